Source: an optimization exercise on an open RTL-to-GDS flow (aim: small area). Production flows keep margins and buffers that such runs may drop. RTL that was checked went through simulation tests only; none was proved equivalent to the original. The runs stand in the order in which they began. Some may have run side by side, so a run need not build on the results above it, and the first need not be the original design. The series may have gaps, and a smaller design here may also do less where the tests do not look. No functional check of the RTL was part of runs 1 and 2. No activity file was given, so power comes from the tool's default toggle rates.

[flow/design.v]
module coretest(
                input wire           clk,
                input wire           reset_n,
                input wire           rx_syn,
                input wire [7 : 0]   rx_data,
                output wire          rx_ack,
                output wire          tx_syn,
                output wire [7 : 0]  tx_data,
                input wire           tx_ack,
                output wire          core_reset_n,
                output wire          core_cs,
                output wire          core_we,
                output wire [15 : 0] core_address,
                output wire [31 : 0] core_write_data,
                input wire  [31 : 0] core_read_data,
                input wire           core_error
               );
  parameter BUFFER_MAX = 4'hf;
  parameter SOC       = 8'h55;
  parameter EOC       = 8'haa;
  parameter RESET_CMD = 8'h01;
  parameter READ_CMD  = 8'h10;
  parameter WRITE_CMD = 8'h11;
  parameter SOR      = 8'haa;
  parameter EOR      = 8'h55;
  parameter UNKNOWN  = 8'hfe;
  parameter ERROR    = 8'hfd;
  parameter READ_OK  = 8'h7f;
  parameter WRITE_OK = 8'h7e;
  parameter RESET_OK = 8'h7d;
  parameter RX_IDLE  = 3'h0;
  parameter RX_ACK   = 3'h1;
  parameter RX_NSYN  = 3'h2;
  parameter TX_IDLE  = 3'h0;
  parameter TX_SYN   = 3'h1;
  parameter TX_NOACK = 3'h2;
  parameter TX_NEXT  = 3'h3;
  parameter TX_SENT  = 3'h4;
  parameter TX_DONE  = 3'h5;
  parameter TEST_IDLE          = 8'h00;
  parameter TEST_GET_CMD       = 8'h10;
  parameter TEST_PARSE_CMD     = 8'h11;
  parameter TEST_GET_ADDR0     = 8'h20;
  parameter TEST_GET_ADDR1     = 8'h21;
  parameter TEST_GET_DATA0     = 8'h24;
  parameter TEST_GET_DATA1     = 8'h25;
  parameter TEST_GET_DATA2     = 8'h26;
  parameter TEST_GET_DATA3     = 8'h27;
  parameter TEST_GET_EOC       = 8'h28;
  parameter TEST_RST_START     = 8'h30;
  parameter TEST_RST_WAIT      = 8'h31;
  parameter TEST_RST_END       = 8'h32;
  parameter TEST_RD_START      = 8'h50;
  parameter TEST_RD_WAIT       = 8'h51;
  parameter TEST_RD_END        = 8'h52;
  parameter TEST_WR_START      = 8'h60;
  parameter TEST_WR_WAIT       = 8'h61;
  parameter TEST_WR_END        = 8'h62;
  parameter TEST_CMD_UNKNOWN   = 8'h80;
  parameter TEST_CMD_ERROR     = 8'h81;
  parameter TEST_SEND_RESPONSE = 8'hc0;
  reg          rx_syn_reg;
  reg          rx_ack_reg;
  reg          rx_ack_new;
  reg          rx_ack_we;
  reg          tx_syn_reg;
  reg          tx_syn_new;
  reg          tx_syn_we;
  reg          tx_ack_reg;
  reg          core_reset_n_reg;
  reg          core_reset_n_new;
  reg          core_reset_n_we;
  reg          core_cs_reg;
  reg          core_cs_new;
  reg          core_cs_we;
  reg          core_we_reg;
  reg          core_we_new;
  reg          core_we_we;
  reg          send_response_reg;
  reg          send_response_new;
  reg          send_response_we;
  reg          response_sent_reg;
  reg          response_sent_new;
  reg          response_sent_we;
  reg [7 : 0]  cmd_reg;
  reg          cmd_we;
  reg [7 : 0]  core_addr_byte0_reg;
  reg          core_addr_byte0_we;
  reg [7 : 0]  core_addr_byte1_reg;
  reg          core_addr_byte1_we;
  reg [7 : 0]  core_wr_data_byte0_reg;
  reg          core_wr_data_byte0_we;
  reg [7 : 0]  core_wr_data_byte1_reg;
  reg          core_wr_data_byte1_we;
  reg [7 : 0]  core_wr_data_byte2_reg;
  reg          core_wr_data_byte2_we;
  reg [7 : 0]  core_wr_data_byte3_reg;
  reg          core_wr_data_byte3_we;
  reg [31 : 0] core_read_data_reg;
  reg          core_error_reg;
  reg          sample_core_output;
  reg [3 : 0]  rx_buffer_rd_ptr_reg;
  reg [3 : 0]  rx_buffer_rd_ptr_new;
  reg          rx_buffer_rd_ptr_we;
  reg          rx_buffer_rd_ptr_inc;
  reg [3 : 0]  rx_buffer_wr_ptr_reg;
  reg [3 : 0]  rx_buffer_wr_ptr_new;
  reg          rx_buffer_wr_ptr_we;
  reg          rx_buffer_wr_ptr_inc;
  reg [3 : 0]  rx_buffer_ctr_reg;
  reg [3 : 0]  rx_buffer_ctr_new;
  reg          rx_buffer_ctr_we;
  reg          rx_buffer_ctr_inc;
  reg          rx_buffer_ctr_dec;
  reg          rx_buffer_full;
  reg          rx_buffer_empty;
  reg [7 : 0]  rx_buffer [0 : 15];
  reg          rx_buffer_we;
  reg [3 : 0]  tx_buffer_ptr_reg;
  reg [3 : 0]  tx_buffer_ptr_new;
  reg          tx_buffer_ptr_we;
  reg          tx_buffer_ptr_inc;
  reg          tx_buffer_ptr_rst;
  reg [7 : 0]  tx_buffer [0 : 8];
  reg          tx_buffer_we;
  reg [3 : 0]  tx_msg_len_reg;
  reg [3 : 0]  tx_msg_len_new;
  reg          tx_msg_len_we;
  reg [2 : 0]  rx_engine_reg;
  reg [2 : 0]  rx_engine_new;
  reg          rx_engine_we;
  reg [2 : 0]  tx_engine_reg;
  reg [2 : 0]  tx_engine_new;
  reg          tx_engine_we;
  reg [7 : 0]  test_engine_reg;
  reg [7 : 0]  test_engine_new;
  reg          test_engine_we;
  reg [7 : 0] tx_buffer_muxed0;
  reg [7 : 0] tx_buffer_muxed1;
  reg [7 : 0] tx_buffer_muxed2;
  reg [7 : 0] tx_buffer_muxed3;
  reg [7 : 0] tx_buffer_muxed4;
  reg [7 : 0] tx_buffer_muxed5;
  reg [7 : 0] tx_buffer_muxed6;
  reg [7 : 0] tx_buffer_muxed7;
  reg [7 : 0] tx_buffer_muxed8;
  reg         update_tx_buffer;
  reg [7 : 0] response_type;
  reg [7 : 0] rx_byte;
  assign rx_ack          = rx_ack_reg;
  assign tx_syn          = tx_syn_reg;
  assign tx_data         = tx_buffer[tx_buffer_ptr_reg];
  assign core_reset_n    = core_reset_n_reg & reset_n;
  assign core_cs         = core_cs_reg;
  assign core_we         = core_we_reg;
  assign core_address    = {core_addr_byte0_reg, core_addr_byte1_reg};
  assign core_write_data = {core_wr_data_byte0_reg, core_wr_data_byte1_reg,
                            core_wr_data_byte2_reg, core_wr_data_byte3_reg};
  always @ (posedge clk or negedge reset_n)
    begin: reg_update
      if (!reset_n)
        begin
          rx_buffer[0]           <= 8'h00;
          rx_buffer[1]           <= 8'h00;
          rx_buffer[2]           <= 8'h00;
          rx_buffer[3]           <= 8'h00;
          rx_buffer[4]           <= 8'h00;
          rx_buffer[5]           <= 8'h00;
          rx_buffer[6]           <= 8'h00;
          rx_buffer[7]           <= 8'h00;
          rx_buffer[8]           <= 8'h00;
          rx_buffer[9]           <= 8'h00;
          rx_buffer[10]          <= 8'h00;
          rx_buffer[11]          <= 8'h00;
          rx_buffer[12]          <= 8'h00;
          rx_buffer[13]          <= 8'h00;
          rx_buffer[14]          <= 8'h00;
          rx_buffer[15]          <= 8'h00;
          tx_buffer[0]           <= 8'h00;
          tx_buffer[1]           <= 8'h00;
          tx_buffer[2]           <= 8'h00;
          tx_buffer[3]           <= 8'h00;
          tx_buffer[4]           <= 8'h00;
          tx_buffer[5]           <= 8'h00;
          tx_buffer[6]           <= 8'h00;
          tx_buffer[7]           <= 8'h00;
          tx_buffer[8]           <= 8'h00;
          rx_syn_reg             <= 0;
          rx_ack_reg             <= 0;
          tx_ack_reg             <= 0;
          tx_syn_reg             <= 0;
          rx_buffer_rd_ptr_reg   <= 4'h0;
          rx_buffer_wr_ptr_reg   <= 4'h0;
          rx_buffer_ctr_reg      <= 4'h0;
          tx_buffer_ptr_reg      <= 4'h0;
          tx_msg_len_reg         <= 4'h0;
          send_response_reg      <= 0;
          response_sent_reg      <= 0;
          cmd_reg                <= 8'h00;
          core_addr_byte0_reg    <= 8'h00;
          core_addr_byte1_reg    <= 8'h00;
          core_wr_data_byte0_reg <= 8'h00;
          core_wr_data_byte1_reg <= 8'h00;
          core_wr_data_byte2_reg <= 8'h00;
          core_wr_data_byte3_reg <= 8'h00;
          core_reset_n_reg       <= 1;
          core_cs_reg            <= 0;
          core_we_reg            <= 0;
          core_error_reg         <= 0;
          core_read_data_reg     <= 32'h00000000;
          rx_engine_reg          <= RX_IDLE;
          tx_engine_reg          <= TX_IDLE;
          test_engine_reg        <= TEST_IDLE;
        end
      else
        begin
          rx_syn_reg <= rx_syn;
          tx_ack_reg <= tx_ack;
          if (rx_ack_we)
            begin
              rx_ack_reg <= rx_ack_new;
            end
          if (tx_syn_we)
            begin
              tx_syn_reg <= tx_syn_new;
            end
          if (rx_buffer_we)
            begin
              rx_buffer[rx_buffer_wr_ptr_reg] <= rx_data;
            end
          if (tx_buffer_we)
            begin
              tx_buffer[0] <= tx_buffer_muxed0;
              tx_buffer[1] <= tx_buffer_muxed1;
              tx_buffer[2] <= tx_buffer_muxed2;
              tx_buffer[3] <= tx_buffer_muxed3;
              tx_buffer[4] <= tx_buffer_muxed4;
              tx_buffer[5] <= tx_buffer_muxed5;
              tx_buffer[6] <= tx_buffer_muxed6;
              tx_buffer[7] <= tx_buffer_muxed7;
              tx_buffer[8] <= tx_buffer_muxed8;
            end
          if (cmd_we)
            begin
              cmd_reg <= rx_byte;
            end
          if (core_addr_byte0_we)
            begin
              core_addr_byte0_reg <= rx_byte;
            end
          if (core_addr_byte1_we)
            begin
              core_addr_byte1_reg <= rx_byte;
            end
          if (core_wr_data_byte0_we)
            begin
              core_wr_data_byte0_reg <= rx_byte;
            end
          if (core_wr_data_byte1_we)
            begin
              core_wr_data_byte1_reg <= rx_byte;
            end
          if (core_wr_data_byte2_we)
            begin
              core_wr_data_byte2_reg <= rx_byte;
            end
          if (core_wr_data_byte3_we)
            begin
              core_wr_data_byte3_reg <= rx_byte;
            end
          if (rx_buffer_rd_ptr_we)
            begin
              rx_buffer_rd_ptr_reg <= rx_buffer_rd_ptr_new;
            end
          if (rx_buffer_wr_ptr_we)
            begin
              rx_buffer_wr_ptr_reg <= rx_buffer_wr_ptr_new;
            end
          if (rx_buffer_ctr_we)
            begin
              rx_buffer_ctr_reg <= rx_buffer_ctr_new;
            end
          if (tx_buffer_ptr_we)
            begin
              tx_buffer_ptr_reg <= tx_buffer_ptr_new;
            end
          if (tx_msg_len_we)
            begin
              tx_msg_len_reg <= tx_msg_len_new;
            end
          if (core_reset_n_we)
            begin
              core_reset_n_reg <= core_reset_n_new;
            end
          if (core_cs_we)
            begin
              core_cs_reg <= core_cs_new;
            end
          if (core_we_we)
            begin
              core_we_reg <= core_we_new;
            end
          if (send_response_we)
            begin
              send_response_reg <= send_response_new;
            end
          if (response_sent_we)
            begin
              response_sent_reg <= response_sent_new;
            end
          if (sample_core_output)
            begin
              core_error_reg     <= core_error;
              core_read_data_reg <= core_read_data;
            end
          if (rx_engine_we)
            begin
              rx_engine_reg <= rx_engine_new;
            end
          if (tx_engine_we)
            begin
              tx_engine_reg <= tx_engine_new;
            end
          if (test_engine_we)
            begin
              test_engine_reg <= test_engine_new;
            end
        end
    end  
  always @*
    begin : read_rx_buffer
      rx_byte = rx_buffer[rx_buffer_rd_ptr_reg];
    end  
  always @*
    begin: tx_buffer_logic
      tx_buffer_muxed0 = 8'h00;
      tx_buffer_muxed1 = 8'h00;
      tx_buffer_muxed2 = 8'h00;
      tx_buffer_muxed3 = 8'h00;
      tx_buffer_muxed4 = 8'h00;
      tx_buffer_muxed5 = 8'h00;
      tx_buffer_muxed6 = 8'h00;
      tx_buffer_muxed7 = 8'h00;
      tx_buffer_muxed8 = 8'h00;
      tx_msg_len_new   = 4'h0;
      tx_msg_len_we    = 0;
      tx_buffer_we     = 0;
      if (update_tx_buffer)
        begin
          tx_buffer_we = 1;
          tx_buffer_muxed0 = SOR;
          case (response_type)
            READ_OK:
              begin
                tx_buffer_muxed1 = READ_OK;
                tx_buffer_muxed2 = core_addr_byte0_reg;
                tx_buffer_muxed3 = core_addr_byte1_reg;
                tx_buffer_muxed4 = core_read_data_reg[31 : 24];
                tx_buffer_muxed5 = core_read_data_reg[23 : 16];
                tx_buffer_muxed6 = core_read_data_reg[15 :  8];
                tx_buffer_muxed7 = core_read_data_reg[7  :  0];
                tx_buffer_muxed8 = EOR;
                tx_msg_len_new   = 4'h8;
                tx_msg_len_we    = 1;
              end
            WRITE_OK:
              begin
                tx_buffer_muxed1 = WRITE_OK;
                tx_buffer_muxed2 = core_addr_byte0_reg;
                tx_buffer_muxed3 = core_addr_byte1_reg;
                tx_buffer_muxed4 = EOR;
                tx_msg_len_new   = 4'h4;
                tx_msg_len_we    = 1;
              end
            RESET_OK:
              begin
                tx_buffer_muxed1 = RESET_OK;
                tx_buffer_muxed2 = EOR;
                tx_msg_len_new   = 4'h2;
                tx_msg_len_we    = 1;
              end
            ERROR:
              begin
                tx_buffer_muxed1 = ERROR;
                tx_buffer_muxed2 = cmd_reg;
                tx_buffer_muxed3 = EOR;
                tx_msg_len_new   = 4'h3;
                tx_msg_len_we    = 1;
              end
            default:
              begin
                tx_buffer_muxed1 = UNKNOWN;
                tx_buffer_muxed2 = cmd_reg;
                tx_buffer_muxed3 = EOR;
                tx_msg_len_new   = 4'h3;
                tx_msg_len_we    = 1;
              end
          endcase  
        end
    end  
  always @*
    begin: rx_buffer_rd_ptr
      rx_buffer_rd_ptr_new = 4'h0;
      rx_buffer_rd_ptr_we  = 1'b0;
      rx_buffer_ctr_dec    = 0;
      if (rx_buffer_rd_ptr_inc)
        begin
          rx_buffer_ctr_dec    = 1;
          rx_buffer_rd_ptr_new = rx_buffer_rd_ptr_reg + 1'b1;
          rx_buffer_rd_ptr_we  = 1'b1;
        end
    end  
  always @*
    begin: rx_buffer_wr_ptr
      rx_buffer_wr_ptr_new = 4'h0;
      rx_buffer_wr_ptr_we  = 1'b0;
      rx_buffer_ctr_inc    = 0;
      if (rx_buffer_wr_ptr_inc)
        begin
          rx_buffer_ctr_inc    = 1;
          rx_buffer_wr_ptr_new = rx_buffer_wr_ptr_reg + 1'b1;
          rx_buffer_wr_ptr_we  = 1'b1;
        end
    end  
  always @*
    begin: rx_buffer_ctr
      rx_buffer_ctr_new = 4'h0;
      rx_buffer_ctr_we  = 1'b0;
      rx_buffer_empty   = 1'b0;
      rx_buffer_full    = 1'b0;
      if (rx_buffer_ctr_inc && !rx_buffer_ctr_dec)
        begin
          rx_buffer_ctr_new = rx_buffer_ctr_reg + 1'b1;
          rx_buffer_ctr_we  = 1'b1;
        end
      else if (rx_buffer_ctr_dec && !rx_buffer_ctr_inc)
        begin
          rx_buffer_ctr_new = rx_buffer_ctr_reg - 1'b1;
          rx_buffer_ctr_we  = 1'b1;
        end
      if (rx_buffer_ctr_reg == 4'h0)
        begin
          rx_buffer_empty = 1'b1;
        end
      if (rx_buffer_ctr_reg == BUFFER_MAX)
        begin
          rx_buffer_full = 1'b1;
        end
    end  
  always @*
    begin: tx_buffer_ptr
      tx_buffer_ptr_new = 4'h0;
      tx_buffer_ptr_we  = 1'b0;
      if (tx_buffer_ptr_inc)
        begin
          tx_buffer_ptr_new = tx_buffer_ptr_reg + 1'b1;
          tx_buffer_ptr_we  = 1'b1;
        end
      else if (tx_buffer_ptr_rst)
        begin
          tx_buffer_ptr_new = 4'h0;
          tx_buffer_ptr_we  = 1'b1;
        end
    end  
  always @*
    begin: rx_engine
      rx_ack_new           = 1'b0;
      rx_ack_we            = 1'b0;
      rx_buffer_we         = 1'b0;
      rx_buffer_wr_ptr_inc = 1'b0;
      rx_engine_new        = RX_IDLE;
      rx_engine_we         = 1'b0;
      case (rx_engine_reg)
        RX_IDLE:
          begin
            if (rx_syn_reg)
              begin
                if (!rx_buffer_full)
                  begin
                    rx_buffer_we  = 1'b1;
                    rx_engine_new = RX_ACK;
                    rx_engine_we  = 1'b1;
                  end
              end
          end
        RX_ACK:
          begin
            rx_ack_new           = 1'b1;
            rx_ack_we            = 1'b1;
            rx_buffer_wr_ptr_inc = 1'b1;
            rx_engine_new        = RX_NSYN;
            rx_engine_we         = 1'b1;
          end
        RX_NSYN:
          begin
            if (!rx_syn_reg)
              begin
                rx_ack_new    = 1'b0;
                rx_ack_we     = 1'b1;
                rx_engine_new = RX_IDLE;
                rx_engine_we  = 1;
              end
          end
        default:
          begin
          end
      endcase  
    end  
  always @*
    begin: tx_engine
      tx_buffer_ptr_inc = 0;
      tx_buffer_ptr_rst = 0;
      response_sent_new = 0;
      response_sent_we  = 0;
      tx_syn_new        = 0;
      tx_syn_we         = 0;
      tx_engine_new     = TX_IDLE;
      tx_engine_we      = 0;
      case (tx_engine_reg)
        TX_IDLE:
          begin
            if (send_response_reg)
              begin
                tx_syn_new    = 1;
                tx_syn_we     = 1;
                tx_engine_new = TX_SYN;
                tx_engine_we  = 1;
              end
          end
        TX_SYN:
          begin
            if (tx_ack_reg)
              begin
                tx_syn_new    = 0;
                tx_syn_we     = 1;
                tx_engine_new = TX_NOACK;
                tx_engine_we  = 1;
              end
          end
        TX_NOACK:
          begin
            if (!tx_ack_reg)
              begin
                tx_engine_new = TX_NEXT;
                tx_engine_we  = 1;
              end
          end
        TX_NEXT:
          begin
            if (tx_buffer_ptr_reg == tx_msg_len_reg)
              begin
                tx_engine_new = TX_SENT;
                tx_engine_we  = 1;
              end
            else
              begin
                tx_buffer_ptr_inc = 1;
                tx_syn_new        = 1;
                tx_syn_we         = 1;
                tx_engine_new     = TX_SYN;
                tx_engine_we      = 1;
              end
          end
        TX_SENT:
          begin
            response_sent_new = 1;
            response_sent_we  = 1;
            tx_engine_new     = TX_DONE;
            tx_engine_we      = 1;
          end
        TX_DONE:
          begin
            response_sent_new = 0;
            response_sent_we  = 1;
            tx_buffer_ptr_rst = 1;
            tx_engine_new     = TX_IDLE;
            tx_engine_we      = 1;
          end
        default:
          begin
            tx_engine_new = TX_IDLE;
            tx_engine_we  = 1;
          end
      endcase  
    end  
  always @*
    begin: test_engine
      core_reset_n_new      = 1;
      core_reset_n_we       = 0;
      core_cs_new           = 0;
      core_cs_we            = 0;
      core_we_new           = 0;
      core_we_we            = 0;
      sample_core_output    = 0;
      update_tx_buffer      = 0;
      response_type         = 8'h00;
      rx_buffer_rd_ptr_inc  = 0;
      cmd_we                = 0;
      core_addr_byte0_we    = 0;
      core_addr_byte1_we    = 0;
      core_wr_data_byte0_we = 0;
      core_wr_data_byte1_we = 0;
      core_wr_data_byte2_we = 0;
      core_wr_data_byte3_we = 0;
      send_response_new     = 0;
      send_response_we      = 0;
      test_engine_new       = TEST_IDLE;
      test_engine_we        = 0;
      case (test_engine_reg)
        TEST_IDLE:
          begin
            if (!rx_buffer_empty)
              begin
                rx_buffer_rd_ptr_inc = 1;
                if (rx_byte == SOC)
                  begin
                    test_engine_new = TEST_GET_CMD;
                    test_engine_we  = 1;
                  end
              end
          end
        TEST_GET_CMD:
          begin
            if (!rx_buffer_empty)
              begin
                rx_buffer_rd_ptr_inc = 1;
                cmd_we               = 1;
                test_engine_new      = TEST_PARSE_CMD;
                test_engine_we       = 1;
              end
          end
        TEST_PARSE_CMD:
          begin
            case (cmd_reg)
              RESET_CMD:
                begin
                  test_engine_new = TEST_GET_EOC;
                  test_engine_we  = 1;
                end
              READ_CMD:
                begin
                  test_engine_new = TEST_GET_ADDR0;
                  test_engine_we  = 1;
                end
              WRITE_CMD:
                begin
                  test_engine_new = TEST_GET_ADDR0;
                  test_engine_we  = 1;
                end
              default:
                begin
                  test_engine_new = TEST_CMD_UNKNOWN;
                  test_engine_we  = 1;
                end
            endcase  
          end
        TEST_GET_ADDR0:
          begin
            if (!rx_buffer_empty)
              begin
                rx_buffer_rd_ptr_inc = 1;
                core_addr_byte0_we   = 1;
                test_engine_new      = TEST_GET_ADDR1;
                test_engine_we       = 1;
              end
          end
        TEST_GET_ADDR1:
          begin
            if (!rx_buffer_empty)
              begin
                rx_buffer_rd_ptr_inc = 1;
                core_addr_byte1_we   = 1;
                case (cmd_reg)
                  READ_CMD:
                    begin
                      test_engine_new = TEST_GET_EOC;
                      test_engine_we  = 1;
                    end
                  WRITE_CMD:
                    begin
                      test_engine_new = TEST_GET_DATA0;
                      test_engine_we  = 1;
                    end
                  default:
                    begin
                      test_engine_new = TEST_CMD_UNKNOWN;
                      test_engine_we  = 1;
                    end
                endcase  
              end
          end
        TEST_GET_DATA0:
          begin
            if (!rx_buffer_empty)
              begin
                rx_buffer_rd_ptr_inc  = 1;
                core_wr_data_byte0_we = 1;
                test_engine_new       = TEST_GET_DATA1;
                test_engine_we        = 1;
              end
          end
        TEST_GET_DATA1:
          begin
            if (!rx_buffer_empty)
              begin
                rx_buffer_rd_ptr_inc  = 1;
                core_wr_data_byte1_we = 1;
                test_engine_new       = TEST_GET_DATA2;
                test_engine_we        = 1;
              end
          end
        TEST_GET_DATA2:
          begin
            if (!rx_buffer_empty)
              begin
                rx_buffer_rd_ptr_inc  = 1;
                core_wr_data_byte2_we = 1;
                test_engine_new       = TEST_GET_DATA3;
                test_engine_we        = 1;
              end
          end
        TEST_GET_DATA3:
          begin
            if (!rx_buffer_empty)
              begin
                rx_buffer_rd_ptr_inc  = 1;
                core_wr_data_byte3_we = 1;
                test_engine_new       = TEST_GET_EOC;
                test_engine_we        = 1;
              end
          end
        TEST_GET_EOC:
          begin
            if (!rx_buffer_empty)
              begin
                rx_buffer_rd_ptr_inc = 1;
                if (rx_byte == EOC)
                  begin
                    case (cmd_reg)
                      RESET_CMD:
                        begin
                          test_engine_new = TEST_RST_START;
                          test_engine_we  = 1;
                        end
                      READ_CMD:
                        begin
                          test_engine_new = TEST_RD_START;
                          test_engine_we  = 1;
                        end
                      WRITE_CMD:
                        begin
                          test_engine_new = TEST_WR_START;
                          test_engine_we  = 1;
                        end
                      default:
                        begin
                          test_engine_new = TEST_CMD_UNKNOWN;
                          test_engine_we  = 1;
                        end
                    endcase  
                  end
                else
                  begin
                    test_engine_new  = TEST_CMD_ERROR;
                    test_engine_we   = 1;
                  end
              end
          end
        TEST_RST_START:
          begin
            core_reset_n_new = 0;
            core_reset_n_we  = 1;
            test_engine_new  = TEST_RST_WAIT;
            test_engine_we   = 1;
          end
        TEST_RST_WAIT:
          begin
            test_engine_new = TEST_RST_END;
            test_engine_we  = 1;
          end
        TEST_RST_END:
          begin
            core_reset_n_new = 1;
            core_reset_n_we  = 1;
            update_tx_buffer = 1;
            response_type    = RESET_OK;
            test_engine_new  = TEST_SEND_RESPONSE;
            test_engine_we   = 1;
          end
        TEST_RD_START:
          begin
            core_cs_new     = 1;
            core_cs_we      = 1;
            test_engine_new = TEST_RD_WAIT;
            test_engine_we  = 1;
          end
        TEST_RD_WAIT:
          begin
            sample_core_output = 1;
            test_engine_new    = TEST_RD_END;
            test_engine_we     = 1;
          end
        TEST_RD_END:
          begin
            core_cs_new        = 0;
            core_cs_we         = 1;
            sample_core_output = 0;
            if (core_error_reg)
              begin
                update_tx_buffer = 1;
                response_type    = ERROR;
              end
            else
              begin
                update_tx_buffer = 1;
                response_type    = READ_OK;
              end
            test_engine_new = TEST_SEND_RESPONSE;
            test_engine_we  = 1;
          end
        TEST_WR_START:
          begin
            core_cs_new = 1;
            core_cs_we  = 1;
            core_we_new = 1;
            core_we_we  = 1;
            test_engine_new = TEST_WR_WAIT;
            test_engine_we  = 1;
          end
        TEST_WR_WAIT:
          begin
            sample_core_output = 1;
            test_engine_new  = TEST_WR_END;
            test_engine_we   = 1;
          end
        TEST_WR_END:
          begin
            core_cs_new        = 0;
            core_cs_we         = 1;
            core_we_new        = 0;
            core_we_we         = 1;
            sample_core_output = 0;
            if (core_error_reg)
              begin
                update_tx_buffer = 1;
                response_type    = ERROR;
              end
            else
              begin
                update_tx_buffer = 1;
                response_type    = WRITE_OK;
              end
            test_engine_new  = TEST_SEND_RESPONSE;
            test_engine_we   = 1;
          end
        TEST_CMD_UNKNOWN:
          begin
            update_tx_buffer = 1;
            response_type    = UNKNOWN;
            test_engine_new  = TEST_SEND_RESPONSE;
            test_engine_we   = 1;
          end
        TEST_CMD_ERROR:
          begin
            update_tx_buffer = 1;
            response_type    = ERROR;
            test_engine_new  = TEST_SEND_RESPONSE;
            test_engine_we   = 1;
          end
        TEST_SEND_RESPONSE:
          begin
            send_response_new = 1;
            send_response_we  = 1;
            if (response_sent_reg)
              begin
                send_response_new = 0;
                send_response_we  = 1;
                test_engine_new   = TEST_IDLE;
                test_engine_we    = 1;
              end
          end
        default:
          begin
            test_engine_new = TEST_IDLE;
            test_engine_we  = 1;
          end
      endcase  
    end  
endmodule  
[flow/run.sh]
#!/bin/bash
# synth_recipe.tcl (not shown) runs the flow's synth.tcl, then flattens the netlist and writes it again
# the make line also repeats each setting of config.mk as NAME=value (left out here)
make -C /OpenROAD-flow-scripts/flow DESIGN_CONFIG=/design/flow/config.mk WORK_HOME=/design/flow/orfs CLKGATE_MAP_FILE= SYNTH_SCRIPT=/design/flow/synth_recipe.tcl finish
[flow/config.mk]
export PLATFORM = sky130hd
export DESIGN_NAME = coretest
export DESIGN_NICKNAME = coretest
export VERILOG_FILES = /design/flow/design.v
export SDC_FILE = /design/flow/constraint.sdc
export NUM_CORES = 4
export LEC_CHECK = 0
export CAP_MARGIN = 20
export CORE_MARGIN = 2
export CORE_UTILIZATION = 40
export SLEW_MARGIN = 20
[flow/constraint.sdc]
create_clock -name core_clock -period 5.0 [get_ports {clk}]
set_input_delay 1.0000 -clock core_clock [delete_from_list [all_inputs] [get_ports {clk}]]
set_output_delay 1.0000 -clock core_clock [all_outputs]
set_load 0.01 [all_outputs]
==> impl_metrics.ini, run 1 <==
[status]
status = finished clean

[cts]
cts_repair_resize_count = 0
clock_tree_from_tritoncts = done
clkSinkCount = 312
cts_setup_buffers = 0
holdBufCountCts = 0
clk-insertion-delay-late_ns = 0.53
clock-root-buffer = clkbuf_16
cts_max_path_buffers = 3
cts.htree.levels = 2
cts_buffer_count = 35
clk_pin_slew_ns = 0.06

[cells_and_area]
final_layout_size_suffix_gt1_share_pct = 23.4
area_delta_synth_final_pct = 17.6
layout.nets = 1347
largest_register_ff_count = 128
fillerInstances = 3224
post-route-cell-area_um2 = 16900
diodes = 0

[setup_path]
timing.critical_path.arrival_ns = 3.10
sort_of_element_at_the_start_of_the_critical_path = flop
cp_slowest_cell = clkdlybuf4s50_1
sort_of_element_at_the_end_of_the_critical_path = output port
critical_path_class = flop to output port
critPathRequiredTime_ns = 4.00
crit_chain = ha_1 -> nor3b_1 -> a21oi_1 -> o311ai_0 -> clkdlybuf4s50_1
critPathMaxStageDelay_ns = 0.63
worst-path-max-fanout = 14

[synth]
syn_avg_cell_area_um2 = 12.1
postSynthNetCount = 1257
synthMostInstantiatedCell = dfrtp_1
ys_async_sr_fraction_pct = 100
yosys.area.top_type = dfrtp_1
netlist-cell-type-count = 77
synth.cells.most_frequent = 311 x dfrtp_1, 217 x mux2_2, 112 x nand2_1, 48 x nor2_1, 48 x o21ai_0
synthFlopType = dfrtp_1
synth_edf_count = 0
postSynthCellCount = 1192
netlist.area_leader.share_pct = 54.1
synth.area.top_cells = dfrtp_1 54%, mux2_2 17%, nand2_1 2.9%, a22o_1 2.4%, ha_1 1.7%
register_area_share_after_synthesis_pct = 54.3
ys_ff_latch = 312
yosys_warnings = 3
synthesis.area_um2 = 14400

[floorplanning]
starting_density_of_the_core_pct = 40.5
die-area_um2 = 37500
die-height_um = 194
die-width_um = 194
num_io_pins = 106
rows = 69
coreArea_um2 = 35500

[timing]
grt_setup_unrepaired = false
max_clock_freq_mhz = 244
final_hold_viol_count = 0
tightest_slew_ns = 1.05
number_of_endpoints_failing_setup_at_the_final_stage = 0
fin_crit_sh_pct = 82.1
final_max_slew_viol_count = 0
worst_clock_skew_ns = 0.0184
final.setup.tns_ns = 0
worst_slew_margin_rel_pct = 30.0
period_minus_slack_ns = 4.10

[power_and_ir_drop]
p_leak_nw = 7.38
internal_power_mw = 6.39
switching_share_pct = 36.8
irDropWorstVdd_uv = 364
seq_power_share_pct = 39.6
comb_power_share_pct = 35.7
p_per_area_nw_per_um2 = 599
netSwitchingPower_mw = 3.72
clock_power_share_pct = 24.6

[global_routing]
vias_in_the_first_global_route = 9903
track_usage_pct = 19.7
remaining_global_route_overflow = 0
grt_pass1_wl_um = 58800
grt_start_max_net_pins = 77
grt_antenna_before_repair = 0

[routing]
routed_wl_um = 37000
drtPass1Iterations = 5
dr_total_vias = 9843
drt.antenna.violating_nets = 0
detail_route.wl_per_cell_um = 20.9
initialDrtViolationCount = 729
route.detailed.drc = 0
vias_per_cell = 5.58

[flow_run]
drv_cap = 0

[placement]
port-buffer-count = 105
place_congestion = 0.895
detailedPlacementHpwl_um = 25100
detailed_place.area_um2 = 15800

[hold_path]
min-delay-path-class = input pin to async pin
metal layers:
layer | share of wire (%) | GRT usage (%)
met3 | 4.1 | 3.19
met4 | 1.8 | 4.66
met5 | 0 | 0
met2 | 48 | 31.5
met1 | 46 | 28.3
critical path, delay by kind of cell (launching register included):
| family | cells | cell delay, ns |
|---|---|---|
| fa+ha+maj | 1 | 0.55 |
| flops | 1 | 0.46 |
| buf+inv | 1 | 0.63 |
| simple gates | 1 | 0.60 |
| compound gates | 2 | 0.33 |
cell families (layout without fill, tap and decap cells):
kind of cell	Yosys count	after routing	share of synthesized area, %
DFF	312	312	54.3
and+or+nand+nor	262	262	8.78
AOI/OAI and AO/OA	248	248	12.6
muxes	235	235	18.4
buffers and inverters	102	214	3.31
adders and majority gates	20	20	1.74
xor gates and xnor gates	13	13	0.792
power groups by stage:
stage	Sequential [mW]	Clock (mW)	Combinational [mW]
floorplan	3.67	0	2.65
global placement	4.03	0	3.54
detailed placement	4.03	0	3.61
CTS	3.99	2.56	3.62
global route	4.10	2.66	3.98
finish	4.01	2.49	3.61
layout make-up:
cell class | instances | area (µm²) | share of cell area (%)
Multi-Input combinational cell | 778 | 6110 | 36.1
Clock inverter | 8 | 104 | 0.615
Timing Repair Buffer | 121 | 1180 | 6.96
Inverter | 34 | 128 | 0.755
Tap cell | 461 | 577 | 3.41
Sequential cell | 312 | 7810 | 46.2
Clock buffer | 51 | 996 | 5.89
per-stage QoR:
step	setup WS (ns)	cells	hold slack [ns]	utilization (%)	total power [mW]
floorplan	2.09	1192	0.439	-	6.33
global placement	1.35	1706	0.454	44.5	7.56
detailed placement	1.21	1706	0.460	44.5	7.63
CTS	0.886	1765	0.385	47.6	10.2
global route	0.648	1765	0.404	47.6	10.7
finish	0.895	1765	0.378	47.6	10.1
final timing paths:
check | from | endpoint | slack, ns | cells after the start
max | tx_buffer_ptr_reg[1] | tx_data[1] | 0.90 | 5
min | reset_n | core_wr_data_byte1_reg[1] | 0.38 | 1
max reg2reg | rx_buffer_rd_ptr_reg[0] | test_engine_reg[4] | 1.20 | 9
min reg2reg | core_read_data_reg[19] | tx_buffer[5][3] | 0.47 | 1
max in group asynchronous | reset_n | tx_buffer[7][6] | 2.81 | 3
min in group core_clock | core_read_data_reg[19] | tx_buffer[5][3] | 0.47 | 1
layout by cell type (no fill, tap or decap), drive strengths merged, types with 17 or more instances in the layout:
| cell | Yosys | routed |
|---|---|---|
| a21oi | 34 | 34 |
| a22o | 39 | 39 |
| a22oi | 19 | 19 |
| buf | 24 | 17 |
| clkbuf | 44 | 51 |
| clkdlybuf4s50 | 0 | 104 |
| dfrtp | 311 | 311 |
| ha | 20 | 20 |
| inv | 33 | 36 |
| mux2 | 217 | 217 |
| nand2 | 112 | 112 |
| nor2 | 50 | 50 |
| nor3 | 19 | 19 |
| o21ai | 49 | 49 |
==> inputs of run 2 (changes only) <==
==> flow/design.v (replaced) <==
module coretest(
                input wire           clk,
                input wire           reset_n,
                input wire           rx_syn,
                input wire [7 : 0]   rx_data,
                output wire          rx_ack,
                output wire          tx_syn,
                output wire [7 : 0]  tx_data,
                input wire           tx_ack,
                output wire          core_reset_n,
                output wire          core_cs,
                output wire          core_we,
                output wire [15 : 0] core_address,
                output wire [31 : 0] core_write_data,
                input wire  [31 : 0] core_read_data,
                input wire           core_error
               );
  localparam [1 : 0] C_UNK = 2'b00;
  localparam [1 : 0] C_RST = 2'b01;
  localparam [1 : 0] C_RD  = 2'b10;
  localparam [1 : 0] C_WR  = 2'b11;
  localparam [4 : 0] S_IDLE  = 5'd0;
  localparam [4 : 0] S_CMD   = 5'd1;
  localparam [4 : 0] S_PARSE = 5'd2;
  localparam [4 : 0] S_A0    = 5'd3;
  localparam [4 : 0] S_A1    = 5'd4;
  localparam [4 : 0] S_D0    = 5'd5;
  localparam [4 : 0] S_D1    = 5'd6;
  localparam [4 : 0] S_D2    = 5'd7;
  localparam [4 : 0] S_D3    = 5'd8;
  localparam [4 : 0] S_EOC   = 5'd9;
  localparam [4 : 0] S_X0    = 5'd10;
  localparam [4 : 0] S_X1    = 5'd11;
  localparam [4 : 0] S_X2    = 5'd12;
  localparam [4 : 0] S_PRE   = 5'd13;
  localparam [4 : 0] S_SEND0 = 5'd14;
  localparam [4 : 0] S_SEND1 = 5'd15;
  localparam [4 : 0] S_SYN   = 5'd16;
  localparam [4 : 0] S_NOACK = 5'd17;
  localparam [4 : 0] S_NEXT  = 5'd18;
  localparam [4 : 0] S_SENT  = 5'd19;
  localparam [4 : 0] S_DONE  = 5'd20;
  reg           rx_syn_reg;
  reg           tx_ack_reg;
  reg           rx_wr_reg;       
  reg           rx_ack_reg;      
  reg [3 : 0]   rx_ctr_reg;      
  reg [119 : 0] rx_fifo_reg;     
  reg [4 : 0]   st_reg;
  reg [1 : 0]   cls_reg;
  reg           err_reg;
  reg [3 : 0]   ptr_reg;
  reg [15 : 0]  addr_reg;
  reg [31 : 0]  data_reg;
  wire          empty   = (rx_ctr_reg == 4'h0);
  wire          full    = (rx_ctr_reg == 4'hf);
  wire [127 : 0] fifo_ext = {rx_fifo_reg, 8'h00};
  wire [7 : 0]  rx_byte = fifo_ext[{rx_ctr_reg, 3'b000} +: 8];
  wire          get_st  = (st_reg == S_IDLE) || (st_reg == S_CMD) ||
                          (st_reg == S_A0)   || (st_reg == S_A1)  ||
                          (st_reg == S_D0)   || (st_reg == S_D1)  ||
                          (st_reg == S_D2)   || (st_reg == S_D3)  ||
                          (st_reg == S_EOC);
  wire          consume = get_st && !empty;
  wire          access  = (st_reg == S_X1) || (st_reg == S_X2);
  reg  [3 : 0]  len;
  reg  [7 : 0]  type_byte;
  always @*
    begin
      if (cls_reg == C_UNK)
        begin
          len = 4'h3; type_byte = 8'hfe;
        end
      else if (err_reg)
        begin
          len = 4'h3; type_byte = 8'hfd;
        end
      else if (cls_reg == C_RST)
        begin
          len = 4'h2; type_byte = 8'h7d;
        end
      else if (cls_reg == C_RD)
        begin
          len = 4'h8; type_byte = 8'h7f;
        end
      else
        begin
          len = 4'h4; type_byte = 8'h7e;
        end
    end
  wire          last     = (ptr_reg == len);
  wire          tx_shift = (st_reg == S_NEXT) && !last && (ptr_reg[3 : 1] != 3'h0);
  reg  [7 : 0]  tx_byte;
  always @*
    begin
      if (ptr_reg == 4'h0)
        tx_byte = 8'haa;
      else if (ptr_reg == 4'h1)
        tx_byte = type_byte;
      else if (last)
        tx_byte = 8'h55;
      else if (err_reg && (cls_reg != C_UNK))
        tx_byte = {3'b000, cls_reg[1], 3'b000, cls_reg[0]};
      else
        tx_byte = addr_reg[15 : 8];
    end
  assign rx_ack          = rx_ack_reg;
  assign tx_syn          = (st_reg == S_SYN);
  assign tx_data         = tx_byte;
  assign core_reset_n    = !(access && (cls_reg == C_RST)) & reset_n;
  assign core_cs         = access && cls_reg[1];
  assign core_we         = access && (cls_reg == C_WR);
  assign core_address    = addr_reg;
  assign core_write_data = data_reg;
  always @ (posedge clk or negedge reset_n)
    begin : ctrl_update
      if (!reset_n)
        begin
          rx_syn_reg <= 1'b0;
          rx_wr_reg  <= 1'b0;
          rx_ack_reg <= 1'b0;
          rx_ctr_reg <= 4'h0;
          st_reg     <= S_IDLE;
          ptr_reg    <= 4'h0;
        end
      else
        begin
          rx_syn_reg <= rx_syn;
          rx_wr_reg  <= !rx_wr_reg && !rx_ack_reg && rx_syn_reg && !full;
          rx_ack_reg <= rx_wr_reg || (rx_ack_reg && rx_syn_reg);
          if (rx_wr_reg && !consume)
            rx_ctr_reg <= rx_ctr_reg + 1'b1;
          else if (consume && !rx_wr_reg)
            rx_ctr_reg <= rx_ctr_reg - 1'b1;
          if ((st_reg == S_NEXT) && !last)
            ptr_reg <= ptr_reg + 1'b1;
          else if (st_reg == S_DONE)
            ptr_reg <= 4'h0;
          case (st_reg)
            S_IDLE:  if (!empty && (rx_byte == 8'h55)) st_reg <= S_CMD;
            S_CMD:   if (!empty) st_reg <= S_PARSE;
            S_PARSE: st_reg <= (cls_reg == C_UNK) ? S_PRE :
                               (cls_reg == C_RST) ? S_EOC : S_A0;
            S_A0:    if (!empty) st_reg <= S_A1;
            S_A1:    if (!empty) st_reg <= (cls_reg == C_WR) ? S_D0 : S_EOC;
            S_D0:    if (!empty) st_reg <= S_D1;
            S_D1:    if (!empty) st_reg <= S_D2;
            S_D2:    if (!empty) st_reg <= S_D3;
            S_D3:    if (!empty) st_reg <= S_EOC;
            S_EOC:   if (!empty) st_reg <= (rx_byte == 8'haa) ? S_X0 : S_PRE;
            S_X0:    st_reg <= S_X1;
            S_X1:    st_reg <= S_X2;
            S_X2:    st_reg <= S_SEND0;
            S_PRE:   st_reg <= S_SEND0;
            S_SEND0: st_reg <= S_SEND1;
            S_SEND1: st_reg <= S_SYN;
            S_SYN:   if (tx_ack_reg) st_reg <= S_NOACK;
            S_NOACK: if (!tx_ack_reg) st_reg <= S_NEXT;
            S_NEXT:  st_reg <= last ? S_SENT : S_SYN;
            S_SENT:  st_reg <= S_DONE;
            default: st_reg <= S_IDLE;
          endcase
        end
    end
  always @ (posedge clk)
    begin : data_update
      tx_ack_reg <= tx_ack;
      if (rx_wr_reg)
        rx_fifo_reg <= {rx_fifo_reg[111 : 0], rx_data};
      if ((st_reg == S_CMD) && !empty)
        begin
          if ((rx_byte[7 : 5] == 3'h0) && (rx_byte[3 : 1] == 3'h0) &&
              (rx_byte[4] || rx_byte[0]))
            cls_reg <= {rx_byte[4], rx_byte[0]};
          else
            cls_reg <= C_UNK;
        end
      if ((st_reg == S_EOC) && !empty)
        err_reg <= (rx_byte != 8'haa);
      else if ((st_reg == S_X1) && cls_reg[1])
        err_reg <= core_error;
      if ((((st_reg == S_CMD) || (st_reg == S_A0) || (st_reg == S_A1)) && !empty) ||
          (st_reg == S_PARSE))
        addr_reg <= {addr_reg[7 : 0], rx_byte};
      else if (tx_shift)
        addr_reg <= {addr_reg[7 : 0], data_reg[31 : 24]};
      if ((((st_reg == S_D0) || (st_reg == S_D1) || (st_reg == S_D2) ||
            (st_reg == S_D3)) && !empty) || tx_shift)
        data_reg <= {data_reg[23 : 0], rx_byte};
      else if ((st_reg == S_X1) && (cls_reg == C_RD))
        data_reg <= core_read_data;
    end
endmodule  
==> run 2 against run 1 <==
Net effect:
- register-to-register slack improved by 0.50 ns
- final area decreased by 39%
- setup slack better by 0.11 ns
- largest power group unchanged
- highest routed layer unchanged
==> impl_metrics.ini, run 2 <==
[status]
status = finished clean

[synth]
netlist-cell-type-count = 63
netlist.area_leader.share_pct = 61.3
synth.cells.most_frequent = 171 x edfxtp_1, 31 x nor2_1, 30 x nand2_1, 26 x o21ai_0, 25 x mux2_2
synth.area.top_cells = edfxtp_1 61%, dfrtp_1 4.8%, mux4_2 4.3%, mux2_2 3.4%, mux2i_1 2.9%
postSynthNetCount = 605
synth_simple_gate_area_share_pct = 7.06
ys_ff_latch = 188
synth_edf_count = 171
yosys.area.top_type = edfxtp_1
ys_async_sr_fraction_pct = 8.51
postSynthCellCount = 548
synth-compound-area-share_pct = 8.65
synth_adder_area_share_pct = 1.88
yosys_warnings = 1
largest_family_of_logic_cells_by_synthesized_area = multiplexers
post_synth_xor_area_fraction_pct = 0.837
syn_avg_cell_area_um2 = 15.3
synthesis.area_um2 = 8370
synthFlopType = edfxtp_1
post_synth_mux_area_share_pct = 12.5
synthMostInstantiatedCell = edfxtp_1
register_area_share_after_synthesis_pct = 66.4

[power_and_ir_drop]
netSwitchingPower_mw = 2.38
comb_power_share_pct = 36.7
power.total_mw = 6.73
clock_power_share_pct = 19.4
seq_power_share_pct = 43.9
internal_power_mw = 4.35
switching_share_pct = 35.4
p_leak_nw = 3.54
irDropWorstVdd_uv = 275
p_per_area_nw_per_um2 = 656

[placement]
detailedPlacementHpwl_um = 12300
place_congestion = 0.848
port-buffer-count = 105
detailed_place.area_um2 = 9670

[global_routing]
vias_in_the_first_global_route = 5030
track_usage_pct = 16.4
grt_start_max_net_pins = 63
grt_pass1_wl_um = 28100
grt_antenna_before_repair = 0
remaining_global_route_overflow = 0

[routing]
dr_total_vias = 5001
route.detailed.drc = 0
drt.antenna.violating_nets = 0
routed-wl-met3_um = 549
vias_per_cell = 5.34
detail_route.wl_per_cell_um = 18.9
routed_wl_um = 17700
drtPass1Iterations = 5
maxUsedRoutingLayer = met4
wirelength_met1_um = 8050
detail_route_met2_wl_um = 8920
initialDrtViolationCount = 270

[cts]
cts.htree.levels = 4
clkSinkCount = 188
holdBufCountCts = 0
cts_buffer_count = 17
cts_max_path_buffers = 2
cts_setup_buffers = 0
clock-root-buffer = clkbuf_16
cts_repair_resize_count = 0
clk-insertion-delay-late_ns = 0.43
clk_pin_slew_ns = 0.07
clock_tree_from_tritoncts = done

[hold_path]
hold_path_depth = 0
worst_hold_path.endpoint = rx_fifo_reg[113]
min-delay-path-class = flop to flop
hold_path_origin = rx_fifo_reg[105]

[setup_path]
timing.critical_path.arrival_ns = 3.00
sort_of_element_at_the_start_of_the_critical_path = flop
reg2regPathDepth = 12
worst-path-max-fanout = 9
r2r_start = rx_ctr_reg[2]
r2r-end = rx_ctr_reg[3]
sort_of_element_at_the_end_of_the_critical_path = output port
critical_path_class = flop to output port
flop_to_flop_setup_slack_ns = 1.70
critPathRequiredTime_ns = 4.00

[timing]
max_clock_freq_mhz = 250
period_minus_slack_ns = 4.00
worst_clock_skew_ns = 0.00899
grt_setup_unrepaired = false
fin_crit_sh_pct = 79.9
number_of_endpoints_failing_setup_at_the_final_stage = 0
final_max_slew_viol_count = 0
final_hold_viol_count = 0
worst_slew_margin_rel_pct = 34.0
final.setup.tns_ns = 0
tightest_slew_ns = 0.990

[cells_and_area]
multiInputGateArea_um2 = 2600
layout.nets = 711
post-route-cell-area_um2 = 10300
diodes = 0
fillerInstances = 1715
largest_register_ff_count = 120
mostFrequentLayoutCell = edfxtp_1
final_layout_size_suffix_gt1_share_pct = 14.2
mostFrequentLayoutCells = 171 x edfxtp_1, 105 x clkdlybuf4s50_1, 31 x nor2_1, 30 x nand2_1
seq_cell_area_um2 = 5560
area_delta_synth_final_pct = 22.6

[floorplanning]
die-area_um2 = 22100
die-height_um = 149
coreArea_um2 = 20400
starting_density_of_the_core_pct = 41.1
num_io_pins = 106
die-width_um = 149
rows = 52

[flow_run]
drv_cap = 0
-- run 2: changes by cell type in the layout (fill, tap and decap cells not counted), sizes merged, moves of 19 or more --
cell,previous run,this run
nor2,50,31
nand2,112,30
dfrtp,311,16
clkbuf,51,18
a22o,39,2
edfxtp,0,171
mux2,217,39
o21ai,49,28
-- run 2: through the flow --
stage,setup slack (ns),utilization [%],cells,hold WS (ns)
after floorplan,0.619,-,548,0.419
after global placement,1.52,47.5,904,0.425
after detailed placement,1.43,47.5,904,0.432
after CTS,0.965,50.2,936,0.447
after global routing,0.773,50.4,937,0.456
final,1.00,50.4,937,0.445
-- run 2: critical path, cell delays in order, from the launching register on --
cell and delay, ns:
edfxtp_1 0.49, inv_1 0.10, ha_1 0.29, or3_1 0.40, a22oi_2 0.29, nor2_1 0.14, a221oi_1 0.28, clkdlybuf4s50_1 0.58
-- run 2: power groups by stage --
stage                     sequential (mW)  combinational (mW)  clock (mW)
after CTS                            2.97                2.47        1.34
final                                2.95                2.47        1.31
after global routing                 3.05                2.70        1.40
after detailed placement             2.99                2.46           0
after global placement               2.97                2.44           0
after floorplan                      2.85                1.66           0
-- run 2: area by class of cell --
cell class / count / share of cell area (%)
Inverter: 11 / 0.402
Tap cell: 270 / 3.29
Sequential cell: 188 / 54.2
Timing Repair Buffer: 116 / 11.2
Clock buffer: 18 / 4.18
Clock inverter: 14 / 1.32
Multi-Input combinational cell: 320 / 25.4
-- run 2: worst max path at each step --
stage / end / slack [ns] / startpoint / depth (start not counted)
6_report: tx_data[0] / 1.00 / cls_reg[1] / 7
3_3_place_gp: core_reset_n / 1.52 / reset_n / 4
3_5_place_dp: tx_data[0] / 1.43 / cls_reg[1] / 7
2_1_floorplan: rx_ctr_reg[3] / 0.62 / rx_wr_reg / 8
5_1_grt: tx_data[0] / 0.77 / cls_reg[1] / 7
4_1_cts: tx_data[0] / 0.96 / cls_reg[1] / 7
-- run 2: kinds of logic after synthesis --
group                      after synthesis
AOI/OAI and AO/OA                      103
and+or+nand+nor                        118
DFF                                    188
xor gates and xnor gates                 8
adders and majority gates               12
buffers and inverters                   40
muxes                                   79
-- run 2: per-layer routing --
layer / GRT usage, % / vias up
met5: 0 / -
met3: 3.74 / 14
li1: - / 2331
met1: 22.7 / 2558
met2: 26.6 / 98
met4: 4.24 / 0
==> inputs of run 3 (changes only) <==
--- a/flow/design.v
+++ b/flow/design.v
@@ -19,34 +19,29 @@
   localparam [1 : 0] C_RST = 2'b01;
   localparam [1 : 0] C_RD  = 2'b10;
   localparam [1 : 0] C_WR  = 2'b11;
-  localparam [4 : 0] S_IDLE  = 5'd0;
-  localparam [4 : 0] S_CMD   = 5'd1;
-  localparam [4 : 0] S_PARSE = 5'd2;
-  localparam [4 : 0] S_A0    = 5'd3;
-  localparam [4 : 0] S_A1    = 5'd4;
-  localparam [4 : 0] S_D0    = 5'd5;
-  localparam [4 : 0] S_D1    = 5'd6;
-  localparam [4 : 0] S_D2    = 5'd7;
-  localparam [4 : 0] S_D3    = 5'd8;
-  localparam [4 : 0] S_EOC   = 5'd9;
-  localparam [4 : 0] S_X0    = 5'd10;
-  localparam [4 : 0] S_X1    = 5'd11;
-  localparam [4 : 0] S_X2    = 5'd12;
-  localparam [4 : 0] S_PRE   = 5'd13;
-  localparam [4 : 0] S_SEND0 = 5'd14;
-  localparam [4 : 0] S_SEND1 = 5'd15;
-  localparam [4 : 0] S_SYN   = 5'd16;
-  localparam [4 : 0] S_NOACK = 5'd17;
-  localparam [4 : 0] S_NEXT  = 5'd18;
-  localparam [4 : 0] S_SENT  = 5'd19;
-  localparam [4 : 0] S_DONE  = 5'd20;
+  localparam [3 : 0] S_IDLE  = 4'd0;
+  localparam [3 : 0] S_CMD   = 4'd1;
+  localparam [3 : 0] S_PARSE = 4'd2;
+  localparam [3 : 0] S_GET   = 4'd3;
+  localparam [3 : 0] S_EOC   = 4'd4;
+  localparam [3 : 0] S_X0    = 4'd5;
+  localparam [3 : 0] S_X1    = 4'd6;
+  localparam [3 : 0] S_X2    = 4'd7;
+  localparam [3 : 0] S_PRE   = 4'd8;
+  localparam [3 : 0] S_SEND0 = 4'd9;
+  localparam [3 : 0] S_SEND1 = 4'd10;
+  localparam [3 : 0] S_SYN   = 4'd11;
+  localparam [3 : 0] S_NOACK = 4'd12;
+  localparam [3 : 0] S_NEXT  = 4'd13;
+  localparam [3 : 0] S_SENT  = 4'd14;
+  localparam [3 : 0] S_DONE  = 4'd15;
   reg           rx_syn_reg;
   reg           tx_ack_reg;
   reg           rx_wr_reg;       
   reg           rx_ack_reg;      
   reg [3 : 0]   rx_ctr_reg;      
   reg [119 : 0] rx_fifo_reg;     
-  reg [4 : 0]   st_reg;
+  reg [3 : 0]   st_reg;
   reg [1 : 0]   cls_reg;
   reg           err_reg;
   reg [3 : 0]   ptr_reg;
@@ -57,10 +52,8 @@
   wire [127 : 0] fifo_ext = {rx_fifo_reg, 8'h00};
   wire [7 : 0]  rx_byte = fifo_ext[{rx_ctr_reg, 3'b000} +: 8];
   wire          get_st  = (st_reg == S_IDLE) || (st_reg == S_CMD) ||
-                          (st_reg == S_A0)   || (st_reg == S_A1)  ||
-                          (st_reg == S_D0)   || (st_reg == S_D1)  ||
-                          (st_reg == S_D2)   || (st_reg == S_D3)  ||
-                          (st_reg == S_EOC);
+                          (st_reg == S_GET)  || (st_reg == S_EOC);
+  wire          get_end = (ptr_reg == 4'h5) || ((ptr_reg == 4'h1) && !cls_reg[0]);
   wire          consume = get_st && !empty;
   wire          access  = (st_reg == S_X1) || (st_reg == S_X2);
   reg  [3 : 0]  len;
@@ -132,21 +125,17 @@
             rx_ctr_reg <= rx_ctr_reg + 1'b1;
           else if (consume && !rx_wr_reg)
             rx_ctr_reg <= rx_ctr_reg - 1'b1;
-          if ((st_reg == S_NEXT) && !last)
+          if (((st_reg == S_NEXT) && !last) ||
+              ((st_reg == S_GET) && !empty && !get_end))
             ptr_reg <= ptr_reg + 1'b1;
-          else if (st_reg == S_DONE)
+          else if ((st_reg == S_DONE) || ((st_reg == S_GET) && !empty))
             ptr_reg <= 4'h0;
           case (st_reg)
             S_IDLE:  if (!empty && (rx_byte == 8'h55)) st_reg <= S_CMD;
             S_CMD:   if (!empty) st_reg <= S_PARSE;
             S_PARSE: st_reg <= (cls_reg == C_UNK) ? S_PRE :
-                               (cls_reg == C_RST) ? S_EOC : S_A0;
-            S_A0:    if (!empty) st_reg <= S_A1;
-            S_A1:    if (!empty) st_reg <= (cls_reg == C_WR) ? S_D0 : S_EOC;
-            S_D0:    if (!empty) st_reg <= S_D1;
-            S_D1:    if (!empty) st_reg <= S_D2;
-            S_D2:    if (!empty) st_reg <= S_D3;
-            S_D3:    if (!empty) st_reg <= S_EOC;
+                               (cls_reg == C_RST) ? S_EOC : S_GET;
+            S_GET:   if (!empty && get_end) st_reg <= S_EOC;
             S_EOC:   if (!empty) st_reg <= (rx_byte == 8'haa) ? S_X0 : S_PRE;
             S_X0:    st_reg <= S_X1;
             S_X1:    st_reg <= S_X2;
@@ -179,13 +168,12 @@
         err_reg <= (rx_byte != 8'haa);
       else if ((st_reg == S_X1) && cls_reg[1])
         err_reg <= core_error;
-      if ((((st_reg == S_CMD) || (st_reg == S_A0) || (st_reg == S_A1)) && !empty) ||
+      if ((((st_reg == S_CMD) || ((st_reg == S_GET) && (ptr_reg[3 : 1] == 3'h0))) && !empty) ||
           (st_reg == S_PARSE))
         addr_reg <= {addr_reg[7 : 0], rx_byte};
       else if (tx_shift)
         addr_reg <= {addr_reg[7 : 0], data_reg[31 : 24]};
-      if ((((st_reg == S_D0) || (st_reg == S_D1) || (st_reg == S_D2) ||
-            (st_reg == S_D3)) && !empty) || tx_shift)
+      if (((st_reg == S_GET) && (ptr_reg[3 : 1] != 3'h0) && !empty) || tx_shift)
         data_reg <= {data_reg[23 : 0], rx_byte};
       else if ((st_reg == S_X1) && (cls_reg == C_RD))
         data_reg <= core_read_data;
==> flow/flow/run.sh (new file) <==
#!/bin/bash
# Standard ORFS layout (standard.sh: unchanged synthesis, floorplan,
# power grid and tap cells), with two changes to how the layout is built:
#  - port buffers use the smallest buffer cell (every port still gets one);
#  - clock tree synthesis uses clkbuf_8 buffers and no dummy loads.
# The make output goes to standard_flow.log; ORFS keeps each step's log
# under orfs/logs.
set -euo pipefail
bash standard.sh \
  "BUFFER_PORTS_ARGS=-buffer_cell sky130_fd_sc_hd__buf_1" \
  "CTS_ARGS=-sink_clustering_enable -repair_clock_nets -dont_use_dummy_load -buf_list sky130_fd_sc_hd__clkbuf_8" \
  finish > standard_flow.log 2>&1
==> flow/standard.sh (new file) <==
#!/bin/bash
# synth_recipe.tcl (not shown) runs the flow's synth.tcl, then flattens the netlist and writes it again
# the make line also repeats each setting of config.mk as NAME=value (left out here)
make -C /OpenROAD-flow-scripts/flow DESIGN_CONFIG=/design/flow/config.mk WORK_HOME=/design/flow/orfs CLKGATE_MAP_FILE= SYNTH_SCRIPT=/design/flow/synth_recipe.tcl "${@:-finish}"
removed: flow/run.sh
==> run 3 against run 2 <==
Net effect:
- clock skew is 0.013 ns higher
- largest power group unchanged
- critical path type unchanged
- clock power fell by 42%
- critical path depth rose by 1
- cell count is 5.7% lower
- combinational power down 19%
- total power shrank 18%
- die area decreased by 1.8%
- sequential power shrank 6%
- non-clock buffer count decreased by 1
- register-to-register slack lost 0.18 ns
- worst hold slack worse by 0.011 ns
==> impl_metrics.ini, run 3 <==
[cells_and_area]
mostFrequentLayoutCells = 171 x edfxtp_1, 105 x buf_1, 45 x mux2_2, 24 x nor2_1, 22 x nand2_1
fillerInstances = 1804
fin_util_pct = 45.1
post-route-cell-area_um2 = 9100
diodes = 0
final_layout_size_suffix_gt1_share_pct = 16.4
area_delta_synth_final_pct = 10.8
largest_register_ff_count = 120
seq_cell_area_um2 = 5540
final-instance-count-excl-fill = 884
multiInputGateArea_um2 = 2480
mostFrequentLayoutCell = edfxtp_1
layout.nets = 675

[cts]
clock-root-buffer = clkbuf_8
clk-insertion-delay-late_ns = 0.46
clk_pin_slew_ns = 0.08
holdBufCountCts = 0
cts_setup_buffers = 0
cts_repair_resize_count = 0
cts.htree.levels = 4
clock_tree_from_tritoncts = done
clkSinkCount = 187
cts_max_path_buffers = 2
cts_buffer_count = 17

[routing]
drt.antenna.violating_nets = 0
route.detailed.drc = 0
detail_route.wl_per_cell_um = 18.6
dr_total_vias = 4705
routed_wl_um = 16400
drtPass1Iterations = 5
vias_per_cell = 5.32
initialDrtViolationCount = 410

[placement]
port-buffer-count = 105
detailed_place.area_um2 = 8870
detailedPlacementHpwl_um = 11000
dp_cells = 867
pre_cts_slack_ns = 1.38
place_congestion = 0.828

[synth]
postSynthCellCount = 507
synthMostInstantiatedCell = edfxtp_1
yosys.area.top_type = edfxtp_1
netlist-cell-type-count = 64
synth_edf_count = 171
netlist.area_leader.share_pct = 62.5
ys_ff_latch = 187
syn_avg_cell_area_um2 = 16.2
ys_async_sr_fraction_pct = 8.02
postSynthNetCount = 566
yosys_warnings = 1
register_area_share_after_synthesis_pct = 67.3
synthFlopType = edfxtp_1
synthesis.area_um2 = 8220
synth.cells.most_frequent = 171 x edfxtp_1, 45 x mux2_2, 24 x nor2_1, 22 x nand2_1
synth.area.top_cells = edfxtp_1 63%, mux2_2 6.2%, mux4_2 4.9%, dfrtp_1 4.6%, ha_1 2.0%

[floorplanning]
starting_density_of_the_core_pct = 40.7
coreArea_um2 = 20200
num_io_pins = 106
die-width_um = 147
die-height_um = 147
rows = 52
die-area_um2 = 21700

[timing]
max_clock_freq_mhz = 241
tightest_slew_ns = 1.08
final.setup.tns_ns = 0
fin_crit_sh_pct = 83.1
final_max_slew_viol_count = 0
period_minus_slack_ns = 4.15
number_of_endpoints_failing_setup_at_the_final_stage = 0
setup_slack_ns = 0.847
worst_clock_skew_ns = 0.0220
fin_hold_ws_ns = 0.435
worst_slew_margin_rel_pct = 28.2
final_hold_viol_count = 0
grt_setup_unrepaired = false

[status]
status = finished clean

[global_routing]
grt_antenna_before_repair = 0
track_usage_pct = 15.7
grt_start_max_net_pins = 65
grt_pass1_wl_um = 26600
remaining_global_route_overflow = 0
vias_in_the_first_global_route = 4962

[setup_path]
r2r_start = cls_reg[1]
reg2regPathDepth = 10
critPathRequiredTime_ns = 4.00
critical_path_class = flop to output port
endpoint = tx_data[0]
sort_of_element_at_the_start_of_the_critical_path = flop
r2r-end = data_reg[14]
crit_path_start = cls_reg[1]
worst-path-max-fanout = 9
flop_to_flop_setup_slack_ns = 1.52
timing.critical_path.arrival_ns = 3.15
sort_of_element_at_the_end_of_the_critical_path = output port

[flow_run]
drv_cap = 0

[power_and_ir_drop]
irDropWorstVdd_uv = 346
power.total_mw = 5.51
p_leak_nw = 3.04
p_per_area_nw_per_um2 = 605

[hold_path]
hold_path_depth = 0
min-delay-path-class = flop to flop
[run 3: cell types whose count changed after synthesis, moves of 4 or more]
| cell | delta |
|---|---|
| nor2_1 | -7 |
| mux2_1 | -11 |
| mux2_2 | +20 |
| nand3b_1 | -4 |
| nand2_1 | -8 |
| and2_1 | -6 |
| nor3_1 | -4 |
| a22oi_1 | -6 |
| o21ai_0 | -8 |
| mux2i_1 | -12 |
| nand3_1 | -4 |
| a21oi_1 | -6 |
[run 3: final cells by class]
class,instances,share of cell area [%]
sequential,187,60.8
multi-input combinational,282,27.2
timing repair buffer,115,5.15
tap,270,3.71
clock buffer,17,2.57
inverter,13,0.536
[run 3: cells by family (layout without fill, tap and decap cells)]
family	Yosys count	count (layout)	synth area share, %
muxes	79	79	13.7
DFF	187	187	67.3
adders and majority gates	14	14	2.22
and+or+nand+nor	95	95	5.97
AOI/OAI and AO/OA	87	87	7.42
buffers and inverters	38	145	2.67
xor gates and xnor gates	7	7	0.746
[run 3: where the power goes]
part	leakage (nW)	internal [mW]	switching, mW	total, mW
clock network	0.122	0.301	0.454	0.756
logic	1.14	0.866	1.12	1.99
registers	1.78	2.32	0.450	2.77
total	3.04	3.48	2.03	5.51
[run 3: worst min-delay path by stage]
stage,start,end
detailed placement,rx_fifo_reg[63],rx_fifo_reg[71]
global placement,rx_fifo_reg[93],rx_fifo_reg[101]
floorplan,rx_fifo_reg[77],rx_fifo_reg[85]
finish,rx_fifo_reg[93],rx_fifo_reg[101]
CTS,rx_fifo_reg[63],rx_fifo_reg[71]
global route,rx_fifo_reg[63],rx_fifo_reg[71]
[run 3: critical path: stages, from the launching register on]
cell       delay (ns)
edfxtp_1         0.55
inv_1            0.18
ha_1             0.25
nand2b_1         0.17
o21a_1           0.18
a2111oi_2        0.66
nor2_1           0.20
a221oi_1         0.34
buf_1            0.18
[run 3: routing by layer]
| metal | vias to the layer above | track usage (%) | share of wire, % |
|---|---|---|---|
| met1 | 2353 | 21.3 | 45 |
| met5 | - | 0 | 0 |
| met2 | 130 | 24.9 | 49 |
| li1 | 2193 | - | - |
| met3 | 29 | 3.82 | 4.3 |
| met4 | 0 | 5.72 | 1.8 |
==> inputs of run 4 (changes only) <==
--- a/flow/design.v
+++ b/flow/design.v
@@ -49,8 +49,14 @@
   reg [31 : 0]  data_reg;
   wire          empty   = (rx_ctr_reg == 4'h0);
   wire          full    = (rx_ctr_reg == 4'hf);
-  wire [127 : 0] fifo_ext = {rx_fifo_reg, 8'h00};
-  wire [7 : 0]  rx_byte = fifo_ext[{rx_ctr_reg, 3'b000} +: 8];
+  reg  [7 : 0]  rx_byte;
+  integer       ri;
+  always @*
+    begin : rx_read
+      rx_byte = 8'h00;
+      for (ri = 1 ; ri < 16 ; ri = ri + 1)
+        rx_byte = rx_byte | (rx_fifo_reg[8 * ri - 1 -: 8] & {8{rx_ctr_reg == ri}});
+    end
   wire          get_st  = (st_reg == S_IDLE) || (st_reg == S_CMD) ||
                           (st_reg == S_GET)  || (st_reg == S_EOC);
   wire          get_end = (ptr_reg == 4'h5) || ((ptr_reg == 4'h1) && !cls_reg[0]);
==> flow/flow/run.sh (replaced) <==
#!/bin/bash
# Layout with standard.sh (ORFS: floorplan, power grid, tap cells,
# placement, CTS, routing as standard), changed in how the cells are made:
#  - synthesis: the standard synthesis script, but ABC maps for area
#    (flow/area.abc) and Yosys maps no half/full adder cells, so ABC
#    optimises that logic too; the registers are the same as the standard
#    synthesis's;
#  - port buffers use the smallest buffer cell (every port still gets one);
#  - clock tree synthesis uses clkbuf_8 and no dummy loads;
#  - power recovery downsizes cells on paths with positive slack.
# make's output goes to standard_flow.log; ORFS keeps each step's log
# under orfs/logs.
set -euo pipefail
here=$(pwd)
export MY_ABC_SCRIPT="$here/flow/area.abc"
bash standard.sh \
  "SYNTH_SCRIPT=$here/flow/synth_area.tcl" \
  "ADDER_MAP_FILE=" \
  "RECOVER_POWER=100" \
  "BUFFER_PORTS_ARGS=-buffer_cell sky130_fd_sc_hd__buf_1" \
  "CTS_ARGS=-sink_clustering_enable -repair_clock_nets -dont_use_dummy_load -buf_list sky130_fd_sc_hd__clkbuf_8" \
  finish > standard_flow.log 2>&1
==> flow/flow/area.abc (new file) <==
&get -n
&st
&dch
&nf -R 1000 -p -F 8 -A 4 -a
&put
topo
dnsize -c
==> flow/flow/synth_area.tcl (new file) <==
# synth_recipe.tcl (the standard synthesis: synth without the fsm and share
# passes, ORFS's synth.tcl, then flatten and rename), except that ABC maps
# the combinational logic with the area-oriented script named by
# MY_ABC_SCRIPT instead of ORFS's speed script. Registers are mapped by
# dfflibmap before ABC runs, so they are the standard synthesis's.
proc synth {args} { yosys synth -nofsm -noshare {*}$args }
proc _abc_override {name1 name2 op} {
  upvar #0 abc_args a
  set i [lsearch -exact $a -script]
  if {$i >= 0} { lset a [expr {$i + 1}] $::env(MY_ABC_SCRIPT) }
}
trace add variable ::abc_args write _abc_override
source $::env(SCRIPTS_DIR)/synth.tcl
# left out here: clear keep_hierarchy, flatten, clean up, hide names made inside functions, write 1_2_yosys.v
==> run 4 against run 3 <==
Net effect:
- the layout now fails its checks (capacitance limit, slew limit)
- sequential share of layout area rose by 5.5 points
- worst hold slack improved by 0.0083 ns
- non-clock buffer count fell by 5
- total power fell by 12%
- critical path type is now flop to flop
==> impl_metrics.ini, run 4 <==
[power_and_ir_drop]
p_per_area_nw_per_um2 = 584
netSwitchingPower_mw = 1.82
seq_power_share_pct = 53.5
p_leak_nw = 2.69
comb_power_share_pct = 31.1
internal_power_mw = 3.06
switching_share_pct = 37.3
irDropWorstVdd_uv = 220
clock_power_share_pct = 15.4

[synth]
postSynthCellCount = 492
netlist-cell-type-count = 37
yosys_warnings = 1
synth.cells.most_frequent = 171 x edfxtp_1, 46 x a22oi_1, 41 x nand2_1, 38 x nor2_1, 27 x o21ai_0
synth_edf_count = 171
netlist.area_leader.share_pct = 69.3
register_area_share_after_synthesis_pct = 74.6
ys_async_sr_fraction_pct = 8.02
synthFlopType = edfxtp_1
postSynthNetCount = 537
synthMostInstantiatedCell = edfxtp_1
syn_avg_cell_area_um2 = 15.1
yosys.area.top_type = edfxtp_1
ys_ff_latch = 187
synth.area.top_cells = edfxtp_1 69%, dfrtp_1 5.1%, a22oi_1 4.7%, mux2_1 3.8%, nand2_1 2.1%
synthesis.area_um2 = 7410

[setup_path]
critPathMaxStageDelay_ns = 0.79
crit_chain = o21ai_0 -> a22oi_1 -> a21oi_1 -> nand3_1 -> nand2b_1 -> nand2_1 -> nand2_1 -> clkbuf_2 -> o21ai_0 -> clkbuf_2
sort_of_element_at_the_start_of_the_critical_path = flop
sort_of_element_at_the_end_of_the_critical_path = flop
timing.critical_path.arrival_ns = 4.11
critPathRequiredTime_ns = 5.01
worst-path-max-fanout = 41
cp_slowest_cell = o21ai_0
critical_path_class = flop to flop

[cts]
clk-insertion-delay-late_ns = 0.46
cts_max_path_buffers = 2
cts.htree.levels = 4
cts_setup_buffers = 0
clkSinkCount = 187
clk_pin_slew_ns = 0.10
cts_repair_resize_count = 0
clock-root-buffer = clkbuf_8
cts_buffer_count = 17
holdBufCountCts = 0
clock_tree_from_tritoncts = done

[global_routing]
remaining_global_route_overflow = 0
track_usage_pct = 17.7
grt_start_max_net_pins = 76
vias_in_the_first_global_route = 4631
grt_antenna_before_repair = 0
grt_pass1_wl_um = 26600

[cells_and_area]
layout.nets = 666
post-route-cell-area_um2 = 8350
mostFrequentLayoutCell = edfxtp_1
mostFrequentLayoutCells = 171 x edfxtp_1, 105 x buf_1, 46 x a22oi_1, 41 x nand2_1, 38 x nor2_1
area_delta_synth_final_pct = 12.6
largest_register_ff_count = 120
final_layout_size_suffix_gt1_share_pct = 3.23
diodes = 0

[floorplanning]
starting_density_of_the_core_pct = 41.0
die-area_um2 = 19600
rows = 49
coreArea_um2 = 18100
num_io_pins = 106
die-width_um = 140
die-height_um = 140

[timing]
final_max_slew_viol_count = 127
fin_hold_ws_ns = 0.443
final.setup.tns_ns = 0
grt_setup_unrepaired = false
worst_slew_margin_rel_pct = -25.7
number_of_endpoints_failing_setup_at_the_final_stage = 0
max_clock_freq_mhz = 244
tightest_slew_ns = 1.89
worst_clock_skew_ns = 0.0353
fin_crit_sh_pct = 81.9
final_hold_viol_count = 0
period_minus_slack_ns = 4.10

[placement]
place_congestion = 0.852
detailedPlacementHpwl_um = 11700
port-buffer-count = 105
detailed_place.area_um2 = 8130

[status]
violations = capacitance limit, slew limit
status = complete, but fails checks

[routing]
initialDrtViolationCount = 544
detail_route.wl_per_cell_um = 20.2
vias_per_cell = 5.73
dr_total_vias = 4859
routed_wl_um = 17100
drt.antenna.violating_nets = 0
drtPass1Iterations = 21
detail_route_met2_wl_um = 8260
route.detailed.drc = 0
wirelength_met1_um = 7590
maxUsedRoutingLayer = met4
routed-wl-met3_um = 928

[flow_run]
drv_cap = 2

[hold_path]
min-delay-path-class = flop to flop
-- run 4: routing by layer --
| metal | GRT usage [%] | vias up |
|---|---|---|
| met4 | 6.11 | 0 |
| met3 | 3.25 | 32 |
| met5 | 0 | - |
| li1 | - | 2222 |
| met2 | 27.7 | 190 |
| met1 | 25.1 | 2415 |
-- run 4: path summary, 6_finish.rpt --
check / from / slack, ns / cells after the start / to
worst max register to register: cls_reg[1] / 0.90 / 10 / data_reg[26]
worst max-delay path: cls_reg[1] / 0.90 / 10 / data_reg[26]
worst min-delay path: rx_fifo_reg[81] / 0.44 / 0 / rx_fifo_reg[89]
worst min register to register: rx_fifo_reg[81] / 0.44 / 0 / rx_fifo_reg[89]
min in group asynchronous: reset_n / 0.77 / 2 / ptr_reg[2]
max in group asynchronous: reset_n / 3.58 / 2 / st_reg[2]
-- run 4: kinds of logic (layout without fill, tap and decap cells) --
logic type             count (synthesis)  count (layout)  share of synthesized area (%)
multiplexers                          25              25                           3.80
AO/OA/AOI/OAI                        124             124                           11.5
XOR/XNOR                               5               5                          0.591
AND/OR/NAND/NOR                      146             146                           9.22
buffers and inverters                  5             132                          0.253
flip-flops                           187             187                           74.6
-- run 4: area by class of cell --
cell class              instances  area [µm²]
clock buffers                  17         234
multi-input cells             300        1860
well taps                     229         287
flip-flops and latches        187        5530
fillers                      1599        9740
inverters                       5        18.8
repair buffers                110         417
-- run 4: power groups by stage --
| stage | clock network, mW | registers, mW | logic [mW] |
|---|---|---|---|
| after floorplan | 0 | 2.65 | 0.898 |
| after global placement | 0 | 2.61 | 1.51 |
| after detailed placement | 0 | 2.62 | 1.54 |
| after CTS | 0.769 | 2.59 | 1.54 |
| after global routing | 0.824 | 2.67 | 1.69 |
| final | 0.751 | 2.61 | 1.52 |
-- run 4: critical path, delay by kind of cell, from the launching register on --
kind / cells / cell delay [ns]
AOI/OAI and AO/OA: 4 / 1.30
buffers and inverters: 2 / 1.25
DFF: 1 / 0.54
and+or+nand+nor: 4 / 0.56
-- run 4: metrics by stage --
stage	setup slack [ns]	utilization (%)	instances	total power [mW]
detailed placement	1.16	45.0	831	4.16
global placement	1.28	45.0	831	4.11
floorplan	0.442	-	492	3.55
CTS	0.933	46.3	848	4.90
finish	0.903	46.1	848	4.88
global route	0.497	46.1	848	5.18

## re-timing with driven ports
The results above use ideal ports. As a check the final layouts listed here were re-extracted and re-timed, cells and wires unchanged.
Step 1 assumes that a clkbuf_16 drives the clock port and a buf_2 every other input.
Step 2, shift: input delay + t, output delay - t, t = (earliest + latest rising clock arrival at the registers) / 2. This alone moves slack from input paths to output paths.
Slacks: no drivers / after step 1 / after step 2; pairs: no drivers / after step 1.
run | t, ns | setup slack, ns | worst setup path after step 2
run 1 | 0.570 | 0.895 / 0.847 / 1.201 | register to register
run 2 | 0.472 | 1.004 / 0.961 / 1.433 | register to output
run 3 | 0.482 | 0.847 / 0.810 / 1.292 | register to output
run 4 | 0.480 | 0.903 / 0.878 / 0.903 | register to register
